This is an optimization exercise on Yosys and OpenROAD, whose aim is small area and a short achievable clock period, not a production implementation. At most, simulation tests tie the RTL to the original design; equivalence was not proved. The runs stand in the order in which they began. Some may have run side by side, so a run need not build on the results above it, and the first need not be the original design. Not every run is shown, and edits may drop behaviour that the tests do not exercise. The RTL of runs 3, 4, 6, 7 and 9 was laid out without a check of its function. No activity file was given, so power comes from the tool's default toggle rates.

==> design.v <==
`timescale 1ns / 1ps
module mux2 #(parameter WIDTH = 8) (
    input       [WIDTH-1:0] d0, d1,
    input       sel,
    output      [WIDTH-1:0] y
);
assign y = (~sel) ? d0 : d1;
endmodule
module Mux_3_by_1 (a,b,c,s,d);
    input [31:0] a,b,c;
    input [1:0] s;
    output [31:0] d;
    assign d = (s == 2'b00) ? a : (s == 2'b01) ? b : (s == 2'b10) ? c : 32'h00000000;
endmodule
module adder #(parameter WIDTH = 32) (
    input       [WIDTH-1:0] a, b,
    output      [WIDTH-1:0] sum
);
assign sum = a + b;
endmodule
module reset_ff #(parameter WIDTH = 8) (
    input       clk, rst,
    input       [WIDTH-1:0] d,
    output reg  [WIDTH-1:0] q
);
always @(posedge clk) begin
    if (rst==1'b0) q <= 0;
    else     q <= d;
end
endmodule
module instr_mem #(parameter DATA_WIDTH = 32, ADDR_WIDTH = 32, MEM_SIZE = 1024) (
    input rst,Flush,
    input       [ADDR_WIDTH-1:0] instr_addr,
    input       [DATA_WIDTH-1:0] rom_data,
    output      [DATA_WIDTH-1:0] instr
);
assign instr = (rst==1'b0||Flush==1'b0)?{32{1'b0}}:rom_data;
endmodule
module fetch_cycle (
    input clk,
    input rst,
    input PCsrcE,
    input [31:0] PCtargetE,
    input Flush,
    output [31:0] instrD, 
    output [31:0] PCD, 
    output [31:0] PCplus4D,  
    output [31:0] PCF,       
    input  [31:0] instr_in   
    );
wire [31:0] PCF_mux,PCplus4f,PCF_flop;
wire [31:0] instrF;
reg [31:0] PCf_reg,PCplus4_reg;
reg [31:0] instrf_reg;
mux2 #(32) PCmux(PCplus4f,PCtargetE,PCsrcE,PCF_mux);
reset_ff #(32) pcflop(clk,rst,PCF_mux,PCF_flop);
instr_mem instrucn_memory(rst,Flush,PCF_flop,instr_in,instrF);
assign PCF=PCF_flop;
adder pcadd4 (PCF_flop,32'h00000001,PCplus4f);
always @(posedge clk or negedge rst) begin
    if (rst==1'b0) begin
        PCf_reg<=32'h00000000;
        PCplus4_reg<=32'h00000000;
        instrf_reg<=32'h00000000;
    end
    else if (Flush==1'b0) begin
        PCf_reg<=32'h00000000;
        PCplus4_reg<=32'h00000000;
        instrf_reg<=32'h00000000;
    end
    else begin
        PCf_reg<=PCF_flop;
        PCplus4_reg<=PCplus4f;
        instrf_reg<=instrF;
    end
end
assign instrD=instrf_reg;
assign PCD=PCf_reg;
assign PCplus4D=PCplus4_reg;
endmodule
`timescale 1ns / 1ps
module Main_Decoder(Op,RegWrite,ImmSrc,ALUSrc,MemWrite,ResultSrc,Branch,ALUOp);
    input [6:0]Op;
    output RegWrite,ALUSrc,MemWrite,ResultSrc,Branch;
    output [1:0]ImmSrc,ALUOp;
    assign RegWrite = (Op == 7'b0000011 | Op == 7'b0110011 | Op == 7'b0010011 ) ? 1'b1 :
                                                              1'b0 ;
    assign ImmSrc = (Op == 7'b0100011) ? 2'b01 : 
                    (Op == 7'b1100011) ? 2'b10 :    
                                         2'b00 ;
    assign ALUSrc = (Op == 7'b0000011 | Op == 7'b0100011 | Op == 7'b0010011) ? 1'b1 :
                                                            1'b0 ;
    assign MemWrite = (Op == 7'b0100011) ? 1'b1 :
                                           1'b0 ;
    assign ResultSrc = (Op == 7'b0000011 ) ? 1'b1 :
                                            1'b0 ;
    assign Branch = (Op == 7'b1100011) ? 1'b1 :
                                         1'b0 ;
    assign ALUOp = (Op == 7'b0110011) ? 2'b10 :
                   (Op == 7'b1100011) ? 2'b01 :
                   (Op == 7'b0010011) ? 2'b11 :
                                        2'b00 ;
endmodule
module ALU_Decoder(ALUOp,funct3,funct7,op,ALUControl);
    input [1:0]ALUOp;
    input [2:0]funct3;
    input [6:0]funct7,op;
    output reg [2:0]ALUControl;
    always @(*) begin
    case (ALUOp)
        2'b00: ALUControl = 3'b000;              
        2'b01: ALUControl = 3'b001;              
        default:
            case (funct3)  
                3'b000: begin
                    if   (funct7[5] & op[5]) ALUControl = 3'b001;  
                    else ALUControl = 3'b000;  
                end
                3'b001:  ALUControl = 3'b100;  
                3'b010:  ALUControl = 3'b101;  
                3'b100:  ALUControl = 3'b110;  
                3'b110:  ALUControl = 3'b011;  
                3'b111:  ALUControl = 3'b010;  
                default: ALUControl = 3'b000;  
            endcase
    endcase
end
endmodule
module Control_Unit_Top(Op,RegWrite,ImmSrc,ALUSrc,MemWrite,ResultSrc,Branch,funct3,funct7,ALUControl);
    input [6:0]Op,funct7;
    input [2:0]funct3;
    output RegWrite,ALUSrc,MemWrite,ResultSrc,Branch;
    output [1:0]ImmSrc;
    output [2:0]ALUControl;
    wire [1:0]ALUOp;
    Main_Decoder Main_Decoder(
                .Op(Op),
                .RegWrite(RegWrite),
                .ImmSrc(ImmSrc),
                .MemWrite(MemWrite),
                .ResultSrc(ResultSrc),
                .Branch(Branch),
                .ALUSrc(ALUSrc),
                .ALUOp(ALUOp)
    );
    ALU_Decoder ALU_Decoder(
                            .ALUOp(ALUOp),
                            .funct3(funct3),
                            .funct7(funct7),
                            .op(Op),
                            .ALUControl(ALUControl)
    );
endmodule
module imm_extend (
    input  [31:7]     instr,
    input  [ 1:0]     immsrc,
    output reg [31:0] immext
);
always @(*) begin
    case(immsrc)
        2'b00:   immext = {{20{instr[31]}}, instr[31:20]};
        2'b01:   immext = {{20{instr[31]}}, instr[31:25], instr[11:7]};
         2'b10:   immext = {{20{instr[31]}}, instr[7], instr[30:25], instr[11:8], 1'b0};
        default: immext = 32'h00000000;  
    endcase
end
endmodule
module Register_File(clk,rst,WE3,WD3,A1,A2,A3,RD1,RD2);
    input clk,rst,WE3;
    input [4:0]A1,A2,A3;
    input [31:0]WD3;
    output [31:0]RD1,RD2;
    reg [31:0] Register [31:0];
    wire [31:0]reg5;
    always @ (posedge clk)
    begin
        if(WE3 & (A3 != 5'h00))
            Register[A3] <= WD3;
    end
    assign RD1 = (rst==1'b0 || A1==5'h00) ? 32'd0 : Register[A1];
    assign RD2 = (rst==1'b0 || A2==5'h00) ? 32'd0 : Register[A2];
endmodule
module decode_cycle (
    input clk,
    input rst,
    input RegwriteW, 
    input [31:0]instrD,PCD,PCplus4D,ResultW,
    input [4:0]RDW,
    output RegwriteE,ALUsrcE,MemwriteE,BranchE,ResultsrcE,
    output [2:0] ALUcontrolE,
    output [31:0] RD1E,RD2E,PCE,PCplus4E,ImmextE,
    output [4:0] RdE,RS1E,RS2E
);
wire RegwriteD,ALUsrcD,MemwriteD,BranchD,ResultSrcD;
wire [1:0] ImmsrcD;
wire [2:0] ALUcontrolD;
wire [31:0] RD1_D,RD2_D,ImmextD;
reg RegwriteD_r,ALUsrcD_r,MemwriteD_r,BranchD_r,ResultsrcD_r;
reg [2:0] ALUcontrolD_r;
reg [31:0] RS1D_r,RS2D_r,RD1D_r,RD2D_r,PCD_r,PCplus4D_r,ImmextD_r;
reg [4:0] RdD_r;
Control_Unit_Top control_unit(
                        .Op(instrD[6:0]),
                        .RegWrite(RegwriteD),
                        .ImmSrc(ImmsrcD),
                        .ALUSrc(ALUsrcD),
                        .MemWrite(MemwriteD),
                        .ResultSrc(ResultSrcD),
                        .Branch(BranchD),
                        .funct3(instrD[14:12]),
                        .funct7(instrD[31:25]),
                        .ALUControl(ALUcontrolD)
                        );
Register_File reg_file(.clk(clk),
                  .rst(rst),
                  .WE3(RegwriteW),
                  .WD3(ResultW),
                  .A1(instrD[19:15]),
                  .A2(instrD[24:20]),
                  .A3(RDW),
                  .RD1(RD1_D),
                  .RD2(RD2_D)
                  );
imm_extend sign_extender(.instr(instrD[31:7]),
                         .immsrc(ImmsrcD),
                         .immext(ImmextD));
always @(posedge clk or negedge rst) begin
    if(rst==1'b0)begin
            RegwriteD_r <= 1'b0;
            ALUsrcD_r <= 1'b0;
            MemwriteD_r <= 1'b0;
            ResultsrcD_r <= 1'b0;
            BranchD_r <= 1'b0;
            ALUcontrolD_r <= 3'b000;
            RD1D_r <= 32'h00000000; 
            RD2D_r <= 32'h00000000; 
            ImmextD_r <= 32'h00000000;
            RdD_r <= 5'b00000;
            PCD_r <= 32'h00000000; 
            PCplus4D_r <= 32'h00000000;
            RS1D_r<=5'b00000;
            RS2D_r<=5'b00000;
    end
    else begin
            RegwriteD_r <=RegwriteD;
            ALUsrcD_r <= ALUsrcD;
            MemwriteD_r <= MemwriteD;
            ResultsrcD_r <= ResultSrcD;
            BranchD_r <= BranchD;
            ALUcontrolD_r <=ALUcontrolD;
            RD1D_r <=RD1_D; 
            RD2D_r <=RD2_D; 
            ImmextD_r <=ImmextD;
            RdD_r <=instrD[11:7];
            PCD_r <=PCD; 
            PCplus4D_r <=PCplus4D;
            RS1D_r<=instrD[19:15];
            RS2D_r<=instrD[24:20];
    end
end
    assign RegwriteE = RegwriteD_r;
    assign ALUsrcE = ALUsrcD_r;
    assign MemwriteE = MemwriteD_r;
    assign ResultsrcE = ResultsrcD_r;
    assign BranchE = BranchD_r;
    assign ALUcontrolE = ALUcontrolD_r;
    assign RD1E = RD1D_r;
    assign RD2E = RD2D_r;
    assign ImmextE = ImmextD_r;
    assign RdE = RdD_r;
    assign PCE = PCD_r;
    assign PCplus4E = PCplus4D_r;
    assign RS1E=RS1D_r;
    assign RS2E=RS2D_r;
endmodule
`timescale 1ns / 1ps
module alu #(parameter WIDTH = 32) (
    input       [WIDTH-1:0] a, b,        
    input       [2:0] alu_ctrl,          
    output reg  [WIDTH-1:0] alu_out,     
    output      zero                     
);
always @(a, b, alu_ctrl) begin
    case (alu_ctrl)
        3'b000: alu_out <= a + b;        
        3'b001: alu_out <= a + ~b + 1;   
        3'b010: alu_out <= a & b;        
        3'b011: alu_out <= a | b;        
        3'b101: begin                    
                    if (a[31] != b[31]) alu_out <= a[31] ? 0 : 1;
                    else alu_out <= a < b ? 1 : 0;
                end
        3'b110: alu_out <= a ^ b;          
        default: alu_out = 0;
    endcase
end
assign zero = (alu_out == 0) ? 1'b1 : 1'b0;
endmodule
module execution (
    input clk,rst,regWriteE,ALUsrcE,MemwriteE,BranchE,ResultSrcE,
    input [2:0] ALUcontrolE,
    input [31:0] RD1E,RD2E,PCE,PCplus4E,ImmextE,
    input [4:0] Rde,
    input [1:0] ForwardAE,ForwardBE,
    input [31:0] ResultW,
    output [31:0] PCtargetE,ALUresultM,WriteDataM,PCplus4M,
    output [4:0] RdM,
    output PCsrcE,
    output RegWriteM,ResultSrcM,MemwriteM
);
wire zeroE;
wire [31:0] ALUresultE,SrcBE;
wire [31:0] Frwrd_A,Frwrd_B;
reg  regwriteE_r,ResultSrcE_r,MemwriteE_r;
reg [31:0] ALUresultE_r,WriteDataE_r,PCplus4E_r;
reg [4:0] RD_E_r;
Mux_3_by_1 MuxA(.a(RD1E),
                .b(ResultW),
                .c(ALUresultE_r),
                .s(ForwardAE),
                .d(Frwrd_A));
Mux_3_by_1 MuxB(.a(RD2E),
                .b(ResultW),
                .c(ALUresultE_r),
                .s(ForwardBE),
                .d(Frwrd_B));
alu ALU(.a(Frwrd_A),
        .b(SrcBE),
        .alu_ctrl(ALUcontrolE),
        .alu_out(ALUresultE),
        .zero(zeroE));
mux2 #(32) oprand_mux(.d0(Frwrd_B),
                .d1(ImmextE),
                .sel(ALUsrcE),
                .y(SrcBE));
adder PCadder(.a(PCE),
              .b(ImmextE),
              .sum(PCtargetE)
);
assign PCsrcE=(zeroE & BranchE);
always @(posedge clk or negedge rst) begin
    if(rst==1'b0)begin
        regwriteE_r<=1'b0;
        ResultSrcE_r<=1'b0;
        MemwriteE_r<=1'b0;
        ALUresultE_r<=32'h00000000;
        WriteDataE_r<=32'h00000000;
        PCplus4E_r<=32'h00000000;
        RD_E_r<=5'b00000;
end
else begin
        regwriteE_r<=regWriteE;
        ResultSrcE_r<=ResultSrcE;
        MemwriteE_r<=MemwriteE;
        ALUresultE_r<=ALUresultE;
        WriteDataE_r<=Frwrd_B;
        PCplus4E_r<=PCplus4E;
        RD_E_r<=Rde;
    end
end
assign RegWriteM=regwriteE_r;
assign ResultSrcM=ResultSrcE_r;
assign MemwriteM=MemwriteE_r;
assign ALUresultM=ALUresultE_r;
assign WriteDataM=WriteDataE_r;
assign PCplus4M=PCplus4E_r;
assign RdM=RD_E_r;
endmodule
`timescale 1ns / 1ps
module data_mem #(parameter DATA_WIDTH = 32, ADDR_WIDTH = 32, MEM_SIZE = 1024) (
    input       clk,wr_en,rst,
    input       [ADDR_WIDTH-1:0] wr_addr, wr_data,
    input       [DATA_WIDTH-1:0] rd_data_in,
    output      [DATA_WIDTH-1:0] rd_data_mem
);
assign rd_data_mem = (rst==1'b0)? 32'h00000000:rd_data_in;
endmodule
module Memory_cycle (
    input clk,rst,
    input [31:0] ALUresultM,WriteDataM,PCplus4M,
    input [4:0] RdM,
    input RegWriteM,ResultSrcM,MemwriteM,
    output RegWriteW,ResultSrcW,
    output [31:0] ReadDataW,ALUresultW,PCplus4W,
    output [4:0] RdW,
    input [31:0] rd_data_in
);
wire [31:0] rd_data;
reg RegWriteM_r,ResultSrcM_r;
reg [31:0] ReadDataM_r,ALUresultM_r,PCplus4M_r;
reg [4:0] RdM_r;
data_mem data_memory(.clk(clk),
                     .wr_en(MemwriteM),
                     .rst(rst),
                     .wr_addr(ALUresultM),
                     .wr_data(WriteDataM),
                     .rd_data_in(rd_data_in),
                     .rd_data_mem(rd_data));
always @(posedge clk or negedge rst) begin
    if(rst==1'b0)begin
                RegWriteM_r<=1'b0;
                ResultSrcM_r<=1'b0;
                ReadDataM_r<=32'h00000000;
                ALUresultM_r<=32'h00000000;
                PCplus4M_r<=32'h00000000;
                RdM_r<=5'b00000;
                end
    else begin 
       RegWriteM_r<=RegWriteM;
       ResultSrcM_r<=ResultSrcM;
       ReadDataM_r<=rd_data;
       ALUresultM_r<=ALUresultM;
       PCplus4M_r<=PCplus4M;
       RdM_r<=RdM;
       end
end
assign RegWriteW=RegWriteM_r;
assign ResultSrcW=ResultSrcM_r;
assign ReadDataW=ReadDataM_r;
assign ALUresultW=ALUresultM_r;
assign PCplus4W=PCplus4M_r;
assign RdW=RdM_r;
endmodule
`timescale 1ns / 1ps
module writeback (
    input clk,rst,ResultSrcW,
    input [31:0] PCplus4W,ALUresultW,ReadDataW,
    output [31:0] ResultW
);
mux2 #(32) result_mux(.d0(ALUresultW),
                     .d1(ReadDataW),
                     .sel(ResultSrcW),
                     .y(ResultW));
    endmodule
`timescale 1ns / 1ps
module hazard_unit (
    input [4:0] RS1E,RS2E,RdM,RdW,
    input rst,RegwriteM,RegwriteW,
    output [1:0] ForwardAE,ForwardBE
);
    assign ForwardAE =(rst==1'b0)?2'b00:
    ((RS1E==RdM & RegwriteM)& RS1E!=0)?2'b10:
    ((RS1E==RdW & RegwriteW)& RS1E!=0)?2'b01:2'b00;
    assign ForwardBE =(rst==1'b0)?2'b00:
    ((RS2E==RdM & RegwriteM)& RS2E!=0)?2'b10:
    ((RS2E==RdW & RegwriteW)& RS2E!=0)?2'b01:2'b00;
endmodule
`timescale 1ns / 1ps
module D_ff #(parameter N=32)(D,clk,rst,Q);
input [ N:0] D;  
input clk;  
input rst;  
output reg  [N:0]Q;  
always @(posedge clk or negedge rst) 
begin
 if(rst==1'b0)
  Q <=0; 
 else 
  Q <= D; 
end 
endmodule 
module branch_detection(
    input clk,rst,PCsrcE,
    input [31:0]PCtargetE,
    output [31:0] stalled_PC,
    output stalled_PCsrcE,sel,
    output Flush
);
wire [32:0]delay_line1,delay_line2;
D_ff flop1({PCsrcE,PCtargetE},clk,rst,delay_line1);
D_ff flop2(delay_line1,clk,rst,delay_line2);
assign Flush=~(PCsrcE|delay_line1[32]|delay_line2[32]);
assign stalled_PC=delay_line2[31:0];
assign stalled_PCsrcE=delay_line2[32];
assign sel=(PCsrcE|delay_line1[32]|delay_line2[32]);
endmodule
`timescale 1ns / 1ps
module pipeline_cpu (
    input clk,rst,
    output [31:0] imem_addr,    
    input  [31:0] imem_data,    
    output        dmem_we,      
    output [31:0] dmem_addr,    
    output [31:0] dmem_wdata,   
    input  [31:0] dmem_rdata    
);
wire PCsrcE;
wire [31:0]PCtargetE,PCtargetE2,stalled_PC,instrD,PCD,PCplus4D,PCplus4E,PCplus4M,PCplus4W,ResultW,PCE,ALUresultM,ALUresultW,WriteDataM,ReadDataW,RD1E,RD2E,ImmextE;
wire RegwriteM,RegwriteW,RegwriteE,ALUsrcE,MemwriteE,MemwriteM,BranchE,ResultsrcE,ResultsrcM,ResultsrcW,stalled_PCsrcE,branch_sel,Flush,PCsrcE2;
wire [4:0] RDW,RDE,RDM,RS1E,RS2E;
wire [2:0] ALUcontrolE;
wire [1:0] ForwardAE,ForwardBE;
fetch_cycle fetch(.clk(clk),
                .rst(rst),
                .PCsrcE(PCsrcE2),
                .PCtargetE(PCtargetE2),
                .Flush(Flush),
                .instrD(instrD),
                .PCD(PCD),
                .PCplus4D(PCplus4D),
                .PCF(imem_addr),
                .instr_in(imem_data)
                );
decode_cycle decode(.clk(clk),
                  .rst(rst),
                  .RegwriteW(RegwriteW),
                  .instrD(instrD),
                  .PCD(PCD),
                  .PCplus4D(PCplus4D),
                  .ResultW(ResultW),
                  .RDW(RDW),
                  .RegwriteE(RegwriteE),
                  .ALUsrcE(ALUsrcE),
                  .MemwriteE(MemwriteE),
                  .BranchE(BranchE),
                  .ResultsrcE(ResultsrcE),
                  .ALUcontrolE(ALUcontrolE),
                  .RD1E(RD1E),
                  .RD2E(RD2E),
                  .PCE(PCE),
                  .PCplus4E(PCplus4E),
                  .ImmextE(ImmextE),
                  .RdE(RDE),
                  .RS1E(RS1E),
                  .RS2E(RS2E)
                  );
execution execute (.clk(clk),
                       .rst(rst),
                       .regWriteE(RegwriteE),
                       .ALUsrcE(ALUsrcE),
                       .MemwriteE(MemwriteE),
                       .BranchE(BranchE),
                       .ResultSrcE(ResultsrcE),
                       .ALUcontrolE(ALUcontrolE),
                       .RD1E(RD1E),
                       .RD2E(RD2E),
                       .PCE(PCE),
                       .PCplus4E(PCplus4E),
                       .ImmextE(ImmextE),
                       .Rde(RDE),
                       .ForwardAE(ForwardAE),
                       .ForwardBE(ForwardBE),
                       .ResultW(ResultW),
                       .PCtargetE(PCtargetE),
                       .ALUresultM(ALUresultM),
                       .WriteDataM(WriteDataM),
                       .PCplus4M(PCplus4M),
                       .RdM(RDM),
                       .PCsrcE(PCsrcE),
                       .RegWriteM(RegwriteM),
                       .ResultSrcM(ResultsrcM),
                       .MemwriteM(MemwriteM)
                       );
Memory_cycle Memory(.clk(clk),
                  .rst(rst),
                  .ALUresultM(ALUresultM),
                  .WriteDataM(WriteDataM),
                  .PCplus4M(PCplus4M),
                  .RdM(RDM),
                  .RegWriteM(RegwriteM),
                  .ResultSrcM(ResultsrcM),
                  .MemwriteM(MemwriteM),
                  .RegWriteW(RegwriteW),
                  .ResultSrcW(ResultsrcW),
                  .ReadDataW(ReadDataW),
                  .ALUresultW(ALUresultW),
                  .PCplus4W(PCplus4W),
                  .RdW(RDW),
                  .rd_data_in(dmem_rdata)
                  );
assign dmem_we = MemwriteM;
assign dmem_addr = ALUresultM;
assign dmem_wdata = WriteDataM;
writeback writeback(.clk(clk),
                     .rst(rst),
                     .ResultSrcW(ResultsrcW),
                     .PCplus4W(PCplus4W),
                     .ALUresultW(ALUresultW),
                     .ReadDataW(ReadDataW),
                     .ResultW(ResultW)
                     );
hazard_unit hazard(.RS1E(RS1E),
                   .RS2E(RS2E),
                   .RdM(RDM),
                   .RdW(RDW),
                   .rst(rst),
                   .RegwriteM(RegwriteM),
                   .RegwriteW(RegwriteW),
                   .ForwardAE(ForwardAE),
                   .ForwardBE(ForwardBE)
                   );
branch_detection branch(.clk(clk),
                       .rst(rst),
                       .PCsrcE(PCsrcE),
                       .PCtargetE(PCtargetE),
                       .stalled_PC(stalled_PC),
                       .stalled_PCsrcE(stalled_PCsrcE),
                       .sel(branch_sel),
                       .Flush(Flush));
mux2 #(1) Branch_Mux(.d0(PCsrcE),
                .d1(stalled_PCsrcE),
                .sel(branch_sel),
                .y(PCsrcE2));
mux2 #(32) Branch_MuxPC(.d0(PCtargetE),
                .d1(stalled_PC),
                .sel(branch_sel),
                .y(PCtargetE2));
endmodule
==> run.sh <==
#!/bin/bash
# synth_recipe.tcl (not shown) runs the flow's synth.tcl, then flattens the netlist and writes it again
# the make line also repeats each setting of config.mk as NAME=value (left out here)
make -C /OpenROAD-flow-scripts/flow DESIGN_CONFIG=/design/flow/config.mk WORK_HOME=/design/flow/orfs CLKGATE_MAP_FILE= SYNTH_SCRIPT=/design/flow/synth_recipe.tcl finish
==> config.mk <==
export PLATFORM = sky130hd
export DESIGN_NAME = pipeline_cpu
export DESIGN_NICKNAME = pipeline_cpu
export VERILOG_FILES = /design/flow/design.v
export SDC_FILE = /design/flow/constraint.sdc
export NUM_CORES = 4
export LEC_CHECK = 0
export CAP_MARGIN = 20
export CORE_MARGIN = 2
export CORE_UTILIZATION = 40
export SLEW_MARGIN = 20
==> constraint.sdc <==
create_clock -name core_clock -period 10.0 [get_ports {clk}]
set_input_delay 2.0000 -clock core_clock [delete_from_list [all_inputs] [get_ports {clk}]]
set_output_delay 2.0000 -clock core_clock [all_outputs]
set_load 0.01 [all_outputs]
==> results of run 1 <==
-- final cells by class --
type	instances	area (µm²)	area share, %
well taps	2325	2910	3.64
clock inverters	83	1010	1.27
multi-input cells	2907	26900	33.7
flip-flops and latches	1461	41600	52.0
inverters	170	638	0.799
repair buffers	269	2500	3.14
clock buffers	206	4300	5.38
diodes	2	5.00	0.00627
-- through the flow --
step	setup WS (ns)	hold WS, ns	utilization (%)	cells
floorplan	2.86	0.331	-	4870
global placement	0.791	0.332	42.9	7132
detailed placement	0.709	0.335	42.9	7132
CTS	1.54	0.344	45.9	7421
global route	0.987	0.352	45.9	7421
finish	1.46	0.343	45.9	7423
-- cell families (layout without fill, tap and decap cells) --
family                   count (synthesis)  count (layout)  share of synthesized area, %
flip-flops                            1461            1461                          59.4
AND/OR/NAND/NOR                        869             869                          6.00
other                                    1              34                       0.00536
AO/OA/AOI/OAI                          996             996                          8.91
XOR/XNOR                                90              90                          1.13
adder cells (fa/ha/maj)                138             138                          2.50
multiplexers                           782             782                          19.3
buffers and inverters                  502             728                          2.75
-- where the power goes --
group | internal, W | total [W] | switching (W) | leakage [nW]
sequential | 0.00694 | 0.00714 | 0.000198 | 14.9
combinational | 0.000665 | 0.00203 | 0.00137 | 10.6
clock | 0.00346 | 0.00597 | 0.00252 | 2.58
total | 0.0111 | 0.0151 | 0.00408 | 28.1
-- worst paths after layout --
| kind | from | end | slack [ns] | depth (start not counted) |
|---|---|---|---|---|
| worst max-delay path | rst | fetch.instrf_reg[0] | 1.46 | 22 |
| worst min register to register | decode.RdD_r[1] | execute.RD_E_r[1] | 0.34 | 0 |
| max in group asynchronous | rst | decode.RD2D_r[22] | 6.95 | 3 |
| min in group asynchronous | rst | fetch.PCf_reg[7] | 1.10 | 1 |
| worst max register to register | execute.RD_E_r[4] | fetch.instrf_reg[0] | 1.68 | 21 |
| worst min-delay path | decode.RdD_r[1] | execute.RD_E_r[1] | 0.34 | 0 |
-- cells in the mapped netlist, types with 57 or more instances --
cell / count / share of area [%]
a21oi_1: 355 / 2.5
and2_1: 77 / 0.69
buf_1: 65 / 0.35
clkbuf_1: 247 / 1.3
dfrtp_1: 405 / 14
edfxtp_1: 1024 / 44
ha_1: 135 / 2.4
inv_1: 168 / 0.90
mux2_2: 66 / 1.1
mux2i_1: 267 / 3.8
mux4_2: 449 / 14
nand2_1: 210 / 1.1
nor2_1: 283 / 1.5
nor3_1: 78 / 0.56
o21ai_0: 205 / 1.5
o221ai_1: 87 / 1.1
o22ai_1: 89 / 0.80
xnor2_1: 57 / 0.71
-- per-layer routing --
layer	global-route usage [%]	vias to the layer above	share of wire, %
met4	9.17	4	3.9
met1	35.2	23900	41
met3	5.03	449	9.3
met5	0	-	0.012
met2	38.2	2303	46
li1	-	19100	-
==> flow_metrics.env, run 1 <==
export IMPL_critPathRequiredTime_ns=10.63
export IMPL_min_period_ns=8.54
export IMPL_nFillCells=15300
export IMPL_fin_crit_sh_pct=85.4
export IMPL_cts_resized=0
export IMPL_largest_register_ffs=1024
export IMPL_worstSetupPathType="in -> reg"
export IMPL_finalSetupTns_ns=0
export IMPL_clkSinkCount=1461
export IMPL_cts_root_buffer="clkbuf_16"
export IMPL_numCtsBuffers=160
export IMPL_dieArea_um2=178000
export IMPL_grt_max_degree=110
export IMPL_fin_area_um2=79900
export IMPL_finalPower_w=0.0151
export IMPL_p_leak_nw=28.1
export IMPL_crit_path_max_fanout=65
export IMPL_synthArstFlopShare_pct=27.7
export IMPL_syn_cell_area_um2=69900
export IMPL_clk_pin_slew_ns=0.06
export IMPL_hp_class="reg -> reg"
export IMPL_cts_setup_buffers=0
export IMPL_cts_tree="yes"
export IMPL_hpwl_um=137000
export IMPL_drtPass1Iterations=6
export IMPL_ys_ff_latch=1461
export IMPL_clk_insertion_delay_late_ns=0.80
export IMPL_synth_area_per_cell_um2=14.5
export IMPL_tightest_slew_ns=1.23
export IMPL_crit_path_max_incr_delay_ns=0.62
export IMPL_io_pins=163
export IMPL_antenna_found_initial=7
export IMPL_overflow=0
export IMPL_cp_cell_sequence="buf_8 > nand3_1 > a2111o_1 > buf_4 > nand2_1 > o221ai_1 > o21ai_0 > ha_1 > inv_1 > fa_1 > a211oi_2 > nor2_1 > a221o_1 > a22o_1 > nor4_1 > or4b_1 > or3_1 > nor4_1 > nand4b_1 > nor4_4 > buf_4 > a21oi_1"
export IMPL_finalWeightedCongestion=0.960
export IMPL_die_w_um=422
export IMPL_fp_dieH_um=422
export IMPL_drive_gt1_share_pct=18.2
export IMPL_yosysSeqAreaShare_pct=59.4
export IMPL_yosys_warnings=10
export IMPL_reg_top3="decode.reg_file.Register x1024, branch.flop1.Q x33, branch.flop2.Q x33"
export IMPL_htreeDepth=4
export IMPL_start_util_pct=40.2
export IMPL_cp_start_kind="input pin"
export IMPL_grt_usage_pct=24.9
export IMPL_final_cell_mix="edfxtp_1, mux4_2, dfrtp_1, a21oi_1, mux2i_1"
export IMPL_hold_viol=0
export IMPL_wire_per_inst_um=30.4
export IMPL_synthDistinctLibCells=82
export IMPL_final_common_cell="edfxtp_1"
export IMPL_max_freq_mhz=117
export IMPL_rows=153
export IMPL_cp_arrival_ns=9.17
export IMPL_max_slew_margin_rel_pct=15.4
export IMPL_area_growth_pct=14.2
export IMPL_drtIter0Drc=5780
export IMPL_power_density_nw_per_um2=190
export IMPL_holdBufCountCts=0
export IMPL_layout_nets=5173
export IMPL_num_vias=45800
export IMPL_cp_slowest_cell="buf_4"
export IMPL_grt_pass1_vias=44800
export IMPL_regMostFlops="decode.reg_file.Register"
export IMPL_cp_top_family="simple AND/OR/NAND/NOR gates"
export IMPL_ys_flop_type="edfxtp_1"
export IMPL_viasPerCell=6.17
export IMPL_rsz0062_at_grt="no"
export IMPL_port_buffers=162
export IMPL_status="complete, no violations"
export IMPL_synth_enable_flop_cells=1024
export IMPL_drtAntennaViolNets=0
export IMPL_cts_path_max_buffers=3
export IMPL_coreArea_um2=174000
export IMPL_grt_first_pass_wirelength_um=323000
export IMPL_slew_violations=0
export IMPL_cp_end_kind="flip-flop"
export IMPL_routed_wl_um=226000
export IMPL_synthCells=4839
export IMPL_setup_violations=0
export IMPL_placed_area_um2=74500
export IMPL_path_buf_inv=4
export IMPL_cap_violations=0
export IMPL_drc=0
export IMPL_finClkSkew_ns=0.0604
export IMPL_vdd_drop_max_v=0.000126
==> inputs of run 2 (changes only) <==
==> design.v (replaced) <==
module pipeline_cpu (
    input clk,rst,
    output [31:0] imem_addr,    
    input  [31:0] imem_data,    
    output        dmem_we,      
    output [31:0] dmem_addr,    
    output [31:0] dmem_wdata,   
    input  [31:0] dmem_rdata    
);
reg  [31:0] pc;
reg  [31:0] ir;             
reg         iv;             
reg  [31:0] a_e, b_e;       
reg  [12:0] imm_e;          
reg  [4:0]  rd_e;
reg         fa_e, fb_e;     
reg         fbx_e;          
reg         src_e;          
reg         regwr_e, memwr_e, lw_e, br_e;
reg         sub_e, s_add_e, s_and_e, s_or_e, s_xor_e, s_slt_e;
reg  [31:0] alu_m, wd_m;    
reg  [4:0]  rd_m;
reg         regwr_m, memwr_m, lw_m;
reg  [31:0] res_w;          
reg  [4:0]  rd_w;
reg         regwr_w;
reg         tk1, tk2;       
reg  [13:0] x1, x2;         
reg  [31:0] rf [1:31];
always @(posedge clk) begin
    if (rst == 1'b0) pc <= 32'd0;
    else             pc <= pc + (tk2 ? {{18{x2[13]}}, x2} : 32'd1);
end
assign imem_addr = pc;
wire pcsrc;
wire flush_n = ~(pcsrc | tk1 | tk2);
always @(posedge clk or negedge rst) begin
    if (rst == 1'b0) iv <= 1'b0;
    else             iv <= flush_n;
end
always @(posedge clk) ir <= imem_data;
wire [6:0] op  = ir[6:0];
wire [4:0] rs1 = ir[19:15];
wire [4:0] rs2 = ir[24:20];
wire [4:0] rd  = ir[11:7];
wire [2:0] f3  = ir[14:12];
wire is_lw = (op == 7'b0000011);
wire is_sw = (op == 7'b0100011);
wire is_r  = (op == 7'b0110011);
wire is_i  = (op == 7'b0010011);
wire is_b  = (op == 7'b1100011);
wire is_alu = is_r | is_i;
wire [31:0] rd1 = (rs1 == 5'd0) ? 32'd0 : rf[rs1];
wire [31:0] rd2 = (rs2 == 5'd0) ? 32'd0 : rf[rs2];
wire [31:0] res_m = lw_m ? dmem_rdata : alu_m;
wire [31:0] a_d = (regwr_m && rd_m == rs1) ? res_m : rd1;
wire [31:0] b_d = (regwr_m && rd_m == rs2) ? res_m : rd2;
wire [12:0] imm_d = is_sw ? {ir[31], ir[31:25], ir[11:7]} :
                    is_b  ? {ir[31], ir[7], ir[30:25], ir[11:8], 1'b0} :
                            {ir[31], ir[31:20]};
wire src_d = is_lw | is_sw | is_i;
wire fa_d  = regwr_e && rd_e == rs1;
wire fb_d  = regwr_e && rd_e == rs2;
reg d_add, d_sub, d_and, d_or, d_xor, d_slt;
always @(*) begin
    d_add = 1'b0; d_sub = 1'b0; d_and = 1'b0; d_or = 1'b0; d_xor = 1'b0; d_slt = 1'b0;
    if (is_alu) begin
        case (f3)
            3'b000: begin d_add = 1'b1; d_sub = is_r & ir[30]; end
            3'b001: ;
            3'b010: begin d_slt = 1'b1; d_sub = 1'b1; end
            3'b100: d_xor = 1'b1;
            3'b110: d_or  = 1'b1;
            3'b111: d_and = 1'b1;
            default: d_add = 1'b1;
        endcase
    end else begin
        d_add = 1'b1;
        d_sub = is_b;
    end
end
always @(posedge clk) begin
    a_e   <= a_d;
    b_e   <= b_d;
    imm_e <= imm_d;
    rd_e  <= rd;
end
always @(posedge clk or negedge rst) begin
    if (rst == 1'b0) begin
        fa_e <= 1'b0; fb_e <= 1'b0; fbx_e <= 1'b0; src_e <= 1'b0;
        regwr_e <= 1'b0; memwr_e <= 1'b0; lw_e <= 1'b0; br_e <= 1'b0;
        sub_e <= 1'b0; s_add_e <= 1'b0; s_and_e <= 1'b0; s_or_e <= 1'b0;
        s_xor_e <= 1'b0; s_slt_e <= 1'b0;
    end else begin
        fa_e    <= fa_d;
        fb_e    <= fb_d;
        fbx_e   <= fb_d & ~src_d;
        src_e   <= src_d;
        regwr_e <= iv & (is_lw | is_alu) & (rd != 5'd0);
        memwr_e <= iv & is_sw;
        lw_e    <= is_lw;
        br_e    <= iv & is_b;
        sub_e   <= d_sub;
        s_add_e <= iv & d_add;
        s_and_e <= iv & d_and;
        s_or_e  <= iv & d_or;
        s_xor_e <= iv & d_xor;
        s_slt_e <= iv & d_slt;
    end
end
wire [31:0] imm32 = {{19{imm_e[12]}}, imm_e};
wire [31:0] a     = fa_e  ? alu_m : a_e;
wire [31:0] rs2v  = fb_e  ? alu_m : b_e;
wire [31:0] b     = fbx_e ? alu_m : (src_e ? imm32 : b_e);
wire [32:0] sum   = {1'b0, a} + {1'b0, b ^ {32{sub_e}}} + {32'd0, sub_e};
wire        lt    = ~sum[32];
wire [31:0] alu   = ({32{s_add_e}} & sum[31:0]) |
                    ({32{s_and_e}} & (a & b)) |
                    ({32{s_or_e}}  & (a | b)) |
                    ({32{s_xor_e}} & (a ^ b)) |
                    {31'd0, s_slt_e & lt};
assign pcsrc = br_e & (a == rs2v);
wire [13:0] imm14 = {imm_e[12], imm_e};
wire [13:0] x_e   = tk1 ? imm14 - x1 - 14'd3 : imm14 - 14'd4;
always @(posedge clk or negedge rst) begin
    if (rst == 1'b0) begin
        tk1 <= 1'b0; tk2 <= 1'b0;
    end else begin
        tk1 <= pcsrc; tk2 <= tk1;
    end
end
always @(posedge clk) begin
    x1 <= x_e;
    x2 <= x1;
end
always @(posedge clk or negedge rst) begin
    if (rst == 1'b0) begin
        alu_m <= 32'd0;
        regwr_m <= 1'b0; memwr_m <= 1'b0; lw_m <= 1'b0;
    end else begin
        alu_m <= alu;
        regwr_m <= regwr_e; memwr_m <= memwr_e; lw_m <= lw_e;
    end
end
always @(posedge clk) begin
    wd_m <= rs2v;
    rd_m <= rd_e;
end
assign dmem_we    = memwr_m;
assign dmem_addr  = alu_m;
assign dmem_wdata = wd_m;
always @(posedge clk or negedge rst) begin
    if (rst == 1'b0) regwr_w <= 1'b0;
    else             regwr_w <= regwr_m;
end
always @(posedge clk) begin
    res_w <= res_m;
    rd_w  <= rd_m;
end
always @(posedge clk) begin
    if (regwr_w) rf[rd_w] <= res_w;
end
endmodule
==> flow_metrics.env, run 2 <==
export IMPL_syn_cell_area_um2=61800
export IMPL_cp_common_cell="a21oi_1"
export IMPL_crit_path_max_fanout=21
export IMPL_finClkSkew_ns=0.0214
export IMPL_min_period_ns=4.51
export IMPL_fin_area_um2=70700
export IMPL_drc=0
export IMPL_largest_register_ffs=992
export IMPL_fin_crit_sh_pct=45.1
export IMPL_area_growth_pct=14.5
export IMPL_slew_violations=0
export IMPL_synth_area_per_cell_um2=14.9
export IMPL_final_cell_mix="edfxtp_1, mux4_2, mux2i_1, dfxtp_1, a21oi_1"
export IMPL_status="complete, no violations"
export IMPL_finalSetupTns_ns=0
export IMPL_synth_top_cell_area_share_pct=48.2
export IMPL_die_w_um=397
export IMPL_grt_max_degree=126
export IMPL_layout_nets=4516
export IMPL_holdBufCountCts=0
export IMPL_hpwl_um=115000
export IMPL_coreArea_um2=154000
export IMPL_cts_resized=0
export IMPL_placed_area_um2=66000
export IMPL_cp_cell_sequence="buf_4 > inv_1 > nor2_1 > buf_4 > a21oi_1 > nor2_1 > a21oi_1 > xnor2_1 > ha_1 > a21oi_1 > nand3_1 > inv_1 > nand3_1 > a211o_1 > and3_1 > a211o_1 > a21oi_1 > xor2_1 > o221ai_1"
export IMPL_dieArea_um2=158000
export IMPL_r2r_slack_ns=5.49
export IMPL_hold_path_depth=0
export IMPL_start_util_pct=40.2
export IMPL_drtIter0Drc=4851
export IMPL_hp_class="reg -> reg"
export IMPL_dp_slack_ns=5.51
export IMPL_drtAntennaViolNets=0
export IMPL_num_vias=39200
export IMPL_synth_adder_area_share_pct=3.34
export IMPL_overflow=0
export IMPL_htreeDepth=4
export IMPL_setup_violations=0
export IMPL_worst_slack_ns=5.49
export IMPL_clkSinkCount=1293
export IMPL_drive_gt1_share_pct=18.7
export IMPL_drtPass1Iterations=8
export IMPL_antenna_found_initial=4
export IMPL_nFillCells=13400
export IMPL_min_from="ir[26]"
export IMPL_grt_usage_pct=24.8
export IMPL_seq_area_um2=36100
export IMPL_ff2ff_path_depth=19
export IMPL_cts_root_buffer="clkbuf_16"
export IMPL_synthSimpleGateAreaFrac_pct=4.32
export IMPL_rows=144
export IMPL_cp_top_family="compound AO/OA/AOI/OAI gates"
export IMPL_reg2reg_to="alu_m[28]"
export IMPL_grt_first_pass_wirelength_um=281000
export IMPL_numCtsBuffers=142
export IMPL_worstSetupPathType="reg -> reg"
export IMPL_max_slew_margin_rel_pct=24.9
export IMPL_place_inst=6187
export IMPL_synth_xor_area_share_pct=2.18
export IMPL_tightest_slew_ns=1.12
export IMPL_rsz0062_at_grt="no"
export IMPL_post_layout_nonfiller_instances=6454
export IMPL_hold_end="imm_e[6]"
export IMPL_max_freq_mhz=222
export IMPL_power_density_nw_per_um2=206
export IMPL_synth_compound_area_share_pct=7.57
export IMPL_regMostFlops="rf"
export IMPL_cp_start_kind="flip-flop"
export IMPL_cts_tree="yes"
export IMPL_grt_pass1_vias=39000
export IMPL_final_common_cell="edfxtp_1"
export IMPL_viasPerCell=6.08
export IMPL_synthTopCellsByArea="edfxtp_1, mux4_2, dfxtp_1"
export IMPL_cp_arrival_ns=5.16
export IMPL_ys_ff_latch=1293
export IMPL_clk_insertion_delay_late_ns=0.80
export IMPL_yosys_area_top_type="edfxtp_1"
export IMPL_path_buf_inv=4
export IMPL_port_buffers=162
export IMPL_cap_violations=0
export IMPL_multi_input_area_um2=24400
export IMPL_synth_top_family_by_area="multiplexers"
export IMPL_crit_path_max_incr_delay_ns=0.49
export IMPL_synthCells=4160
export IMPL_io_pins=163
export IMPL_p_leak_nw=24.8
export IMPL_vdd_drop_max_v=0.000131
export IMPL_cp_slowest_cell="inv_1"
export IMPL_clk_pin_slew_ns=0.06
export IMPL_cts_path_max_buffers=3
export IMPL_synth_mux_area_share_pct=21.5
export IMPL_synthDistinctLibCells=68
export IMPL_synth_most_common_cell="edfxtp_1"
export IMPL_wire_per_inst_um=30.5
export IMPL_synth_enable_flop_cells=992
export IMPL_yosys_warnings=1
export IMPL_yosys_top_cells_count="edfxtp_1, mux4_2, mux2i_1, dfxtp_1, nor2_1"
export IMPL_yosysSeqAreaShare_pct=58.4
export IMPL_critPathRequiredTime_ns=10.64
export IMPL_cp_end_kind="flip-flop"
export IMPL_ys_flop_type="edfxtp_1"
export IMPL_cts_setup_buffers=0
export IMPL_timing_rr_start="src_e"
export IMPL_routed_wl_um=197000
export IMPL_synthArstFlopShare_pct=4.10
export IMPL_hold_viol=0
export IMPL_finalWeightedCongestion=0.876
export IMPL_fp_dieH_um=397
-- run 2: cells by family after synthesis --
| group | count (synthesis) |
|---|---|
| flops | 1293 |
| mux | 813 |
| compound gates | 733 |
| simple gates | 582 |
| buf+inv | 422 |
| fa+ha+maj | 163 |
| xor+xnor | 154 |
-- run 2: stage by stage --
step / power [W] / util (%) / hold WS (ns)
2_1_floorplan: 0.00819 / - / 0.310
3_3_place_gp: 0.00922 / 42.9 / 0.315
3_5_place_dp: 0.00925 / 42.9 / 0.315
4_1_cts: 0.0146 / 46.0 / 0.319
5_1_grt: 0.0150 / 46.0 / 0.324
6_report: 0.0145 / 46.0 / 0.325
-- run 2: worst max-delay path by stage --
stage | from | to | slack [ns] | depth (start not counted)
3_3_place_gp | fa_e | alu_m[28] | 5.60 | 15
6_report | src_e | alu_m[28] | 5.49 | 19
5_1_grt | src_e | alu_m[28] | 5.08 | 19
3_5_place_dp | fa_e | alu_m[28] | 5.51 | 15
4_1_cts | fa_e | alu_m[28] | 5.52 | 15
2_1_floorplan | src_e | alu_m[29] | 6.13 | 16
-- run 2: final cells by class --
cell class | instances | share of cell area, %
antenna | 2 | 0.00707
clock buffer | 196 | 5.75
clock inverter | 69 | 0.994
inverter | 158 | 0.838
multi-input combinational | 2445 | 34.4
sequential | 1293 | 51.1
tap | 2044 | 3.62
timing repair buffer | 247 | 3.31
-- run 2: routing by layer --
| metal | track usage, % | wire length [µm] | vias to the layer above |
|---|---|---|---|
| met5 | 0 | 0 | - |
| met4 | 9.00 | 7060 | 0 |
| met3 | 4.90 | 16900 | 353 |
| li1 | - | - | 16600 |
| met2 | 39.0 | 92100 | 1929 |
| met1 | 34.1 | 80900 | 20300 |
-- run 2: power breakdown --
| group | switching, W | leakage, nW | internal, W | total, W |
|---|---|---|---|---|
| combinational | 0.00101 | 10.8 | 0.000769 | 0.00178 |
| sequential | 0.000794 | 11.6 | 0.00662 | 0.00741 |
| clock | 0.00225 | 2.33 | 0.00311 | 0.00536 |
| total | 0.00405 | 24.8 | 0.0105 | 0.0145 |
==> inputs of run 3 (changes only) <==
--- a/design.v
+++ b/design.v
@@ -50,8 +50,16 @@
 wire is_i  = (op == 7'b0010011);
 wire is_b  = (op == 7'b1100011);
 wire is_alu = is_r | is_i;
-wire [31:0] rd1 = (rs1 == 5'd0) ? 32'd0 : rf[rs1];
-wire [31:0] rd2 = (rs2 == 5'd0) ? 32'd0 : rf[rs2];
+reg  [31:0] rd1, rd2;
+integer k;
+always @(*) begin
+    rd1 = 32'd0;
+    rd2 = 32'd0;
+    for (k = 1; k < 32; k = k + 1) begin
+        rd1 = rd1 | ({32{rs1 == k}} & rf[k]);
+        rd2 = rd2 | ({32{rs2 == k}} & rf[k]);
+    end
+end
 wire [31:0] res_m = lw_m ? dmem_rdata : alu_m;
 wire [31:0] a_d = (regwr_m && rd_m == rs1) ? res_m : rd1;
 wire [31:0] b_d = (regwr_m && rd_m == rs2) ? res_m : rd2;
--- a/config.mk
+++ b/config.mk
@@ -8,4 +8,5 @@
 export CAP_MARGIN = 20
 export CORE_MARGIN = 2
 export CORE_UTILIZATION = 40
+export SETUP_SLACK_MARGIN = 5
 export SLEW_MARGIN = 20
==> flow_metrics.env, run 3 <==
export IMPL_final_cell_mix="edfxtp_1, a221oi_1, a22o_1, dfxtp_1, a21oi_1"
export IMPL_ff2ff_path_depth=17
export IMPL_synthArstFlopShare_pct=4.10
export IMPL_hpwl_um=138000
export IMPL_io_pins=163
export IMPL_num_vias=45700
export IMPL_yosysSeqAreaShare_pct=64.0
export IMPL_worst_slack_ns=5.28
export IMPL_slew_violations=0
export IMPL_crit_end="alu_m[31]"
export IMPL_yosys_warnings=1
export IMPL_tightest_slew_ns=1.36
export IMPL_die_w_um=379
export IMPL_synthCells=4131
export IMPL_min_period_ns=4.72
export IMPL_critPathRequiredTime_ns=10.67
export IMPL_cp_end_kind="flip-flop"
export IMPL_hold_viol=0
export IMPL_coreArea_um2=140000
export IMPL_clk_insertion_delay_late_ns=0.81
export IMPL_placed_area_um2=61000
export IMPL_cp_start_kind="flip-flop"
export IMPL_crit_path_max_fanout=21
export IMPL_dieArea_um2=144000
export IMPL_cap_violations=0
export IMPL_synth_area_per_cell_um2=13.6
export IMPL_routed_wl_um=254000
export IMPL_drc=0
export IMPL_fp_dieH_um=379
export IMPL_synthDistinctLibCells=79
export IMPL_clk_pin_slew_ns=0.06
export IMPL_largest_register_ffs=992
export IMPL_overflow=0
export IMPL_dp_slack_ns=5.25
export IMPL_grt_first_pass_wirelength_um=341000
export IMPL_area_growth_pct=16.7
export IMPL_synth_enable_flop_cells=992
export IMPL_fin_crit_sh_pct=47.2
export IMPL_vdd_drop_max_v=0.000128
export IMPL_drtAntennaViolNets=0
export IMPL_ys_ff_latch=1293
export IMPL_max_slew_margin_rel_pct=8.80
export IMPL_grt_usage_pct=34.3
export IMPL_globalRouteMet1Util_pct=41.6
export IMPL_max_freq_mhz=212
export IMPL_finalSetupTns_ns=0
export IMPL_wire_per_inst_um=40.3
export IMPL_hp_class="reg -> reg"
export IMPL_grt_pass1_vias=42600
export IMPL_use_met3_pct=16.9
export IMPL_synth_most_common_cell="edfxtp_1"
export IMPL_reg2reg_to="alu_m[31]"
export IMPL_rows=137
export IMPL_cts_path_max_buffers=3
export IMPL_synthTopCellsByArea="edfxtp_1, dfxtp_1, a221oi_1"
export IMPL_hold_path_depth=0
export IMPL_syn_cell_area_um2=56400
export IMPL_start_util_pct=40.3
export IMPL_clkSinkCount=1293
export IMPL_htreeDepth=4
export IMPL_cts_tree="yes"
export IMPL_grt_use_met2_pct=49.1
export IMPL_ys_flop_type="edfxtp_1"
export IMPL_viasPerCell=7.26
export IMPL_antenna_found_initial=6
export IMPL_yosys_area_top_type="edfxtp_1"
export IMPL_drive_gt1_share_pct=11.8
export IMPL_startpoint="src_e"
export IMPL_fin_area_um2=65700
export IMPL_drtIter0Drc=11100
export IMPL_drtPass1Iterations=10
export IMPL_r2r_slack_ns=5.28
export IMPL_cts_root_buffer="clkbuf_16"
export IMPL_final_common_cell="edfxtp_1"
export IMPL_setup_violations=0
export IMPL_p_leak_nw=22.6
export IMPL_layout_nets=4518
export IMPL_grt_max_degree=64
export IMPL_busiest_layer="met2"
export IMPL_numCtsBuffers=135
export IMPL_worstSetupPathType="reg -> reg"
export IMPL_regMostFlops="rf"
export IMPL_port_buffers=162
export IMPL_synth_top_cell_area_share_pct=52.9
export IMPL_timing_rr_start="src_e"
export IMPL_power_density_nw_per_um2=218
export IMPL_yosys_top_cells_count="edfxtp_1, a221oi_1, a22o_1, dfxtp_1, clkbuf_1"
export IMPL_status="complete, no violations"
export IMPL_finClkSkew_ns=0.0419
export IMPL_final_core_util_pct=47.1
export IMPL_rsz0062_at_grt="no"
export IMPL_finalWeightedCongestion=0.954
export IMPL_cp_arrival_ns=5.39
[run 3: changes by cell type after synthesis, sizes merged, moves of 41 or more]
cell,change
clkbuf,+64
nor2,-41
buf,-62
mux2i,-290
nand4,+124
a221oi,+413
nor3,+64
o21ai,-73
mux4,-409
a22o,+441
a222oi,+64
a22oi,-62
nand2,-60
a211oi,-41
[run 3: worst min-delay path by stage]
stage,startpoint,to,slack (ns)
floorplan,ir[25],imm_e[5],0.31
global placement,ir[25],imm_e[5],0.32
detailed placement,ir[26],imm_e[6],0.32
CTS,ir[26],imm_e[6],0.33
global route,ir[26],imm_e[6],0.34
finish,ir[26],imm_e[6],0.33
[run 3: area by class of cell]
type                            count  area (µm²)
Multi-Input combinational cell   2409       19400
Antenna cell                        8        20.0
Timing Repair Buffer              295        2630
Clock buffer                      177        3720
Fill cell                       12100       74000
Inverter                          163         616
Sequential cell                  1293       36100
Clock inverter                     72         888
Tap cell                         1876        2350
[run 3: cells by family (layout without fill, tap and decap cells)]
group | after synthesis | count (layout) | share of synthesized area [%]
AO/OA/AOI/OAI | 1355 | 1355 | 19.4
XOR/XNOR | 152 | 152 | 2.36
adder cells (fa/ha/maj) | 155 | 155 | 3.48
buffers and inverters | 429 | 707 | 2.86
flip-flops | 1293 | 1293 | 64.0
multiplexers | 113 | 113 | 2.10
other | 0 | 8 | 0
AND/OR/NAND/NOR | 634 | 634 | 5.77
[run 3: power by group]
group	internal, W	total [W]	switching (W)	leakage, nW
Combinational	0.000633	0.00167	0.00103	8.74
Clock	0.00302	0.00528	0.00225	2.25
Sequential	0.00663	0.00739	0.000754	11.6
Total	0.0103	0.0143	0.00404	22.6
[run 3: routing by layer]
| metal | wire length, µm | up-vias |
|---|---|---|
| met5 | 365 | - |
| met4 | 19100 | 18 |
| met3 | 44000 | 1410 |
| met2 | 103000 | 4824 |
| met1 | 86900 | 22200 |
| li1 | - | 17300 |
[run 3: worst max-delay path: stages, from the launching register on]
cell and delay [ns]:
dfrtp_1 0.32, buf_4 0.28, clkinvlp_4 0.47, nor2_1 0.21
buf_4 0.30, a21oi_1 0.07, nor2_1 0.09, a21oi_1 0.08
xnor2_1 0.17, ha_1 0.42, a21o_1 0.23, or4_1 0.46
o21ai_1 0.32, nand2_1 0.23, a31oi_1 0.36, a21oi_1 0.13
xor2_1 0.16, a221o_1 0.29
[run 3: what timing repair did]
item | 4_1_cts | 5_1_grt
setup endpoints to repair | 0 | 2
resized for setup | 0 | 2
setup buffers | 0 | 0
hold buffers | 0 | 0
[run 3: per-stage QoR]
| stage | std cells | hold WS (ns) | total power [W] |
|---|---|---|---|
| final | 6293 | 0.332 | 0.0143 |
| after global routing | 6285 | 0.336 | 0.0147 |
| after CTS | 6285 | 0.332 | 0.0142 |
| after detailed placement | 6036 | 0.321 | 0.00903 |
| after global placement | 6035 | 0.317 | 0.00901 |
| after floorplan | 4131 | 0.310 | 0.00800 |
==> inputs of run 4 (changes only) <==
==> flow/run.sh (new file) <==
#!/bin/bash
set -euo pipefail
bash standard.sh SETUP_SLACK_MARGIN=6.7 finish > standard_flow.log 2>&1
==> standard.sh (new file) <==
#!/bin/bash
# synth_recipe.tcl (not shown) runs the flow's synth.tcl, then flattens the netlist and writes it again
# the make line also repeats each setting of config.mk as NAME=value (left out here)
make -C /OpenROAD-flow-scripts/flow DESIGN_CONFIG=/design/flow/config.mk WORK_HOME=/design/flow/orfs CLKGATE_MAP_FILE= SYNTH_SCRIPT=/design/flow/synth_recipe.tcl "${@:-finish}"
--- a/config.mk
+++ b/config.mk
@@ -8,5 +8,4 @@
 export CAP_MARGIN = 20
 export CORE_MARGIN = 2
 export CORE_UTILIZATION = 40
-export SETUP_SLACK_MARGIN = 5
 export SLEW_MARGIN = 20
removed: run.sh
==> flow_metrics.env, run 4 <==
export IMPL_fp_dieH_um=379
export IMPL_grt_max_degree=64
export IMPL_startpoint="src_e"
export IMPL_final_common_cell="edfxtp_1"
export IMPL_synthDistinctLibCells=79
export IMPL_crit_path_max_incr_delay_ns=0.44
export IMPL_synth_area_per_cell_um2=13.6
export IMPL_layout_nets=4652
export IMPL_ys_ff_latch=1293
export IMPL_max_slew_margin_rel_pct=11.8
export IMPL_synthTopCellsByArea="edfxtp_1, dfxtp_1, a221oi_1"
export IMPL_dieArea_um2=144000
export IMPL_tightest_slew_ns=1.32
export IMPL_ys_flop_type="edfxtp_1"
export IMPL_coreArea_um2=140000
export IMPL_hp_class="reg -> reg"
export IMPL_synthCells=4131
export IMPL_start_util_pct=40.3
export IMPL_vdd_drop_max_v=0.000176
export IMPL_finalSetupTns_ns=0
export IMPL_routed_wl_um=259000
export IMPL_cp_start_kind="flip-flop"
export IMPL_synth_enable_flop_cells=992
export IMPL_rows=137
export IMPL_rsz0062_at_grt="yes"
export IMPL_max_freq_mhz=259
export IMPL_critPathRequiredTime_ns=10.62
export IMPL_grt_pass1_vias=43100
export IMPL_synth_most_common_cell="edfxtp_1"
export IMPL_cts_root_buffer="clkbuf_16"
export IMPL_cts_tree="yes"
export IMPL_crit_end="alu_m[30]"
export IMPL_hpwl_um=141000
export IMPL_drtIter0Drc=10600
export IMPL_r2r_slack_ns=6.15
export IMPL_antenna_found_initial=9
export IMPL_viasPerCell=7.24
export IMPL_post_layout_nonfiller_instances=6432
export IMPL_multi_input_area_um2=20400
export IMPL_cp_top_family="compound AO/OA/AOI/OAI gates"
export IMPL_seq_area_um2=36200
export IMPL_worstSetupPathType="reg -> reg"
export IMPL_num_vias=46600
export IMPL_fin_area_um2=67600
export IMPL_power_density_nw_per_um2=217
export IMPL_path_buf_inv=4
export IMPL_largest_register_ffs=992
export IMPL_crit_path_max_fanout=8
export IMPL_yosys_top_cells_count="edfxtp_1, a221oi_1, a22o_1, dfxtp_1, clkbuf_1"
export IMPL_regMostFlops="rf"
export IMPL_die_w_um=379
export IMPL_clk_insertion_delay_late_ns=0.81
export IMPL_cts_path_max_buffers=3
export IMPL_yosys_warnings=1
export IMPL_place_inst=6028
export IMPL_whs_ns=0.331
export IMPL_hold_viol=0
export IMPL_cp_end_kind="flip-flop"
export IMPL_numCtsBuffers=137
export IMPL_ff2ff_path_depth=19
export IMPL_htreeDepth=4
export IMPL_final_core_util_pct=48.4
export IMPL_finClkSkew_ns=0.0361
export IMPL_wire_per_inst_um=40.3
export IMPL_timing_rr_start="src_e"
export IMPL_nFillCells=12100
export IMPL_p_leak_nw=23.6
export IMPL_cp_cell_sequence="buf_12 > clkinvlp_4 > nor2_4 > buf_12 > buf_16 > a21oi_1 > nor2_1 > a21oi_2 > xnor2_1 > ha_2 > a21o_1 > a21oi_1 > o21ai_2 > a221oi_2 > o41ai_4 > a211oi_2 > o21bai_2 > xnor2_1 > o221ai_1"
export IMPL_area_growth_pct=20.0
export IMPL_synthArstFlopShare_pct=4.10
export IMPL_crit_cells=19
export IMPL_fin_crit_sh_pct=38.5
export IMPL_synth_top_cell_area_share_pct=52.9
export IMPL_syn_cell_area_um2=56400
export IMPL_clkSinkCount=1293
export IMPL_clk_pin_slew_ns=0.07
export IMPL_cp_slowest_cell="dfrtp_2"
export IMPL_io_pins=163
export IMPL_overflow=0
export IMPL_yosys_area_top_type="edfxtp_1"
export IMPL_yosysSeqAreaShare_pct=64.0
export IMPL_reg2reg_to="alu_m[30]"
export IMPL_grt_first_pass_wirelength_um=347000
export IMPL_drtPass1Iterations=13
export IMPL_drtAntennaViolNets=0
export IMPL_placed_area_um2=61100
export IMPL_port_buffers=162
export IMPL_min_period_ns=3.85
export IMPL_cp_arrival_ns=4.48
export IMPL_drive_gt1_share_pct=21.0
export IMPL_cap_violations=0
export IMPL_setup_violations=0
export IMPL_grt_usage_pct=35.0
export IMPL_status="complete, no violations"
export IMPL_holdBufCountCts=0
export IMPL_final_cell_mix="edfxtp_1, a22o_1, a221oi_1, buf_4, dfxtp_1"
export IMPL_drc=0
export IMPL_slew_violations=0
export IMPL_finalWeightedCongestion=0.970
## run 4: how the worst min path moves through the flow
stage / startpoint / slack (ns) / cells past startpoint / to
floorplan: ir[25] / 0.31 / 0 / imm_e[5]
global placement: ir[25] / 0.32 / 0 / imm_e[5]
detailed placement: ir[25] / 0.32 / 0 / imm_e[5]
CTS: ir[27] / 0.33 / 0 / imm_e[7]
global route: ir[25] / 0.34 / 0 / imm_e[5]
finish: ir[27] / 0.33 / 0 / imm_e[7]
## run 4: kinds of logic (layout without fill, tap and decap cells)
| group | after synthesis | in the layout | synth area share, % |
|---|---|---|---|
| fa+ha+maj | 155 | 155 | 3.48 |
| flops | 1293 | 1293 | 64.0 |
| simple gates | 634 | 634 | 5.77 |
| other cells | 0 | 10 | 0 |
| compound gates | 1355 | 1355 | 19.4 |
| mux | 113 | 113 | 2.10 |
| xor+xnor | 152 | 152 | 2.36 |
| buf+inv | 429 | 844 | 2.86 |
## run 4: per-stage QoR
step                setup slack, ns  total power [W]
finish                         6.15           0.0147
detailed placement             5.44          0.00904
global route                   6.04           0.0150
floorplan                      6.67          0.00802
global placement               5.42          0.00902
CTS                            6.30           0.0144
## run 4: repair_timing
item                                    CTS  global route
gates resized for setup                 577           101
endpoints found under the setup margin  188           119
pin swaps                                44            68
buffers inserted                         77            59
cloned                                    4             0
## run 4: area by class of cell
cell class / instances / share of cell area, %
repair inverters: 1 / 0.0111
inverters: 163 / 0.910
flip-flops and latches: 1293 / 53.5
clock inverters: 78 / 1.27
diodes: 10 / 0.0370
multi-input cells: 2409 / 30.1
clock buffers: 176 / 5.53
well taps: 1876 / 3.47
repair buffers: 426 / 5.20
## run 4: metal layers
metal / routed length (µm) / up-vias / track usage [%]
li1: - / 17500 / -
met1: 86700 / 22500 / 41.8
met5: 952 / - / 1.27
met3: 44300 / 1487 / 17.4
met2: 105000 / 5008 / 49.8
met4: 21800 / 34 / 21.9
## run 4: where the power goes
part,internal [W],switching (W)
Clock,0.00297,0.00227
Sequential,0.00665,0.000705
Combinational,0.000817,0.00125
==> inputs of run 5 (changes only) <==
--- a/design.v
+++ b/design.v
@@ -11,11 +11,11 @@
 reg  [31:0] ir;             
 reg         iv;             
 reg  [31:0] a_e, b_e;       
-reg  [12:0] imm_e;          
+reg  [12:1] imm_e;          
+reg  [31:0] bop_e;          
 reg  [4:0]  rd_e;
 reg         fa_e, fb_e;     
-reg         fbx_e;          
-reg         src_e;          
+reg         fbp_e, fbn_e;   
 reg         regwr_e, memwr_e, lw_e, br_e;
 reg         sub_e, s_add_e, s_and_e, s_or_e, s_xor_e, s_slt_e;
 reg  [31:0] alu_m, wd_m;    
@@ -63,10 +63,9 @@
 wire [31:0] res_m = lw_m ? dmem_rdata : alu_m;
 wire [31:0] a_d = (regwr_m && rd_m == rs1) ? res_m : rd1;
 wire [31:0] b_d = (regwr_m && rd_m == rs2) ? res_m : rd2;
-wire [12:0] imm_d = is_sw ? {ir[31], ir[31:25], ir[11:7]} :
-                    is_b  ? {ir[31], ir[7], ir[30:25], ir[11:8], 1'b0} :
-                            {ir[31], ir[31:20]};
+wire [11:0] imm_d = is_sw ? {ir[31:25], ir[11:7]} : ir[31:20];
 wire src_d = is_lw | is_sw | is_i;
+wire [31:0] imm32_d = {{20{imm_d[11]}}, imm_d};
 wire fa_d  = regwr_e && rd_e == rs1;
 wire fb_d  = regwr_e && rd_e == rs2;
 reg d_add, d_sub, d_and, d_or, d_xor, d_slt;
@@ -90,20 +89,21 @@
 always @(posedge clk) begin
     a_e   <= a_d;
     b_e   <= b_d;
-    imm_e <= imm_d;
+    bop_e <= (src_d ? imm32_d : b_d) ^ {32{d_sub}};
+    imm_e <= {ir[31], ir[7], ir[30:25], ir[11:8]};
     rd_e  <= rd;
 end
 always @(posedge clk or negedge rst) begin
     if (rst == 1'b0) begin
-        fa_e <= 1'b0; fb_e <= 1'b0; fbx_e <= 1'b0; src_e <= 1'b0;
+        fa_e <= 1'b0; fb_e <= 1'b0; fbp_e <= 1'b0; fbn_e <= 1'b0;
         regwr_e <= 1'b0; memwr_e <= 1'b0; lw_e <= 1'b0; br_e <= 1'b0;
         sub_e <= 1'b0; s_add_e <= 1'b0; s_and_e <= 1'b0; s_or_e <= 1'b0;
         s_xor_e <= 1'b0; s_slt_e <= 1'b0;
     end else begin
         fa_e    <= fa_d;
         fb_e    <= fb_d;
-        fbx_e   <= fb_d & ~src_d;
-        src_e   <= src_d;
+        fbp_e   <= fb_d & ~src_d & ~d_sub;
+        fbn_e   <= fb_d & ~src_d & d_sub;
         regwr_e <= iv & (is_lw | is_alu) & (rd != 5'd0);
         memwr_e <= iv & is_sw;
         lw_e    <= is_lw;
@@ -116,19 +116,18 @@
         s_slt_e <= iv & d_slt;
     end
 end
-wire [31:0] imm32 = {{19{imm_e[12]}}, imm_e};
 wire [31:0] a     = fa_e  ? alu_m : a_e;
 wire [31:0] rs2v  = fb_e  ? alu_m : b_e;
-wire [31:0] b     = fbx_e ? alu_m : (src_e ? imm32 : b_e);
-wire [32:0] sum   = {1'b0, a} + {1'b0, b ^ {32{sub_e}}} + {32'd0, sub_e};
+wire [31:0] bx    = fbp_e ? alu_m : fbn_e ? ~alu_m : bop_e;
+wire [32:0] sum   = {1'b0, a} + {1'b0, bx} + {32'd0, sub_e};
 wire        lt    = ~sum[32];
 wire [31:0] alu   = ({32{s_add_e}} & sum[31:0]) |
-                    ({32{s_and_e}} & (a & b)) |
-                    ({32{s_or_e}}  & (a | b)) |
-                    ({32{s_xor_e}} & (a ^ b)) |
+                    ({32{s_and_e}} & (a & bx)) |
+                    ({32{s_or_e}}  & (a | bx)) |
+                    ({32{s_xor_e}} & (a ^ bx)) |
                     {31'd0, s_slt_e & lt};
 assign pcsrc = br_e & (a == rs2v);
-wire [13:0] imm14 = {imm_e[12], imm_e};
+wire [13:0] imm14 = {imm_e[12], imm_e, 1'b0};
 wire [13:0] x_e   = tk1 ? imm14 - x1 - 14'd3 : imm14 - 14'd4;
 always @(posedge clk or negedge rst) begin
     if (rst == 1'b0) begin
==> flow_metrics.env, run 5 <==
export IMPL_regMostFlops="rf"
export IMPL_port_buffers=162
export IMPL_cts_tree="yes"
export IMPL_yosys_warnings=1
export IMPL_start_util_pct=40.4
export IMPL_wire_per_inst_um=39.4
export IMPL_ys_ff_latch=1319
export IMPL_layout_nets=4892
export IMPL_hp_class="reg -> reg"
export IMPL_grt_max_degree=55
export IMPL_ff2ff_path_depth=19
export IMPL_synthTopCellsByArea="edfxtp_1, dfxtp_1, a22oi_1"
export IMPL_hold_viol=0
export IMPL_seq_power_share_pct=50.1
export IMPL_final_core_util_pct=48.4
export IMPL_drtPass1Iterations=13
export IMPL_tightest_slew_ns=1.15
export IMPL_p_clk_share_pct=36.1
export IMPL_cp_start_kind="flip-flop"
export IMPL_p_sw_w=0.00431
export IMPL_nFillCells=12300
export IMPL_r2r_slack_ns=6.48
export IMPL_status="complete, no violations"
export IMPL_clkSinkCount=1319
export IMPL_seq_area_um2=36700
export IMPL_clk_pin_slew_ns=0.06
export IMPL_cts_path_max_buffers=3
export IMPL_drtAntennaViolNets=0
export IMPL_worstSetupPathType="reg -> reg"
export IMPL_max_freq_mhz=284
export IMPL_hpwl_um=143000
export IMPL_drc=0
export IMPL_fp_dieH_um=383
export IMPL_netSwitchingFraction_pct=29.1
export IMPL_synth_enable_flop_cells=992
export IMPL_finalSetupTns_ns=0
export IMPL_viasPerCell=7.12
export IMPL_synthDistinctLibCells=83
export IMPL_yosys_top_cells_count="edfxtp_1, a22oi_1, dfxtp_1, a221oi_1, nor2_1"
export IMPL_worst_slack_ns=6.48
export IMPL_clk_insertion_delay_late_ns=0.82
export IMPL_critPathRequiredTime_ns=10.68
export IMPL_hold_path_depth=0
export IMPL_timing_rr_start="fbp_e"
export IMPL_p_comb_share_pct=13.8
export IMPL_overflow=0
export IMPL_numCtsBuffers=140
export IMPL_holdBufCountCts=0
export IMPL_finClkSkew_ns=0.0354
export IMPL_fin_crit_sh_pct=35.2
export IMPL_p_leak_nw=24.2
export IMPL_max_slew_margin_rel_pct=23.5
export IMPL_die_w_um=383
export IMPL_yosysSeqAreaShare_pct=63.8
export IMPL_synthArstFlopShare_pct=4.02
export IMPL_p_int_w=0.0105
export IMPL_ys_flop_type="edfxtp_1"
export IMPL_synthCells=4398
export IMPL_synth_top_cell_area_share_pct=51.9
export IMPL_min_period_ns=3.52
export IMPL_multi_input_area_um2=20400
export IMPL_routed_wl_um=265000
export IMPL_hold_end="memwr_m"
export IMPL_min_from="memwr_e"
export IMPL_area_growth_pct=19.9
export IMPL_cts_root_buffer="clkbuf_16"
export IMPL_dieArea_um2=146000
export IMPL_drtIter0Drc=10600
export IMPL_slew_violations=0
export IMPL_crit_path_max_fanout=4
export IMPL_cap_violations=0
export IMPL_io_pins=163
export IMPL_yosys_area_top_type="edfxtp_1"
export IMPL_cp_arrival_ns=4.20
export IMPL_rsz0062_at_grt="yes"
export IMPL_largest_register_ffs=992
export IMPL_synth_area_per_cell_um2=13.0
export IMPL_grt_usage_pct=34.9
export IMPL_final_common_cell="edfxtp_1"
export IMPL_dp_slack_ns=5.68
export IMPL_power_density_nw_per_um2=216
export IMPL_syn_cell_area_um2=57300
export IMPL_synth_most_common_cell="edfxtp_1"
export IMPL_drive_gt1_share_pct=20.1
export IMPL_htreeDepth=4
export IMPL_coreArea_um2=142000
export IMPL_grt_pass1_vias=44400
export IMPL_vdd_drop_max_v=0.000190
export IMPL_setup_violations=0
export IMPL_rows=138
export IMPL_grt_first_pass_wirelength_um=356000
export IMPL_antenna_found_initial=12
export IMPL_num_vias=47900
export IMPL_reg2reg_to="alu_m[26]"
export IMPL_finalWeightedCongestion=0.975
export IMPL_cp_end_kind="flip-flop"
export IMPL_final_cell_mix="edfxtp_1, a22oi_1, a221oi_1, dfxtp_1, buf_4"
export IMPL_finalPower_w=0.0148
[run 5: changes by cell type in the layout (fill, tap and decap cells not counted), sizes merged, moves of 33 or more]
| cell | delta |
|---|---|
| nor2 | +68 |
| nand2 | +136 |
| nand3 | +35 |
| a22o | -225 |
| ha | -33 |
| a22oi | +438 |
| nand4 | -38 |
| a221oi | -190 |
[run 5: critical path: stages (launching register included)]
cell	delay (ns)
dfrtp_2	0.42
buf_12	0.14
nand2b_4	0.15
buf_12	0.14
nor2_4	0.10
a221oi_4	0.05
inv_2	0.07
fa_2	0.20
inv_2	0.04
fa_2	0.37
nor2b_2	0.14
o31a_1	0.18
o21ai_2	0.08
a21o_1	0.22
a211o_1	0.37
buf_4	0.15
nor2b_4	0.12
o211a_1	0.22
o21ai_1	0.11
o211ai_1	0.11
[run 5: how the worst max path moves through the flow]
stage               startpoint   endpoint  cells past startpoint
floorplan                fbp_e  alu_m[30]                     16
global placement         fbp_e  alu_m[30]                     18
detailed placement       fbp_e  alu_m[30]                     18
CTS                      fbp_e  alu_m[26]                     18
global route             fbp_e  alu_m[26]                     19
finish                   fbp_e  alu_m[26]                     19
[run 5: metal layers]
metal  track usage [%]  up-vias  share of wire (%)
li1                  -    18300                  -
met1              41.9    23000                 34
met2              49.7     5116                 41
met3              18.0     1466                 17
met4              20.3       20                7.9
met5              1.32        -               0.22
[run 5: cells by family after synthesis]
| logic type | Yosys count | share of synthesized area (%) |
|---|---|---|
| compound gates | 1386 | 18.8 |
| flops | 1319 | 63.8 |
| simple gates | 886 | 7.50 |
| buf+inv | 443 | 3.17 |
| xor+xnor | 130 | 1.99 |
| fa+ha+maj | 123 | 2.74 |
| mux | 111 | 2.01 |
[run 5: final cells by class]
| cell class | instances | area share (%) |
|---|---|---|
| clock inverter | 82 | 1.29 |
| tap | 1890 | 3.44 |
| antenna | 14 | 0.0509 |
| multi-input combinational | 2637 | 29.7 |
| inverter | 172 | 0.939 |
| timing repair buffer | 433 | 5.68 |
| clock buffer | 178 | 5.53 |
| sequential | 1319 | 53.4 |
[run 5: stage by stage]
step	area, µm²	std cells	hold slack [ns]
6_report	68800	6725	0.350
5_1_grt	68700	6714	0.361
4_1_cts	68000	6676	0.349
3_5_place_dp	61800	6304	0.336
3_3_place_gp	61800	6304	0.336
2_1_floorplan	57400	4398	0.323
[run 5: power groups by stage]
| stage | clock (W) | sequential, W | combinational (W) |
|---|---|---|---|
| after floorplan | 0 | 0.00728 | 0.000814 |
| after global placement | 0 | 0.00756 | 0.00155 |
| after detailed placement | 0 | 0.00758 | 0.00156 |
| after CTS | 0.00536 | 0.00739 | 0.00187 |
| after global routing | 0.00556 | 0.00748 | 0.00213 |
| final | 0.00536 | 0.00744 | 0.00205 |
[run 5: repair_timing]
item                                    4_1_cts  5_1_grt
setup buffers                               105       35
pin swaps                                    37       48
cloned                                        7        0
resized for setup                           638      107
endpoints found under the setup margin      206      137
==> inputs of run 6 (changes only) <==
--- a/design.v
+++ b/design.v
@@ -16,9 +16,13 @@
 reg  [4:0]  rd_e;
 reg         fa_e, fb_e;     
 reg         fbp_e, fbn_e;   
+reg         fan_e;          
+reg         fbs_e;          
+reg         fbq_e;          
 reg         regwr_e, memwr_e, lw_e, br_e;
 reg         sub_e, s_add_e, s_and_e, s_or_e, s_xor_e, s_slt_e;
 reg  [31:0] alu_m, wd_m;    
+reg  [31:0] alu_n;          
 reg  [4:0]  rd_m;
 reg         regwr_m, memwr_m, lw_m;
 reg  [31:0] res_w;          
@@ -60,7 +64,7 @@
         rd2 = rd2 | ({32{rs2 == k}} & rf[k]);
     end
 end
-wire [31:0] res_m = lw_m ? dmem_rdata : alu_m;
+wire [31:0] res_m = lw_m ? dmem_rdata : ~alu_n;
 wire [31:0] a_d = (regwr_m && rd_m == rs1) ? res_m : rd1;
 wire [31:0] b_d = (regwr_m && rd_m == rs2) ? res_m : rd2;
 wire [11:0] imm_d = is_sw ? {ir[31:25], ir[11:7]} : ir[31:20];
@@ -93,22 +97,26 @@
     imm_e <= {ir[31], ir[7], ir[30:25], ir[11:8]};
     rd_e  <= rd;
 end
+always @(posedge clk) begin
+    fa_e    <= fa_d;
+    fb_e    <= fb_d;
+    fbp_e   <= fb_d & ~src_d & ~d_sub;
+    fbn_e   <= fb_d & ~src_d & d_sub;
+    fan_e   <= ~fa_d;
+    fbs_e   <= ~(fb_d & ~src_d);
+    fbq_e   <= ~(fb_d & ~src_d & d_sub);
+    sub_e   <= d_sub;
+    lw_e    <= is_lw;
+end
 always @(posedge clk or negedge rst) begin
     if (rst == 1'b0) begin
-        fa_e <= 1'b0; fb_e <= 1'b0; fbp_e <= 1'b0; fbn_e <= 1'b0;
-        regwr_e <= 1'b0; memwr_e <= 1'b0; lw_e <= 1'b0; br_e <= 1'b0;
-        sub_e <= 1'b0; s_add_e <= 1'b0; s_and_e <= 1'b0; s_or_e <= 1'b0;
+        regwr_e <= 1'b0; memwr_e <= 1'b0; br_e <= 1'b0;
+        s_add_e <= 1'b0; s_and_e <= 1'b0; s_or_e <= 1'b0;
         s_xor_e <= 1'b0; s_slt_e <= 1'b0;
     end else begin
-        fa_e    <= fa_d;
-        fb_e    <= fb_d;
-        fbp_e   <= fb_d & ~src_d & ~d_sub;
-        fbn_e   <= fb_d & ~src_d & d_sub;
         regwr_e <= iv & (is_lw | is_alu) & (rd != 5'd0);
         memwr_e <= iv & is_sw;
-        lw_e    <= is_lw;
         br_e    <= iv & is_b;
-        sub_e   <= d_sub;
         s_add_e <= iv & d_add;
         s_and_e <= iv & d_and;
         s_or_e  <= iv & d_or;
@@ -116,9 +124,12 @@
         s_slt_e <= iv & d_slt;
     end
 end
-wire [31:0] a     = fa_e  ? alu_m : a_e;
-wire [31:0] rs2v  = fb_e  ? alu_m : b_e;
-wire [31:0] bx    = fbp_e ? alu_m : fbn_e ? ~alu_m : bop_e;
+wire [31:0] fwd   = ~alu_n;
+wire [31:0] a     = {fan_e ? a_e[31:16] : fwd[31:16],
+                     fa_e  ? fwd[15:0] : a_e[15:0]};
+wire [31:0] rs2v  = fb_e  ? fwd : b_e;
+wire [31:0] bx    = {fbs_e ? bop_e[31:16] : fbq_e ? fwd[31:16] : alu_n[31:16],
+                     fbp_e ? fwd[15:0] : fbn_e ? alu_n[15:0] : bop_e[15:0]};
 wire [32:0] sum   = {1'b0, a} + {1'b0, bx} + {32'd0, sub_e};
 wire        lt    = ~sum[32];
 wire [31:0] alu   = ({32{s_add_e}} & sum[31:0]) |
@@ -143,13 +154,15 @@
 always @(posedge clk or negedge rst) begin
     if (rst == 1'b0) begin
         alu_m <= 32'd0;
-        regwr_m <= 1'b0; memwr_m <= 1'b0; lw_m <= 1'b0;
+        regwr_m <= 1'b0; memwr_m <= 1'b0;
     end else begin
         alu_m <= alu;
-        regwr_m <= regwr_e; memwr_m <= memwr_e; lw_m <= lw_e;
+        regwr_m <= regwr_e; memwr_m <= memwr_e;
     end
 end
 always @(posedge clk) begin
+    lw_m  <= lw_e;
+    alu_n <= ~alu;
     wd_m <= rs2v;
     rd_m <= rd_e;
 end
==> flow/run.sh (replaced) <==
#!/bin/bash
set -euo pipefail
bash standard.sh SETUP_SLACK_MARGIN=6.8 finish > standard_flow.log 2>&1
--- a/config.mk
+++ b/config.mk
@@ -8,4 +8,7 @@
 export CAP_MARGIN = 20
 export CORE_MARGIN = 2
 export CORE_UTILIZATION = 40
+export CTS_BUF_LIST = sky130_fd_sc_hd__clkbuf_16
+export CTS_CLUSTER_DIAMETER = 60
+export CTS_CLUSTER_SIZE = 24
 export SLEW_MARGIN = 20
==> flow_metrics.env, run 6 <==
export IMPL_status="complete, no violations"
export IMPL_antenna_found_initial=13
export IMPL_dieArea_um2=148000
export IMPL_drtAntennaViolNets=0
export IMPL_wire_per_inst_um=38.4
export IMPL_grt_pass1_vias=44700
export IMPL_drive_gt1_share_pct=18.6
export IMPL_synthCells=4583
export IMPL_finalWeightedCongestion=0.961
export IMPL_viasPerCell=7.01
export IMPL_power_density_nw_per_um2=206
export IMPL_synth_most_common_cell="edfxtp_1"
export IMPL_synth_top_cell_area_share_pct=51.3
export IMPL_clk_pin_slew_ns=0.09
export IMPL_routed_wl_um=264000
export IMPL_cp_arrival_ns=4.19
export IMPL_grt_first_pass_wirelength_um=355000
export IMPL_setup_violations=0
export IMPL_clk_insertion_delay_late_ns=0.79
export IMPL_synth_enable_flop_cells=992
export IMPL_drc=0
export IMPL_layout_nets=5049
export IMPL_overflow=0
export IMPL_ys_ff_latch=1354
export IMPL_yosys_top_cells_count="edfxtp_1, a22oi_1, dfxtp_1, nand2_1, nor2_1"
export IMPL_cp_common_cell="buf_6"
export IMPL_die_w_um=385
export IMPL_synth_area_per_cell_um2=12.7
export IMPL_finalSetupTns_ns=0
export IMPL_hold_viol=0
export IMPL_hpwl_um=148000
export IMPL_port_buffers=162
export IMPL_io_pins=163
export IMPL_worstSetupPathType="reg -> reg"
export IMPL_drtPass1Iterations=11
export IMPL_slew_violations=0
export IMPL_ys_flop_type="edfxtp_1"
export IMPL_grt_usage_pct=34.5
export IMPL_vdd_drop_max_v=0.000146
export IMPL_cts_root_buffer="clkbuf_16"
export IMPL_max_slew_margin_rel_pct=18.0
export IMPL_critPathRequiredTime_ns=10.67
export IMPL_final_cell_mix="edfxtp_1, a22oi_1, nand2_1, buf_4, dfxtp_1"
export IMPL_grt_max_degree=74
export IMPL_yosys_warnings=1
export IMPL_cap_violations=0
export IMPL_finClkSkew_ns=0.0487
export IMPL_yosys_area_top_type="edfxtp_1"
export IMPL_fp_dieH_um=385
export IMPL_cts_path_max_buffers=3
export IMPL_final_common_cell="edfxtp_1"
export IMPL_area_growth_pct=18.5
export IMPL_crit_path_max_incr_delay_ns=0.40
export IMPL_synthDistinctLibCells=87
export IMPL_rows=139
export IMPL_cp_slowest_cell="dfxtp_4"
export IMPL_regMostFlops="rf"
export IMPL_numCtsBuffers=104
export IMPL_dr_wl_met3_um=47100
export IMPL_max_freq_mhz=283
export IMPL_tightest_slew_ns=1.23
export IMPL_top_layer="met5"
export IMPL_wirelength_met1_um=88400
export IMPL_synthArstFlopShare_pct=3.40
export IMPL_hp_class="reg -> reg"
export IMPL_min_period_ns=3.53
export IMPL_cp_cell_sequence="mux2_4 > o21ai_4 > inv_2 > buf_4 > buf_6 > buf_4 > buf_4 > buf_6 > buf_6 > buf_6 > buf_6 > buf_6 > buf_6 > buf_6 > buf_4 > buf_4 > buf_6 > buf_6 > ha_4 > nand2_1 > o211ai_1 > a311o_1"
export IMPL_htreeDepth=3
export IMPL_crit_path_max_fanout=5
export IMPL_largest_register_ffs=992
export IMPL_start_util_pct=40.4
export IMPL_cp_start_kind="flip-flop"
export IMPL_final_core_util_pct=47.8
export IMPL_syn_cell_area_um2=58100
export IMPL_fin_crit_sh_pct=35.3
export IMPL_p_leak_nw=24.4
export IMPL_dr_wl_met2_um=106000
export IMPL_rsz0062_at_grt="yes"
export IMPL_num_vias=48100
export IMPL_coreArea_um2=144000
export IMPL_synthTopCellsByArea="edfxtp_1, dfxtp_1, a22oi_1"
export IMPL_yosysSeqAreaShare_pct=64.2
export IMPL_cts_tree="yes"
export IMPL_drtIter0Drc=10800
export IMPL_cp_end_kind="flip-flop"
export IMPL_clkSinkCount=1354
[run 6: changes by cell type after synthesis, sizes merged, moves of 37 or more]
cell    change
a221oi    -131
nand3      +57
clkbuf     +43
dfxtp      +42
a22oi     +197
buf        -37
a22o       -99
nand2      +79
o21ai      +61
[run 6: final timing paths]
path	startpoint	endpoint	slack [ns]	cells after the start
worst max-delay path	fbn_e	alu_m[0]	6.47	22
worst min-delay path	lw_e	lw_m	0.33	0
worst max register to register	fbn_e	alu_m[0]	6.47	22
worst min register to register	lw_e	lw_m	0.33	0
max in group asynchronous	rst	alu_m[20]	7.84	2
min in group asynchronous	rst	br_e	1.07	1
[run 6: final cells by class]
cell class,instances,area [µm²]
antenna,9,22.5
clock buffer,106,2650
clock inverter,91,1160
fill,12500,75000
inverter,174,658
multi-input combinational,2779,20600
sequential,1354,37400
tap,1903,2380
timing repair buffer,447,3950
[run 6: timing repair]
action,4_1_cts,5_1_grt
cloned,0,1
pin swaps,62,43
gates resized for setup,625,129
hold buffers,0,0
endpoints found under the hold margin,0,0
setup endpoints to repair,256,228
buffers inserted,100,39
[run 6: worst max-delay path: cells and delay by family, from the launching register on]
kind | cells | cell delay, ns
buf+inv | 16 | 1.74
flops | 1 | 0.40
fa+ha+maj | 1 | 0.14
simple gates | 1 | 0.06
compound gates | 3 | 0.75
mux | 1 | 0.32
[run 6: routing by layer]
metal / global-route usage [%] / vias to the layer above
met5: 0.845 / -
met1: 42.0 / 23000
met3: 16.8 / 1437
met2: 49.0 / 5082
met4: 20.7 / 28
li1: - / 18600
[run 6: logic make-up (layout without fill, tap and decap cells)]
| logic type | after synthesis | in the layout | share of synthesized area, % |
|---|---|---|---|
| AOI/OAI and AO/OA | 1420 | 1420 | 18.3 |
| DFF | 1354 | 1354 | 64.2 |
| and+or+nand+nor | 1024 | 1024 | 8.43 |
| buffers and inverters | 450 | 818 | 3.06 |
| xor gates and xnor gates | 143 | 143 | 2.16 |
| adders and majority gates | 123 | 123 | 2.70 |
| muxes | 69 | 69 | 1.23 |
| other | 0 | 9 | 0 |
[run 6: power by group]
part / internal (W) / switching [W] / leakage (nW)
registers: 0.00693 / 0.000730 / 12.2
clock network: 0.00221 / 0.00244 / 1.85
logic: 0.000706 / 0.00115 / 10.4
total: 0.00985 / 0.00432 / 24.4
[run 6: metrics by stage]
| stage | total power (W) | cells | instance area, µm² | setup slack [ns] | hold slack [ns] |
|---|---|---|---|---|---|
| floorplan | 0.00835 | 4583 | 58100 | 6.72 | 0.310 |
| global placement | 0.00937 | 6516 | 62800 | 5.71 | 0.317 |
| detailed placement | 0.00939 | 6516 | 62800 | 5.71 | 0.322 |
| CTS | 0.0140 | 6813 | 67900 | 6.49 | 0.334 |
| global route | 0.0145 | 6856 | 68800 | 6.37 | 0.336 |
| finish | 0.0142 | 6863 | 68800 | 6.47 | 0.332 |
==> inputs of run 7 (changes only) <==
--- a/config.mk
+++ b/config.mk
@@ -12,3 +12,4 @@
 export CTS_CLUSTER_DIAMETER = 60
 export CTS_CLUSTER_SIZE = 24
 export SLEW_MARGIN = 20
+export TNS_END_PERCENT = 10
==> flow_metrics.env, run 7 <==
export IMPL_status="complete, no violations"
export IMPL_largest_register_ffs=992
export IMPL_dieArea_um2=148000
export IMPL_overflow=0
export IMPL_holdBufCountCts=0
export IMPL_layout_nets=4999
export IMPL_worstSetupPathType="reg -> reg"
export IMPL_setup_violations=0
export IMPL_routed_wl_um=260000
export IMPL_whs_ns=0.323
export IMPL_synth_enable_flop_cells=992
export IMPL_drtPass1Iterations=13
export IMPL_vdd_drop_max_v=0.000143
export IMPL_hold_path_depth=0
export IMPL_regMostFlops="rf"
export IMPL_coreArea_um2=144000
export IMPL_nFillCells=12600
export IMPL_drive_gt1_share_pct=14.0
export IMPL_max_slew_margin_rel_pct=9.18
export IMPL_cp_slowest_cell="nor3_1"
export IMPL_placed_area_um2=62700
export IMPL_final_core_util_pct=47.2
export IMPL_io_pins=163
export IMPL_synthDistinctLibCells=87
export IMPL_die_w_um=385
export IMPL_cts_root_buffer="clkbuf_16"
export IMPL_grt_first_pass_wirelength_um=349000
export IMPL_drc=0
export IMPL_min_from="lw_e"
export IMPL_worst_slack_ns=6.44
export IMPL_num_vias=48000
export IMPL_ff2ff_path_depth=9
export IMPL_final_cell_mix="edfxtp_1, a22oi_1, nand2_1, dfxtp_1, buf_4"
export IMPL_antenna_found_initial=17
export IMPL_cp_arrival_ns=4.14
export IMPL_start_util_pct=40.4
export IMPL_reg2reg_to="a_e[9]"
export IMPL_tightest_slew_ns=1.36
export IMPL_fin_crit_sh_pct=35.6
export IMPL_synth_top_cell_area_share_pct=51.3
export IMPL_numCtsBuffers=102
export IMPL_yosys_area_top_type="edfxtp_1"
export IMPL_crit_path_max_incr_delay_ns=0.79
export IMPL_min_period_ns=3.56
export IMPL_finalWeightedCongestion=0.980
export IMPL_yosys_warnings=1
export IMPL_slew_violations=0
export IMPL_drtAntennaViolNets=0
export IMPL_fin_area_um2=67900
export IMPL_cts_path_max_buffers=3
export IMPL_finClkSkew_ns=0.0691
export IMPL_synthArstFlopShare_pct=3.40
export IMPL_ys_flop_type="edfxtp_1"
export IMPL_grt_max_degree=65
export IMPL_syn_cell_area_um2=58100
export IMPL_grt_pass1_vias=44300
export IMPL_cp_end_kind="flip-flop"
export IMPL_synth_most_common_cell="edfxtp_1"
export IMPL_hold_viol=0
export IMPL_clk_insertion_delay_late_ns=0.79
export IMPL_rows=139
export IMPL_cap_violations=0
export IMPL_yosys_top_cells_count="edfxtp_1, a22oi_1, dfxtp_1, nand2_1, nor2_1"
export IMPL_ys_ff_latch=1354
export IMPL_yosysSeqAreaShare_pct=64.2
export IMPL_synthTopCellsByArea="edfxtp_1, dfxtp_1, a22oi_1"
export IMPL_synthCells=4583
export IMPL_hold_end="lw_m"
export IMPL_htreeDepth=3
export IMPL_timing_rr_start="ir[17]"
export IMPL_port_buffers=162
export IMPL_cts_tree="yes"
export IMPL_finalSetupTns_ns=0
export IMPL_area_growth_pct=17.0
export IMPL_hp_class="reg -> reg"
export IMPL_p_leak_nw=24.1
export IMPL_crit_path_max_fanout=21
export IMPL_rsz0062_at_grt="yes"
export IMPL_final_common_cell="edfxtp_1"
export IMPL_wire_per_inst_um=38.2
export IMPL_viasPerCell=7.05
export IMPL_power_density_nw_per_um2=209
export IMPL_dp_slack_ns=5.74
export IMPL_cp_start_kind="flip-flop"
export IMPL_grt_usage_pct=33.9
export IMPL_max_freq_mhz=281
export IMPL_clk_pin_slew_ns=0.09
export IMPL_cp_cell_sequence="or3_1 > nor2_4 > buf_4 > buf_4 > a22o_1 > a221oi_1 > nand4_1 > nor3_1 > a21oi_1"
export IMPL_r2r_slack_ns=6.44
export IMPL_critPathRequiredTime_ns=10.58
export IMPL_clkSinkCount=1354
export IMPL_fp_dieH_um=385
export IMPL_cp_common_cell="buf_4"
export IMPL_synth_area_per_cell_um2=12.7
export IMPL_hpwl_um=149000
export IMPL_drtIter0Drc=11200
==> run 7: cell families after synthesis <==
kind of cell,after synthesis,share of synthesized area [%]
flip-flops,1354,64.2
buffers and inverters,450,3.06
AO/OA/AOI/OAI,1420,18.3
XOR/XNOR,143,2.16
AND/OR/NAND/NOR,1024,8.43
adder cells (fa/ha/maj),123,2.70
multiplexers,69,1.23
==> run 7: layout make-up <==
class | count | area, µm² | area share, %
clock buffers | 103 | 2580 | 3.79
flip-flops and latches | 1354 | 37300 | 54.9
multi-input cells | 2782 | 20300 | 29.8
well taps | 1903 | 2380 | 3.50
repair buffers | 396 | 3390 | 4.99
diodes | 5 | 12.5 | 0.0184
clock inverters | 91 | 1340 | 1.97
inverters | 174 | 658 | 0.969
==> run 7: where the power goes <==
group,switching [W],internal (W)
logic,0.00107,0.000669
registers,0.000771,0.00693
clock network,0.00249,0.00224
total,0.00433,0.00984
==> run 7: timing repair <==
action | CTS | global route
pin swaps | 37 | 28
endpoints found under the setup margin | 258 | 236
endpoints found under the hold margin | 0 | 0
setup buffers | 43 | 53
gates resized for setup | 178 | 76
gates cloned | 0 | 3
==> run 7: stage by stage <==
stage / total power (W) / instances
floorplan: 0.00835 / 4583
global placement: 0.00937 / 6505
detailed placement: 0.00940 / 6508
CTS: 0.0140 / 6745
global route: 0.0145 / 6804
finish: 0.0142 / 6808
==> run 7: worst max path at each step <==
stage / start / end / cells past startpoint
6_report: ir[17] / a_e[9] / 9
5_1_grt: ir[15] / a_e[19] / 9
4_1_cts: fbn_e / alu_n[20] / 14
3_5_place_dp: dmem_rdata[25] / bop_e[25] / 7
3_3_place_gp: dmem_rdata[25] / bop_e[25] / 7
2_1_floorplan: fbn_e / alu_m[24] / 15
==> run 7: worst max-delay path: cells and delay by family, from the launching register on <==
family / cells / cell delay [ns]
and+or+nand+nor: 4 / 1.36
DFF: 1 / 0.58
AOI/OAI and AO/OA: 3 / 0.67
buffers and inverters: 2 / 0.71
==> run 7: routing by layer <==
layer | global-route usage (%) | routed length (µm) | vias up
met4 | 20.4 | 20800 | 24
met1 | 41.5 | 87400 | 23000
li1 | - | - | 18500
met2 | 48.0 | 105000 | 5026
met3 | 16.3 | 46800 | 1491
met5 | 0.617 | 406 | -
==> inputs of run 8 (changes only) <==
--- a/design.v
+++ b/design.v
@@ -22,7 +22,6 @@
 reg         regwr_e, memwr_e, lw_e, br_e;
 reg         sub_e, s_add_e, s_and_e, s_or_e, s_xor_e, s_slt_e;
 reg  [31:0] alu_m, wd_m;    
-reg  [31:0] alu_n;          
 reg  [4:0]  rd_m;
 reg         regwr_m, memwr_m, lw_m;
 reg  [31:0] res_w;          
@@ -64,7 +63,7 @@
         rd2 = rd2 | ({32{rs2 == k}} & rf[k]);
     end
 end
-wire [31:0] res_m = lw_m ? dmem_rdata : ~alu_n;
+wire [31:0] res_m = lw_m ? dmem_rdata : alu_m;
 wire [31:0] a_d = (regwr_m && rd_m == rs1) ? res_m : rd1;
 wire [31:0] b_d = (regwr_m && rd_m == rs2) ? res_m : rd2;
 wire [11:0] imm_d = is_sw ? {ir[31:25], ir[11:7]} : ir[31:20];
@@ -97,26 +96,26 @@
     imm_e <= {ir[31], ir[7], ir[30:25], ir[11:8]};
     rd_e  <= rd;
 end
-always @(posedge clk) begin
-    fa_e    <= fa_d;
-    fb_e    <= fb_d;
-    fbp_e   <= fb_d & ~src_d & ~d_sub;
-    fbn_e   <= fb_d & ~src_d & d_sub;
-    fan_e   <= ~fa_d;
-    fbs_e   <= ~(fb_d & ~src_d);
-    fbq_e   <= ~(fb_d & ~src_d & d_sub);
-    sub_e   <= d_sub;
-    lw_e    <= is_lw;
-end
 always @(posedge clk or negedge rst) begin
     if (rst == 1'b0) begin
-        regwr_e <= 1'b0; memwr_e <= 1'b0; br_e <= 1'b0;
-        s_add_e <= 1'b0; s_and_e <= 1'b0; s_or_e <= 1'b0;
+        fa_e <= 1'b0; fb_e <= 1'b0; fbp_e <= 1'b0; fbn_e <= 1'b0;
+        fan_e <= 1'b1; fbs_e <= 1'b1; fbq_e <= 1'b1;
+        regwr_e <= 1'b0; memwr_e <= 1'b0; lw_e <= 1'b0; br_e <= 1'b0;
+        sub_e <= 1'b0; s_add_e <= 1'b0; s_and_e <= 1'b0; s_or_e <= 1'b0;
         s_xor_e <= 1'b0; s_slt_e <= 1'b0;
     end else begin
+        fa_e    <= fa_d;
+        fb_e    <= fb_d;
+        fbp_e   <= fb_d & ~src_d & ~d_sub;
+        fbn_e   <= fb_d & ~src_d & d_sub;
+        fan_e   <= ~fa_d;
+        fbs_e   <= ~(fb_d & ~src_d);
+        fbq_e   <= ~(fb_d & ~src_d & d_sub);
         regwr_e <= iv & (is_lw | is_alu) & (rd != 5'd0);
         memwr_e <= iv & is_sw;
+        lw_e    <= is_lw;
         br_e    <= iv & is_b;
+        sub_e   <= d_sub;
         s_add_e <= iv & d_add;
         s_and_e <= iv & d_and;
         s_or_e  <= iv & d_or;
@@ -124,12 +123,11 @@
         s_slt_e <= iv & d_slt;
     end
 end
-wire [31:0] fwd   = ~alu_n;
-wire [31:0] a     = {fan_e ? a_e[31:16] : fwd[31:16],
-                     fa_e  ? fwd[15:0] : a_e[15:0]};
-wire [31:0] rs2v  = fb_e  ? fwd : b_e;
-wire [31:0] bx    = {fbs_e ? bop_e[31:16] : fbq_e ? fwd[31:16] : alu_n[31:16],
-                     fbp_e ? fwd[15:0] : fbn_e ? alu_n[15:0] : bop_e[15:0]};
+wire [31:0] a     = {fan_e ? a_e[31:16] : alu_m[31:16],
+                     fa_e  ? alu_m[15:0] : a_e[15:0]};
+wire [31:0] rs2v  = fb_e  ? alu_m : b_e;
+wire [31:0] bx    = {fbs_e ? bop_e[31:16] : fbq_e ? alu_m[31:16] : ~alu_m[31:16],
+                     fbp_e ? alu_m[15:0] : fbn_e ? ~alu_m[15:0] : bop_e[15:0]};
 wire [32:0] sum   = {1'b0, a} + {1'b0, bx} + {32'd0, sub_e};
 wire        lt    = ~sum[32];
 wire [31:0] alu   = ({32{s_add_e}} & sum[31:0]) |
@@ -154,15 +152,13 @@
 always @(posedge clk or negedge rst) begin
     if (rst == 1'b0) begin
         alu_m <= 32'd0;
-        regwr_m <= 1'b0; memwr_m <= 1'b0;
+        regwr_m <= 1'b0; memwr_m <= 1'b0; lw_m <= 1'b0;
     end else begin
         alu_m <= alu;
-        regwr_m <= regwr_e; memwr_m <= memwr_e;
+        regwr_m <= regwr_e; memwr_m <= memwr_e; lw_m <= lw_e;
     end
 end
 always @(posedge clk) begin
-    lw_m  <= lw_e;
-    alu_n <= ~alu;
     wd_m <= rs2v;
     rd_m <= rd_e;
 end
--- a/config.mk
+++ b/config.mk
@@ -12,4 +12,3 @@
 export CTS_CLUSTER_DIAMETER = 60
 export CTS_CLUSTER_SIZE = 24
 export SLEW_MARGIN = 20
-export TNS_END_PERCENT = 10
==> flow_metrics.env, run 8 <==
export IMPL_yosys_top_cells_count="edfxtp_1, a22oi_1, dfxtp_1, a221oi_1, nand2_1"
export IMPL_clkSinkCount=1322
export IMPL_cp_top_family="flip-flops"
export IMPL_synthDistinctLibCells=69
export IMPL_dieArea_um2=146000
export IMPL_drtIter0Drc=10400
export IMPL_crit_cells=1
export IMPL_fp_dieH_um=382
export IMPL_port_buffers=162
export IMPL_max_slew_margin_rel_pct=26.2
export IMPL_ff2ff_path_depth=14
export IMPL_ys_flop_type="edfxtp_1"
export IMPL_cp_start_kind="flip-flop"
export IMPL_cp_cell_sequence="buf_6"
export IMPL_grt_usage_pct=33.9
export IMPL_coreArea_um2=142000
export IMPL_cts_tree="yes"
export IMPL_cp_slowest_cell="dfrtp_2"
export IMPL_final_cell_mix="edfxtp_1, a22oi_1, nand2_1, buf_4, a221oi_1"
export IMPL_r2r_slack_ns=6.65
export IMPL_numCtsBuffers=95
export IMPL_post_layout_nonfiller_instances=6647
export IMPL_wire_per_inst_um=38.8
export IMPL_crit_path_max_fanout=2
export IMPL_synth_area_per_cell_um2=13.0
export IMPL_synth_enable_flop_cells=992
export IMPL_cts_path_max_buffers=3
export IMPL_vdd_drop_max_v=0.000201
export IMPL_min_period_ns=3.36
export IMPL_synthTopCellsByArea="edfxtp_1, dfxtp_1, a22oi_1"
export IMPL_startpoint="alu_m[0]"
export IMPL_whs_ns=0.347
export IMPL_setup_violations=0
export IMPL_htreeDepth=3
export IMPL_rows=138
export IMPL_regMostFlops="rf"
export IMPL_hp_class="reg -> reg"
export IMPL_clk_insertion_delay_late_ns=0.78
export IMPL_fin_area_um2=68000
export IMPL_seq_power_share_pct=53.9
export IMPL_synthArstFlopShare_pct=4.24
export IMPL_overflow=0
export IMPL_largest_register_ffs=992
export IMPL_crit_end="dmem_addr[0]"
export IMPL_antenna_found_initial=8
export IMPL_grt_first_pass_wirelength_um=347000
export IMPL_tightest_slew_ns=1.11
export IMPL_start_util_pct=40.3
export IMPL_netSwitchingFraction_pct=30.6
export IMPL_path_buf_inv=1
export IMPL_drc=0
export IMPL_ys_ff_latch=1322
export IMPL_synthCells=4405
export IMPL_p_comb_share_pct=14.7
export IMPL_yosys_area_top_type="edfxtp_1"
export IMPL_p_sw_w=0.00421
export IMPL_slew_violations=0
export IMPL_cts_root_buffer="clkbuf_16"
export IMPL_place_inst=6299
export IMPL_die_w_um=382
export IMPL_synth_top_cell_area_share_pct=52.1
export IMPL_worstSetupPathType="reg -> out"
export IMPL_io_pins=163
export IMPL_cp_end_kind="primary output"
export IMPL_status="complete, no violations"
export IMPL_finClkSkew_ns=0.0494
export IMPL_max_freq_mhz=297
export IMPL_clk_pin_slew_ns=0.08
export IMPL_final_common_cell="edfxtp_1"
export IMPL_reg2reg_to="alu_m[27]"
export IMPL_timing_rr_start="fbq_e"
export IMPL_cp_arrival_ns=1.36
export IMPL_yosysSeqAreaShare_pct=64.2
export IMPL_grt_pass1_vias=43500
export IMPL_routed_wl_um=258000
export IMPL_critPathRequiredTime_ns=8.00
export IMPL_final_core_util_pct=47.9
export IMPL_p_leak_nw=23.9
export IMPL_drtPass1Iterations=17
export IMPL_synth_most_common_cell="edfxtp_1"
export IMPL_viasPerCell=7.05
export IMPL_finalWeightedCongestion=0.918
export IMPL_fin_crit_sh_pct=33.6
export IMPL_rsz0062_at_grt="yes"
export IMPL_syn_cell_area_um2=57200
export IMPL_area_growth_pct=18.9
export IMPL_grt_max_degree=65
export IMPL_placed_area_um2=61600
export IMPL_p_clk_share_pct=31.4
export IMPL_power_density_nw_per_um2=203
export IMPL_hpwl_um=133000
export IMPL_cap_violations=0
export IMPL_drive_gt1_share_pct=19.9
export IMPL_p_int_w=0.00955
export IMPL_hold_viol=0
export IMPL_layout_nets=4861
export IMPL_num_vias=46900
export IMPL_yosys_warnings=1
export IMPL_drtAntennaViolNets=0
export IMPL_holdBufCountCts=0
export IMPL_crit_path_max_incr_delay_ns=0.47
export IMPL_finalSetupTns_ns=0
export IMPL_min_from="lw_e"
-- run 8: changes by cell type in the layout (fill, tap and decap cells not counted), moves of 49 or more --
| cell | change |
|---|---|
| a221oi_1 | +102 |
| a22o_1 | +99 |
| a22oi_1 | -196 |
| buf_6 | +91 |
| dfxtp_1 | -76 |
| dlygate4sd2_1 | -92 |
| nand2_1 | -60 |
| nand3_1 | -49 |
| o21ai_0 | -56 |
-- run 8: through the flow --
stage,power (W),worst slack (ns)
CTS,0.0136,6.61
detailed placement,0.00910,5.47
global placement,0.00908,5.51
floorplan,0.00809,6.79
finish,0.0138,6.64
global route,0.0141,6.52
-- run 8: worst min path at each step --
stage                      to  slack (ns)  cells past startpoint
floorplan           imm_e[12]        0.32                      0
global placement         lw_m        0.33                      0
detailed placement       lw_m        0.34                      0
CTS                      lw_m        0.35                      0
global route             lw_m        0.35                      0
finish                   lw_m        0.35                      0
-- run 8: repair_timing --
item,4_1_cts,5_1_grt
resized for setup,714,147
pin swaps,41,57
setup endpoints to repair,238,189
setup buffers,117,48
gates cloned,0,1
-- run 8: metal layers --
layer  GRT usage [%]  vias up  wire (µm)
met3            14.3     1368      43700
met4            20.6       14      20700
met1            41.5    22600      86700
met5           0.794        -        159
met2            49.4     4853     106000
li1                -    18100          -
-- run 8: logic make-up (layout without fill, tap and decap cells) --
| kind of cell | Yosys count | after routing | share of synthesized area, % |
|---|---|---|---|
| multiplexers | 112 | 112 | 2.03 |
| flip-flops | 1322 | 1322 | 64.2 |
| buffers and inverters | 439 | 786 | 3.00 |
| AO/OA/AOI/OAI | 1377 | 1377 | 18.4 |
| other | 0 | 4 | 0 |
| adder cells (fa/ha/maj) | 123 | 123 | 2.74 |
| XOR/XNOR | 148 | 148 | 2.27 |
| AND/OR/NAND/NOR | 884 | 885 | 7.37 |
-- run 8: layout make-up --
| type | count | area [µm²] |
|---|---|---|
| Antenna cell | 4 | 10.0 |
| Clock buffer | 95 | 2380 |
| Clock inverter | 83 | 1120 |
| Fill cell | 12300 | 73800 |
| Inverter | 168 | 632 |
| Multi-Input combinational cell | 2645 | 20600 |
| Sequential cell | 1322 | 36800 |
| Tap cell | 1890 | 2360 |
| Timing Repair Buffer | 440 | 4070 |
-- run 8: power groups by stage --
stage | combinational, W | sequential, W | clock (W)
floorplan | 0.000797 | 0.00729 | 0
global placement | 0.00151 | 0.00757 | 0
global route | 0.00210 | 0.00748 | 0.00454
CTS | 0.00185 | 0.00738 | 0.00433
finish | 0.00202 | 0.00742 | 0.00433
detailed placement | 0.00152 | 0.00758 | 0
==> inputs of run 9 (changes only) <==
==> design.v: back to that of run 6 <==
==> flow/run.sh (replaced) <==
#!/bin/bash
set -euo pipefail
bash standard.sh SETUP_SLACK_MARGIN=6.8 "BUFFER_PORTS_ARGS=-buffer_cell sky130_fd_sc_hd__buf_2" finish > standard_flow.log 2>&1
--- a/config.mk
+++ b/config.mk
@@ -7,7 +7,7 @@
 export LEC_CHECK = 0
 export CAP_MARGIN = 20
 export CORE_MARGIN = 2
-export CORE_UTILIZATION = 40
+export CORE_UTILIZATION = 50
 export CTS_BUF_LIST = sky130_fd_sc_hd__clkbuf_16
 export CTS_CLUSTER_DIAMETER = 60
 export CTS_CLUSTER_SIZE = 24
==> flow_metrics.env, run 9 <==
export IMPL_status="complete, no violations"
export IMPL_dieArea_um2=119000
export IMPL_synth_area_per_cell_um2=12.7
export IMPL_start_util_pct=50.2
export IMPL_ys_flop_type="edfxtp_1"
export IMPL_drtIter0Drc=10900
export IMPL_hpwl_um=137000
export IMPL_cp_start_kind="flip-flop"
export IMPL_vdd_drop_max_v=0.000180
export IMPL_hold_viol=0
export IMPL_critPathRequiredTime_ns=10.62
export IMPL_coreArea_um2=116000
export IMPL_ys_ff_latch=1354
export IMPL_fin_crit_sh_pct=34.9
export IMPL_cp_common_cell="fa_2"
export IMPL_synthCells=4583
export IMPL_die_w_um=345
export IMPL_drive_gt1_share_pct=19.7
export IMPL_synthTopCellsByArea="edfxtp_1, dfxtp_1, a22oi_1"
export IMPL_largest_register_ffs=992
export IMPL_numCtsBuffers=109
export IMPL_power_density_nw_per_um2=212
export IMPL_drtPass1Iterations=14
export IMPL_fp_dieH_um=345
export IMPL_antenna_found_initial=8
export IMPL_max_slew_margin_rel_pct=11.7
export IMPL_drc=0
export IMPL_cts_root_buffer="clkbuf_16"
export IMPL_htreeDepth=3
export IMPL_worstSetupPathType="reg -> reg"
export IMPL_cts_tree="yes"
export IMPL_io_pins=163
export IMPL_routed_wl_um=255000
export IMPL_tightest_slew_ns=1.31
export IMPL_cp_end_kind="flip-flop"
export IMPL_synth_most_common_cell="edfxtp_1"
export IMPL_placed_area_um2=61500
export IMPL_synthArstFlopShare_pct=3.40
export IMPL_yosys_top_cells_count="edfxtp_1, a22oi_1, dfxtp_1, nand2_1, nor2_1"
export IMPL_cp_cell_sequence="mux2_4 > o21ai_4 > inv_2 > fa_2 > fa_2 > a21o_1 > nand4_1 > a21oi_4 > o21a_4 > and3_4 > o31ai_4 > a21oi_2 > mux2i_1 > a211o_1"
export IMPL_yosys_warnings=1
export IMPL_cts_path_max_buffers=3
export IMPL_synthDistinctLibCells=87
export IMPL_holdBufCountCts=0
export IMPL_cap_violations=0
export IMPL_finalWeightedCongestion=0.960
export IMPL_syn_cell_area_um2=58100
export IMPL_overflow=0
export IMPL_wire_per_inst_um=39.5
export IMPL_max_freq_mhz=287
export IMPL_final_cell_mix="edfxtp_1, a22oi_1, nand2_1, dfxtp_1, buf_4"
export IMPL_grt_pass1_vias=43600
export IMPL_finClkSkew_ns=0.0477
export IMPL_post_layout_nonfiller_instances=6457
export IMPL_regMostFlops="rf"
export IMPL_cp_arrival_ns=4.10
export IMPL_finalPower_w=0.0144
export IMPL_hp_class="reg -> reg"
export IMPL_crit_path_max_fanout=4
export IMPL_cp_slowest_cell="dfxtp_4"
export IMPL_synth_enable_flop_cells=992
export IMPL_drtAntennaViolNets=0
export IMPL_grt_usage_pct=41.6
export IMPL_area_growth_pct=17.2
export IMPL_final_common_cell="edfxtp_1"
export IMPL_clk_insertion_delay_late_ns=0.76
export IMPL_port_buffers=162
export IMPL_place_inst=6134
export IMPL_grt_max_degree=65
export IMPL_yosys_area_top_type="edfxtp_1"
export IMPL_grt_first_pass_wirelength_um=342000
export IMPL_min_period_ns=3.49
export IMPL_p_leak_nw=24.3
export IMPL_clk_pin_slew_ns=0.09
export IMPL_setup_violations=0
export IMPL_finalSetupTns_ns=0
export IMPL_num_vias=47500
export IMPL_viasPerCell=7.36
export IMPL_crit_path_max_incr_delay_ns=0.40
export IMPL_rsz0062_at_grt="yes"
export IMPL_synth_top_cell_area_share_pct=51.3
export IMPL_rows=125
export IMPL_clkSinkCount=1354
export IMPL_slew_violations=0
export IMPL_yosysSeqAreaShare_pct=64.2
export IMPL_layout_nets=5017
export IMPL_fin_area_um2=68000
run 9: cell types whose count changed in the layout (fill, tap and decap cells not counted), moves of 20 or more:
cell and change:
a22o_1 -99, dfrtp_1 +27, buf_2 +87, clkdlybuf4s50_1 -64, and2_1 +20, a21oi_1 -52
o21ai_0 +40, dfrtp_2 -34, a221oi_1 -103, dfxtp_1 +40, buf_4 -21, a22oi_1 +196
nand2_1 +60, nand3_1 +48
run 9: kinds of logic (layout without fill, tap and decap cells):
logic type	after synthesis	count (layout)	synth area share, %
xor gates and xnor gates	143	143	2.16
other	0	8	0
buffers and inverters	450	792	3.06
and+or+nand+nor	1024	1024	8.43
adders and majority gates	123	123	2.70
AOI/OAI and AO/OA	1420	1420	18.3
DFF	1354	1354	64.2
muxes	69	69	1.23
run 9: where the power goes:
part	total [W]	internal, W	switching (W)
combinational	0.00194	0.000746	0.00120
clock	0.00484	0.00230	0.00254
sequential	0.00761	0.00693	0.000676
total	0.0144	0.00998	0.00442
run 9: area by class of cell:
class                      instances  area, µm²
clock buffer                     110       2750
fill                            9255      47700
inverter                         174        661
multi-input combinational       2779      20800
timing repair buffer             410       3220
sequential                      1354      37400
tap                             1524       1910
clock inverter                    98       1330
antenna                            8       20.0
run 9: what timing repair did:
| item | 4_1_cts | 5_1_grt |
|---|---|---|
| resized for setup | 211 | 182 |
| pin swaps | 50 | 57 |
| setup endpoints to repair | 228 | 186 |
| buffers inserted | 56 | 51 |
run 9: layer usage:
| metal | global-route usage [%] | share of wire, % |
|---|---|---|
| met1 | 52.3 | 34 |
| met2 | 58.3 | 40 |
| met3 | 19.8 | 18 |
| met4 | 23.6 | 7.7 |
| met5 | 1.00 | 0.26 |
run 9: path summary, 6_finish.rpt:
| kind | start | to | slack [ns] | depth (start not counted) |
|---|---|---|---|---|
| max in group asynchronous | rst | alu_m[18] | 7.72 | 2 |
| max | fbn_e | alu_m[24] | 6.51 | 14 |
| max reg2reg | fbn_e | alu_m[24] | 6.51 | 14 |
| min | lw_e | lw_m | 0.33 | 0 |
| min in group asynchronous | rst | tk2 | 1.15 | 1 |
| min reg2reg | lw_e | lw_m | 0.33 | 0 |
run 9: metrics by stage:
stage / setup WS, ns / utilization, % / hold slack, ns
floorplan: 6.72 / - / 0.310
global placement: 5.80 / 53.1 / 0.314
detailed placement: 5.76 / 53.1 / 0.312
CTS: 6.48 / 57.7 / 0.331
global route: 6.45 / 58.8 / 0.340
finish: 6.51 / 58.8 / 0.331
run 9: worst max-delay path: cells and delay by family (launching register included):
family | cells | cell delay, ns
AO/OA/AOI/OAI | 7 | 1.29
adder cells (fa/ha/maj) | 2 | 0.76
multiplexers | 2 | 0.45
flip-flops | 1 | 0.40
AND/OR/NAND/NOR | 2 | 0.39
buffers and inverters | 1 | 0.06
==> inputs of run 10 (changes only) <==
--- a/design.v
+++ b/design.v
@@ -130,7 +130,24 @@
 wire [31:0] rs2v  = fb_e  ? fwd : b_e;
 wire [31:0] bx    = {fbs_e ? bop_e[31:16] : fbq_e ? fwd[31:16] : alu_n[31:16],
                      fbp_e ? fwd[15:0] : fbn_e ? alu_n[15:0] : bop_e[15:0]};
-wire [32:0] sum   = {1'b0, a} + {1'b0, bx} + {32'd0, sub_e};
+wire [31:0] pg [0:5];
+wire [31:0] pp [0:5];
+assign pg[0] = a & bx;
+assign pp[0] = a ^ bx;
+genvar lv, bi;
+generate for (lv = 1; lv <= 5; lv = lv + 1) begin : ks
+    for (bi = 0; bi < 32; bi = bi + 1) begin : kb
+        if (bi >= (1 << (lv - 1))) begin : c
+            assign pg[lv][bi] = pg[lv-1][bi] | (pp[lv-1][bi] & pg[lv-1][bi - (1 << (lv - 1))]);
+            assign pp[lv][bi] = pp[lv-1][bi] & pp[lv-1][bi - (1 << (lv - 1))];
+        end else begin : p
+            assign pg[lv][bi] = pg[lv-1][bi];
+            assign pp[lv][bi] = pp[lv-1][bi];
+        end
+    end
+end endgenerate
+wire [32:0] cy    = {pg[5] | (pp[5] & {32{sub_e}}), sub_e};
+wire [32:0] sum   = {cy[32], pp[0] ^ cy[31:0]};
 wire        lt    = ~sum[32];
 wire [31:0] alu   = ({32{s_add_e}} & sum[31:0]) |
                     ({32{s_and_e}} & (a & bx)) |
==> flow_metrics.env, run 10 <==
export IMPL_antenna_found_initial=18
export IMPL_tightest_slew_ns=1.34
export IMPL_critPathRequiredTime_ns=10.65
export IMPL_synth_most_common_cell="edfxtp_1"
export IMPL_synth_top_cell_area_share_pct=51.6
export IMPL_grt_max_degree=65
export IMPL_regMostFlops="rf"
export IMPL_setup_violations=0
export IMPL_num_vias=47900
export IMPL_die_w_um=344
export IMPL_p_clk_share_pct=34.6
export IMPL_finClkSkew_ns=0.0550
export IMPL_layout_nets=5008
export IMPL_cp_end_kind="flip-flop"
export IMPL_slew_violations=0
export IMPL_cp_top_family="compound AO/OA/AOI/OAI gates"
export IMPL_largest_register_ffs=992
export IMPL_drtPass1Iterations=13
export IMPL_finalWeightedCongestion=0.951
export IMPL_p_sw_w=0.00439
export IMPL_cp_cell_sequence="buf_6 > buf_12 > mux2_4 > o21ai_4 > ha_4 > and3_4 > a22o_4 > a31o_4 > and4_4 > nor3_4 > buf_6 > o31a_1 > o21bai_1 > xor2_1 > a21o_1"
export IMPL_routed_wl_um=258000
export IMPL_cts_tree="yes"
export IMPL_rsz0062_at_grt="yes"
export IMPL_max_freq_mhz=296
export IMPL_clkSinkCount=1354
export IMPL_cts_root_buffer="clkbuf_16"
export IMPL_cts_path_max_buffers=3
export IMPL_numCtsBuffers=112
export IMPL_grt_pass1_vias=43800
export IMPL_area_growth_pct=17.9
export IMPL_dp_slack_ns=5.61
export IMPL_finalSetupTns_ns=0
export IMPL_hp_class="reg -> reg"
export IMPL_worst_slack_ns=6.62
export IMPL_synthArstFlopShare_pct=3.40
export IMPL_drc=0
export IMPL_path_buf_inv=3
export IMPL_netSwitchingFraction_pct=30.1
export IMPL_port_buffers=162
export IMPL_synthCells=4553
export IMPL_cap_violations=0
export IMPL_wire_per_inst_um=40.1
export IMPL_drtIter0Drc=11400
export IMPL_synthDistinctLibCells=71
export IMPL_ys_flop_type="edfxtp_1"
export IMPL_hpwl_um=139000
export IMPL_rows=124
export IMPL_io_pins=163
export IMPL_overflow=0
export IMPL_dieArea_um2=118000
export IMPL_crit_path_max_incr_delay_ns=0.40
export IMPL_start_util_pct=50.4
export IMPL_synthTopCellsByArea="edfxtp_1, dfxtp_1, a22oi_1"
export IMPL_cp_start_kind="flip-flop"
export IMPL_hold_viol=0
export IMPL_vdd_drop_max_v=0.000169
export IMPL_fp_dieH_um=344
export IMPL_yosys_warnings=1
export IMPL_coreArea_um2=115000
export IMPL_p_comb_share_pct=12.9
export IMPL_ys_ff_latch=1354
export IMPL_viasPerCell=7.44
export IMPL_cp_arrival_ns=4.03
export IMPL_p_int_w=0.0102
export IMPL_fin_crit_sh_pct=33.8
export IMPL_p_leak_nw=24.3
export IMPL_nFillCells=9060
export IMPL_multi_input_area_um2=20400
export IMPL_worstSetupPathType="reg -> reg"
export IMPL_synth_enable_flop_cells=992
export IMPL_grt_first_pass_wirelength_um=348000
export IMPL_clk_insertion_delay_late_ns=0.78
export IMPL_crit_path_max_fanout=5
export IMPL_seq_power_share_pct=52.5
export IMPL_yosysSeqAreaShare_pct=64.6
export IMPL_max_slew_margin_rel_pct=9.72
export IMPL_syn_cell_area_um2=57700
export IMPL_yosys_area_top_type="edfxtp_1"
export IMPL_drive_gt1_share_pct=20.1
export IMPL_htreeDepth=3
export IMPL_drtAntennaViolNets=0
export IMPL_synth_area_per_cell_um2=12.7
export IMPL_final_common_cell="edfxtp_1"
export IMPL_placed_area_um2=61200
export IMPL_min_period_ns=3.38
export IMPL_cp_slowest_cell="dfxtp_4"
export IMPL_cp_common_cell="buf_6"
export IMPL_grt_usage_pct=42.7
export IMPL_power_density_nw_per_um2=214
export IMPL_status="complete, no violations"
export IMPL_yosys_top_cells_count="edfxtp_1, a22oi_1, dfxtp_1, nand2_1, nor2_1"
export IMPL_fin_area_um2=68100
export IMPL_final_cell_mix="edfxtp_1, a22oi_1, nand2_1, dfxtp_1, buf_4"
export IMPL_clk_pin_slew_ns=0.09
export IMPL_seq_area_um2=37400
==> run 10: final timing paths <==
kind / from / endpoint / slack [ns] / cells past startpoint
worst max-delay path: fbn_e / alu_m[29] / 6.62 / 15
worst min-delay path: lw_e / lw_m / 0.33 / 0
worst max register to register: fbn_e / alu_m[29] / 6.62 / 15
worst min register to register: lw_e / lw_m / 0.33 / 0
max in group asynchronous: rst / tk2 / 8.09 / 2
min in group asynchronous: rst / s_add_e / 1.39 / 2
==> run 10: logic make-up after synthesis <==
group	count (synthesis)	share of synthesized area, %
flip-flops	1354	64.6
XOR/XNOR	151	2.29
adder cells (fa/ha/maj)	122	2.68
AND/OR/NAND/NOR	993	8.10
multiplexers	70	1.25
buffers and inverters	464	3.11
AO/OA/AOI/OAI	1399	18.0
==> run 10: metal layers <==
| layer | routed length [µm] | up-vias | GRT usage [%] |
|---|---|---|---|
| met4 | 20500 | 28 | 24.6 |
| met1 | 87200 | 23000 | 53.6 |
| li1 | - | 18500 | - |
| met2 | 103000 | 5086 | 59.5 |
| met3 | 46900 | 1381 | 20.9 |
| met5 | 591 | - | 1.04 |
==> run 10: repair_timing <==
action                     CTS  global route
cloned                       1             0
setup endpoints to repair  245           200
setup buffers               84            38
hold buffers                 0             0
gates resized for setup    267           120
pin swaps                   68            32
==> run 10: power by group through the flow <==
stage	Clock [W]	Combinational, W	Sequential [W]
global route	0.00525	0.00197	0.00771
global placement	0	0.00153	0.00772
finish	0.00505	0.00188	0.00765
floorplan	0	0.000826	0.00749
detailed placement	0	0.00154	0.00772
CTS	0.00503	0.00168	0.00760
==> run 10: worst register-to-register path, stage by stage (launching register included) <==
cell and delay, ns:
dfxtp_4 0.40, buf_6 0.13, buf_12 0.11, mux2_4 0.31, o21ai_4 0.18, ha_4 0.22, and3_4 0.16, a22o_4 0.25
a31o_4 0.26, and4_4 0.22, nor3_4 0.27, buf_6 0.14, o31a_1 0.18, o21bai_1 0.11, xor2_1 0.18, a21o_1 0.16
==> run 10: area by class of cell <==
cell class	count	share of cell area, %
multi-input combinational	2736	30.0
sequential	1354	54.9
timing repair buffer	429	4.97
clock inverter	99	2.03
tap	1512	2.78
clock buffer	115	4.23
antenna	8	0.0294
inverter	187	1.03
==> run 10: through the flow <==
stage / util [%] / hold WS, ns / cells / power (W)
floorplan: - / 0.310 / 4553 / 0.00831
global placement: 53.4 / 0.316 / 6095 / 0.00925
detailed placement: 53.4 / 0.321 / 6095 / 0.00926
CTS: 58.7 / 0.332 / 6394 / 0.0143
global route: 59.4 / 0.336 / 6433 / 0.0149
finish: 59.5 / 0.331 / 6440 / 0.0146
==> inputs of run 11 (changes only) <==
==> flow/run.sh (replaced) <==
#!/bin/bash
set -euo pipefail
bash standard.sh SETUP_SLACK_MARGIN=6.6 "BUFFER_PORTS_ARGS=-buffer_cell sky130_fd_sc_hd__buf_2" finish > standard_flow.log 2>&1
--- a/config.mk
+++ b/config.mk
@@ -7,7 +7,7 @@
 export LEC_CHECK = 0
 export CAP_MARGIN = 20
 export CORE_MARGIN = 2
-export CORE_UTILIZATION = 50
+export CORE_UTILIZATION = 40
 export CTS_BUF_LIST = sky130_fd_sc_hd__clkbuf_16
 export CTS_CLUSTER_DIAMETER = 60
 export CTS_CLUSTER_SIZE = 24
==> flow_metrics.env, run 11 <==
export IMPL_cts_path_max_buffers=3
export IMPL_p_leak_nw=23.7
export IMPL_drtAntennaViolNets=0
export IMPL_drtIter0Drc=11200
export IMPL_coreArea_um2=143000
export IMPL_wire_per_inst_um=38.4
export IMPL_cp_top_family="simple AND/OR/NAND/NOR gates"
export IMPL_overflow=0
export IMPL_ys_flop_type="edfxtp_1"
export IMPL_drive_gt1_share_pct=17.0
export IMPL_critPathRequiredTime_ns=10.63
export IMPL_cp_cell_sequence="nand2_1 > nor2_4 > buf_4 > a22o_1 > a221oi_1 > nand4_1 > nor3_1 > a21oi_1"
export IMPL_crit_path_max_fanout=20
export IMPL_num_vias=48000
export IMPL_synth_compound_area_share_pct=18.0
export IMPL_grt_max_degree=65
export IMPL_cp_arrival_ns=4.20
export IMPL_yosys_warnings=1
export IMPL_max_freq_mhz=280
export IMPL_final_cell_mix="edfxtp_1, a22oi_1, dfxtp_1, nand2_1, buf_4"
export IMPL_start_util_pct=40.2
export IMPL_layout_nets=4955
export IMPL_synthTopCellsByArea="edfxtp_1, dfxtp_1, a22oi_1"
export IMPL_fp_dieH_um=384
export IMPL_status="complete, no violations"
export IMPL_tightest_slew_ns=1.24
export IMPL_routed_wl_um=260000
export IMPL_path_buf_inv=1
export IMPL_finalSetupTns_ns=0
export IMPL_synth_top_family_by_area="compound AO/OA/AOI/OAI gates"
export IMPL_synthArstFlopShare_pct=3.40
export IMPL_slew_violations=0
export IMPL_io_pins=163
export IMPL_synthCells=4553
export IMPL_final_common_cell="edfxtp_1"
export IMPL_clk_insertion_delay_late_ns=0.80
export IMPL_hpwl_um=148000
export IMPL_timing_rr_start="ir[16]"
export IMPL_clk_pin_slew_ns=0.09
export IMPL_ys_ff_latch=1354
export IMPL_synthSimpleGateAreaFrac_pct=8.10
export IMPL_worstSetupPathType="reg -> reg"
export IMPL_die_w_um=384
export IMPL_min_from="lw_e"
export IMPL_power_density_nw_per_um2=208
export IMPL_finalWeightedCongestion=0.970
export IMPL_regMostFlops="rf"
export IMPL_clkSinkCount=1354
export IMPL_cap_violations=0
export IMPL_viasPerCell=7.09
export IMPL_cts_root_buffer="clkbuf_16"
export IMPL_rsz0062_at_grt="yes"
export IMPL_synth_enable_flop_cells=992
export IMPL_worst_slack_ns=6.43
export IMPL_dp_slack_ns=5.83
export IMPL_whs_ns=0.329
export IMPL_antenna_found_initial=13
export IMPL_grt_first_pass_wirelength_um=348000
export IMPL_finClkSkew_ns=0.0777
export IMPL_cp_start_kind="flip-flop"
export IMPL_vdd_drop_max_v=0.000199
export IMPL_synthDistinctLibCells=71
export IMPL_hold_viol=0
export IMPL_synth_mux_area_share_pct=1.25
export IMPL_htreeDepth=3
export IMPL_yosys_top_cells_count="edfxtp_1, a22oi_1, dfxtp_1, nand2_1, nor2_1"
export IMPL_largest_register_ffs=992
export IMPL_max_slew_margin_rel_pct=17.0
export IMPL_drtPass1Iterations=15
export IMPL_rows=139
export IMPL_area_growth_pct=15.7
export IMPL_cp_slowest_cell="nor3_1"
export IMPL_cp_end_kind="flip-flop"
export IMPL_syn_cell_area_um2=57700
export IMPL_startpoint="ir[16]"
export IMPL_hp_class="reg -> reg"
export IMPL_cts_tree="yes"
export IMPL_yosysSeqAreaShare_pct=64.6
export IMPL_synth_top_cell_area_share_pct=51.6
export IMPL_holdBufCountCts=0
export IMPL_min_period_ns=3.57
export IMPL_numCtsBuffers=101
export IMPL_yosys_area_top_type="edfxtp_1"
export IMPL_grt_usage_pct=33.9
export IMPL_crit_path_max_incr_delay_ns=0.74
export IMPL_grt_pass1_vias=43600
export IMPL_synth_area_per_cell_um2=12.7
export IMPL_setup_violations=0
export IMPL_port_buffers=162
export IMPL_synth_xor_area_share_pct=2.29
export IMPL_drc=0
export IMPL_synth_most_common_cell="edfxtp_1"
export IMPL_synth_adder_area_share_pct=2.68
export IMPL_dieArea_um2=147000
export IMPL_fin_crit_sh_pct=35.7
## run 11: cell counts after synthesis
Identical to the previous run, type by type.
## run 11: through the flow
stage | utilization (%) | area [µm²] | total power (W) | std cells
2_1_floorplan | - | 57700 | 0.00831 | 4553
5_1_grt | 46.5 | 66800 | 0.0143 | 6758
3_3_place_gp | 43.0 | 61700 | 0.00926 | 6494
4_1_cts | 46.1 | 66100 | 0.0137 | 6727
3_5_place_dp | 43.0 | 61700 | 0.00928 | 6495
6_report | 46.6 | 66800 | 0.0139 | 6771
## run 11: worst paths after layout
| check | end | slack, ns | depth (start not counted) |
|---|---|---|---|
| max | a_e[23] | 6.43 | 8 |
| min | lw_m | 0.33 | 0 |
| max reg2reg | a_e[23] | 6.43 | 8 |
| min reg2reg | lw_m | 0.33 | 0 |
| max in group asynchronous | alu_m[10] | 8.15 | 2 |
| min in group asynchronous | regwr_m | 1.36 | 2 |
## run 11: layer usage
| metal | routed length, µm | track usage [%] | vias up |
|---|---|---|---|
| li1 | - | - | 18300 |
| met1 | 88000 | 42.5 | 22800 |
| met5 | 713 | 2.89 | - |
| met4 | 20100 | 18.3 | 30 |
| met3 | 48400 | 16.7 | 1534 |
| met2 | 103000 | 47.3 | 5296 |
## run 11: cell families (layout without fill, tap and decap cells)
logic type	after synthesis	after routing
AO/OA/AOI/OAI	1399	1399
flip-flops	1354	1354
AND/OR/NAND/NOR	993	994
buffers and inverters	464	765
XOR/XNOR	151	151
adder cells (fa/ha/maj)	122	122
multiplexers	70	70
other	0	13
## run 11: report_power, final
group / total (W) / leakage (nW) / internal, W / switching [W]
Clock: 0.00450 / 1.80 / 0.00207 / 0.00243
Sequential: 0.00767 / 12.2 / 0.00694 / 0.000731
Combinational: 0.00175 / 9.73 / 0.000645 / 0.00111
## run 11: cell type report
type                    count  area, µm²
inverters                 187        702
flip-flops and latches   1354      37300
well taps                1903       2380
multi-input cells        2736      20100
repair buffers            387       2620
clock buffers             101       2530
clock inverters            90       1160
diodes                     13       32.5
fillers                 12600      76700
## run 11: worst reg2reg max path, stage by stage, from the launching register on
cell and delay, ns:
dfxtp_1 0.39, nand2_1 0.61, nor2_4 0.35, buf_4 0.45, a22o_1 0.32, a221oi_1 0.23
nand4_1 0.13, nor3_1 0.74, a21oi_1 0.19
## run 11: timing repair
| action | in CTS | in global routing |
|---|---|---|
| endpoints found under the setup margin | 130 | 70 |
| setup buffers | 41 | 30 |
| hold endpoints to repair | 0 | 0 |
| resized for setup | 94 | 90 |
| pin swaps | 32 | 28 |
| cloned | 0 | 1 |
==> inputs of run 12 (changes only) <==
--- a/config.mk
+++ b/config.mk
@@ -7,7 +7,7 @@
 export LEC_CHECK = 0
 export CAP_MARGIN = 20
 export CORE_MARGIN = 2
-export CORE_UTILIZATION = 40
+export CORE_UTILIZATION = 50
 export CTS_BUF_LIST = sky130_fd_sc_hd__clkbuf_16
 export CTS_CLUSTER_DIAMETER = 60
 export CTS_CLUSTER_SIZE = 24
==> flow_metrics.env, run 12 <==
export IMPL_status="complete, no violations"
export IMPL_ys_ff_latch=1354
export IMPL_p_int_w=0.00989
export IMPL_fin_crit_sh_pct=35.7
export IMPL_drtAntennaViolNets=0
export IMPL_timing_rr_start="ir[24]"
export IMPL_largest_register_ffs=992
export IMPL_clkSinkCount=1354
export IMPL_synth_top_cell_area_share_pct=51.6
export IMPL_viasPerCell=7.46
export IMPL_hold_end="lw_m"
export IMPL_drc=0
export IMPL_clk_pin_slew_ns=0.08
export IMPL_cts_path_max_buffers=3
export IMPL_numCtsBuffers=106
export IMPL_setup_violations=0
export IMPL_min_period_ns=3.57
export IMPL_slew_violations=0
export IMPL_syn_cell_area_um2=57700
export IMPL_dp_slack_ns=5.77
export IMPL_finalWeightedCongestion=0.953
export IMPL_synthArstFlopShare_pct=3.40
export IMPL_synth_most_common_cell="edfxtp_1"
export IMPL_final_common_cell="edfxtp_1"
export IMPL_synth_area_per_cell_um2=12.7
export IMPL_overflow=0
export IMPL_whs_ns=0.330
export IMPL_finalPower_w=0.0142
export IMPL_grt_usage_pct=42.4
export IMPL_max_slew_margin_rel_pct=13.7
export IMPL_antenna_found_initial=18
export IMPL_netSwitchingFraction_pct=30.1
export IMPL_min_from="lw_e"
export IMPL_synthCells=4553
export IMPL_layout_nets=4941
export IMPL_crit_path_max_fanout=18
export IMPL_yosys_area_top_type="edfxtp_1"
export IMPL_reg2reg_to="bop_e[9]"
export IMPL_p_comb_share_pct=12.4
export IMPL_grt_first_pass_wirelength_um=345000
export IMPL_yosys_warnings=1
export IMPL_p_sw_w=0.00426
export IMPL_finalSetupTns_ns=0
export IMPL_yosys_top_cells_count="edfxtp_1, a22oi_1, dfxtp_1, nand2_1, nor2_1"
export IMPL_power_density_nw_per_um2=213
export IMPL_yosysSeqAreaShare_pct=64.6
export IMPL_num_vias=47500
export IMPL_hold_viol=0
export IMPL_start_util_pct=50.4
export IMPL_drtPass1Iterations=13
export IMPL_p_clk_share_pct=33.7
export IMPL_worst_slack_ns=6.43
export IMPL_routed_wl_um=258000
export IMPL_finClkSkew_ns=0.0370
export IMPL_regMostFlops="rf"
export IMPL_final_cell_mix="edfxtp_1, a22oi_1, dfxtp_1, nand2_1, inv_1"
export IMPL_io_pins=163
export IMPL_seq_area_um2=37300
export IMPL_cp_end_kind="flip-flop"
export IMPL_ys_flop_type="edfxtp_1"
export IMPL_hpwl_um=140000
export IMPL_die_w_um=344
export IMPL_worstSetupPathType="reg -> reg"
export IMPL_nFillCells=9240
export IMPL_vdd_drop_max_v=0.000159
export IMPL_drive_gt1_share_pct=17.0
export IMPL_grt_max_degree=65
export IMPL_grt_pass1_vias=43100
export IMPL_htreeDepth=3
export IMPL_multi_input_area_um2=20200
export IMPL_hold_path_depth=0
export IMPL_synthTopCellsByArea="edfxtp_1, dfxtp_1, a22oi_1"
export IMPL_synth_enable_flop_cells=992
export IMPL_cp_arrival_ns=4.16
export IMPL_synthDistinctLibCells=71
export IMPL_r2r_slack_ns=6.43
export IMPL_cap_violations=0
export IMPL_cts_root_buffer="clkbuf_16"
export IMPL_fp_dieH_um=344
export IMPL_cp_start_kind="flip-flop"
export IMPL_critPathRequiredTime_ns=10.58
export IMPL_rows=124
export IMPL_clk_insertion_delay_late_ns=0.76
export IMPL_coreArea_um2=115000
export IMPL_area_growth_pct=15.2
export IMPL_rsz0062_at_grt="yes"
export IMPL_cts_tree="yes"
export IMPL_hp_class="reg -> reg"
export IMPL_placed_area_um2=61200
export IMPL_drtIter0Drc=11100
export IMPL_fin_area_um2=66500
export IMPL_tightest_slew_ns=1.28
export IMPL_port_buffers=162
export IMPL_p_leak_nw=23.7
export IMPL_max_freq_mhz=280
export IMPL_wire_per_inst_um=40.5
export IMPL_ff2ff_path_depth=10
export IMPL_seq_power_share_pct=53.9
export IMPL_dieArea_um2=118000
[run 12: how the worst max path moves through the flow]
| stage | start | end | slack (ns) | depth (start not counted) |
|---|---|---|---|---|
| 2_1_floorplan | fbn_e | alu_m[30] | 6.65 | 14 |
| 3_3_place_gp | fa_e | alu_m[31] | 5.86 | 11 |
| 3_5_place_dp | fa_e | alu_m[31] | 5.77 | 11 |
| 4_1_cts | ir[22] | bop_e[0] | 6.60 | 10 |
| 5_1_grt | alu_n[0] | alu_n[25] | 6.55 | 13 |
| 6_report | ir[24] | bop_e[9] | 6.43 | 10 |
[run 12: worst max-delay path, cell delays in order, from the launching register on]
cell and delay, ns:
dfxtp_1 0.45, or3b_2 0.64, nor2_4 0.11, buf_4 0.49, buf_6 0.42, a22oi_1 0.16, nand2_1 0.11, nor4_1 0.05
a31oi_1 0.61, mux2i_1 0.20, xnor2_1 0.17
[run 12: cells by family (layout without fill, tap and decap cells)]
family	after synthesis	in the layout	synth area share [%]
AO/OA/AOI/OAI	1399	1399	18.0
flip-flops	1354	1354	64.6
AND/OR/NAND/NOR	993	994	8.10
buffers and inverters	464	754	3.11
XOR/XNOR	151	151	2.29
adder cells (fa/ha/maj)	122	122	2.68
multiplexers	70	70	1.25
other	0	9	0
[run 12: area by class of cell]
| cell class | count | area share (%) |
|---|---|---|
| flip-flops and latches | 1354 | 56.1 |
| multi-input cells | 2736 | 30.3 |
| clock buffers | 110 | 4.14 |
| diodes | 9 | 0.0339 |
| repair buffers | 368 | 3.75 |
| clock inverters | 89 | 1.78 |
| inverters | 187 | 1.06 |
| well taps | 1512 | 2.84 |
[run 12: timing repair]
action,CTS,global route
hold buffers,0,0
gates resized for setup,83,120
endpoints found under the hold margin,0,0
gates cloned,1,0
setup endpoints to repair,127,74
setup buffers,18,40
pin swaps,17,36
[run 12: power by group through the flow]
stage	registers, W	clock network [W]	logic [W]
floorplan	0.00749	0	0.000825
global placement	0.00771	0	0.00153
detailed placement	0.00771	0	0.00154
CTS	0.00759	0.00476	0.00158
global route	0.00769	0.00497	0.00184
finish	0.00763	0.00477	0.00176
[run 12: layer usage]
metal  track usage [%]  up-vias  part of all wire [%]
met5              1.04        -                  0.24
met3              20.4     1495                    18
met2              59.3     5003                    40
li1                  -    18300                     -
met1              52.8    22700                    34
met4              25.6       32                   8.3
[run 12: stage by stage]
step / cells / util (%)
2_1_floorplan: 4553 / -
3_3_place_gp: 6097 / 53.4
3_5_place_dp: 6098 / 53.4
4_1_cts: 6316 / 57.3
5_1_grt: 6357 / 58.1
6_report: 6365 / 58.1

==> re-timing with driven ports <==
The flow's constraints put no driver on any port. The routed layouts listed below were extracted and timed again, unchanged, in two steps. Step 1 sets driving cells, clkbuf_16 on the clock port and buf_2 on the other inputs (assumed; they add their load-dependent delay and slew). Step 2 times the ports against the registers' clock, not the clock port: input delays grow and output delays shrink by t, the midpoint of the rising clock arrivals with the driver on. a / b / c = ideal ports / drivers / drivers and shift; a / b = the first two.
| run | shift t [ns] | setup WS [ns] | worst setup path at the end | cell pins on the clock port's net |
|---|---|---|---|---|
| run 1 | 0.865 | 1.460 / 1.489 / 0.624 | input to register | 1 |
| run 2 | 0.860 | 5.487 / 5.487 / 5.487 | register to register | 1 |
| run 3 | 0.873 | 5.280 / 5.280 / 5.280 | register to register | 1 |
| run 4 | 0.881 | 6.146 / 6.146 / 6.049 | input to register | 1 |
| run 5 | 0.871 | 6.480 / 6.480 / 6.145 | input to register | 1 |
| run 6 | 0.853 | 6.473 / 6.473 / 6.040 | input to register | 1 |
| run 7 | 0.839 | 6.444 / 6.444 / 6.006 | input to register | 1 |
| run 8 | 0.835 | 6.637 / 6.559 / 6.060 | input to register | 1 |
| run 9 | 0.812 | 6.511 / 6.511 / 6.319 | input to register | 1 |
| run 10 | 0.823 | 6.618 / 6.618 / 6.153 | input to register | 1 |
| run 11 | 0.863 | 6.430 / 6.430 / 6.096 | input to register | 1 |
| run 12 | 0.809 | 6.425 / 6.425 / 6.110 | input to register | 1 |
After both steps setup and hold are still met in every run listed. For run 1, which loses most, drivers alone change the setup slack by +0.029 ns; drivers and shift together by -0.836 ns.
